Context: an optimization exercise on an open-source flow, tuned for small area. The choices shown serve that exercise and are no tape-out recipe. In this exercise RTL edits were held to simulation tests only and were not proved equivalent to the original. Runs are listed by start time; runs that overlapped did not see each other's results, and the first one shown may already differ from the original design. Some runs may be left out. An edit can pass the tests and still lose a function that they never use. The clock port is modelled as an ideal driver; clocking choices that lean on that would not hold on a real chip. No activity file was given, so power comes from the tool's default toggle rates.

**design/flow/design.v**
```verilog
module final_project(clk, rst, a_in, sw, HEX3, HEX2, HEX1, btn2, btn1, btn0, HEX0, led);
	input clk;
	input rst;
	input [3:0] a_in;
	input [5:0] sw;
	output reg [0:7] HEX3;
	output reg [0:7] HEX2;
	output reg [0:7] HEX1;
	output reg [0:7] HEX0;
	input btn2;
	input btn1;
	input btn0;
	output reg [9:0] led;
	reg [9:0] n;
	reg [3:0] i, j;
	reg c;
	localparam [0:7] SEG0 = 8'b00000011;
	localparam [0:7] SEG1 = 8'b10011111;
	localparam [0:7] SEG2 = 8'b00100101;
	localparam [0:7] SEG3 = 8'b00001101;
	localparam [0:7] SEG4 = 8'b10011001;
	localparam [0:7] SEG5 = 8'b01001001;
	localparam [0:7] SEG6 = 8'b01000001;
	localparam [0:7] SEG7 = 8'b00011011;
	localparam [0:7] SEG8 = 8'b00000001;
	localparam [0:7] SEG9 = 8'b00001001;
	localparam [0:7] answer0 = SEG4;
	localparam [0:7] answer1 = SEG3;
	localparam [0:7] answer2 = SEG2;
	localparam [0:7] answer3 = SEG1;
	function [0:7] num;
		input [3:0] k;
		case (k)
			4'd0: num = SEG0;
			4'd1: num = SEG1;
			4'd2: num = SEG2;
			4'd3: num = SEG3;
			4'd4: num = SEG4;
			4'd5: num = SEG5;
			4'd6: num = SEG6;
			4'd7: num = SEG7;
			4'd8: num = SEG8;
			4'd9: num = SEG9;
			default: num = 8'b00000000;
		endcase
	endfunction
	reg [0:7] h3, h2, h1, h0;
	reg [0:7] nh3, nh2, nh1, nh0;
	reg [9:0] nled, nn;
	reg [3:0] ni, nj;
	reg nc;
	reg guess;
	always @* begin
		h3 = HEX3; h2 = HEX2; h1 = HEX1; h0 = HEX0;
		nled = led; nn = n; ni = i; nj = j; nc = c;
		if (sw[4]) begin
			h3 = SEG0; h2 = SEG0; h1 = SEG0; h0 = SEG0;
			ni = 4'd0;
			nj = 4'd0;
			if (n < 10'd10) nled[n] = 1'b0;
			if (nled[0] == 1'b0) begin
				h3 = 8'b11100011;  
				h2 = 8'b00000011;  
				h1 = 8'b01001001;  
				h0 = 8'b01100001;  
			end
			nc = 1'b0;
		end else begin
			if (sw[3] && a_in <= 4'd9) h3 = num(a_in);
			if (sw[2]) h2 = num(a_in);
			if (sw[1]) h1 = num(a_in);
			if (sw[0]) h0 = num(a_in);
		end
		guess = sw[5] && !c;
		if (guess && h3 == answer3)
			nj = nj + 4'd1;
		else if (guess && (h3 == answer0 || h3 == answer1 || h3 == answer2) &&
		         h2 != answer2 && h1 != answer1 && h0 != answer0)
			ni = ni + 4'd1;
		if (guess && h2 == answer2)
			nj = nj + 4'd1;
		else if (guess && (h2 == answer0 || h2 == answer1 || h2 == answer3) &&
		         h3 != answer3 && h1 != answer1 && h0 != answer0)
			ni = ni + 4'd1;
		if (guess && h1 == answer1)
			nj = nj + 4'd1;
		else if (guess && (h1 == answer0 || h1 == answer2 || h1 == answer3) &&
		         h2 != answer2 && h3 != answer3 && h0 != answer0)
			ni = ni + 4'd1;
		if (guess && h0 == answer0)
			nj = nj + 4'd1;
		else if (guess && (h0 == answer1 || h0 == answer2 || h0 == answer3) &&
		         h2 != answer2 && h1 != answer1 && h3 != answer3)
			ni = ni + 4'd1;
		nh3 = h3; nh2 = h2; nh1 = h1; nh0 = h0;
		if (guess && nj == 4'd4) begin
			nh3 = 8'b01000001;  
			nh2 = 8'b11000101;  
			nh1 = 8'b11000101;  
			nh0 = 8'b10000101;  
		end else if (guess) begin
			nh3 = num(nj);
			nh2 = 8'b00010001;  
			nh1 = num(ni);
			nh0 = 8'b00000001;  
			nc = 1'b1;
			nn = n - 10'd1;
		end
	end
	always @(posedge clk) begin
		if (rst) begin
			HEX3 <= SEG0;
			HEX2 <= SEG0;
			HEX1 <= SEG0;
			HEX0 <= SEG0;
			led <= 10'b1111111111;
			n <= 10'd10;
			i <= 4'd0;
			j <= 4'd0;
			c <= 1'b0;
		end else begin
			HEX3 <= nh3;
			HEX2 <= nh2;
			HEX1 <= nh1;
			HEX0 <= nh0;
			led <= nled;
			n <= nn;
			i <= ni;
			j <= nj;
			c <= nc;
		end
	end
endmodule
```
**design/flow/run.sh**
```bash
#!/bin/bash
# synth_recipe.tcl (not shown) runs the flow's synth.tcl, then flattens the netlist and writes it again
# the make line also repeats each setting of config.mk as NAME=value (left out here)
make -C /OpenROAD-flow-scripts/flow DESIGN_CONFIG=/design/flow/config.mk WORK_HOME=/design/flow/orfs CLKGATE_MAP_FILE= SYNTH_SCRIPT=/design/flow/synth_recipe.tcl finish
```
**design/flow/config.mk**
```make
export PLATFORM = sky130hd
export DESIGN_NAME = final_project
export DESIGN_NICKNAME = final_project
export VERILOG_FILES = /design/flow/design.v
export SDC_FILE = /design/flow/constraint.sdc
export NUM_CORES = 4
export LEC_CHECK = 0
export CAP_MARGIN = 20
export CORE_MARGIN = 2
export CORE_UTILIZATION = 40
export SLEW_MARGIN = 20
```
**design/flow/constraint.sdc**
```tcl
create_clock -name core_clock -period 8.0 [get_ports {clk}]
set_input_delay 1.6000 -clock core_clock [delete_from_list [all_inputs] [get_ports {clk}]]
set_output_delay 1.6000 -clock core_clock [all_outputs]
set_load 0.01 [all_outputs]
```
==> summary.md, run 1 <==
| Metric | Value |
|---|---|
| Die Height | `117 µm` |
| Most frequent cells after synthesis | `68 x nor2_1, 67 x nand2_1, 61 x dfxtp_1` |
| Most common cell in the netlist | `nor2_1` |
| Async SR Flop Fraction | `0%` |
| Post-CTS resize count | `0` |
| Register area | `0.00122 mm²` |
| CTS Sinks | `~60` |
| Xor/xnor share of the synthesized area | `5.26%` |
| Kind of cell adding the most delay to the critical path | `simple AND/OR/NAND/NOR gates` |
| Area of the multi-input gates | `0.00363 mm²` |
| Critical path type | `in -> reg` |
| Layout area overhead | `18.7%` |
| Max Clock Skew | `0.00586 ns` |
| H-tree Lvls | `3` |
| Initial cell density of the core | `40.9%` |
| Fin area | `0.00610 mm²` |
| Synth Cell Area | `0.00514 mm²` |
| EDFF count, synth | `0` |
| Total global routing overflow | `0` |
| CP max stage cell | `clkdlybuf4s50_1` |
| Core Area | `0.0126 mm²` |
| Vias in the first global route | `5014` |
| Slew Viols, Final | `0` |
| CP cell instances | `clkdlybuf4s50_1 -> inv_1 -> ha_1 -> or3b_2 -> a31o_2 -> a22oi_2 -> nand3_1 -> nor2_1 -> nand2_1 -> o21ai_0 -> ha_1 -> nand2_1 -> or4_1 -> mux2i_1 -> xor2_1 -> xnor2_1 -> o2111ai_1 -> xnor2_2 -> o21ai_1 -> buf_4 -> or3_1 -> mux2i_1` |
| Synth Area in Adders | `6.09%` |
| Mapped Nets | `705` |
| DRC | `0` |
| Top post-synthesis cells by area | `dfxtp_1 24%, ha_1 6.1%, nor2_1 5.0%` |
| Final Instance Count excl. Fillers | `883` |
| Leakage dissipation | `2.36 nW` |
| Setup violators final | `0` |
| IO buf count | `53` |
| Worst EP required | `8.23 ns` |
| Largest family of logic cells by synthesized area | `simple AND/OR/NAND/NOR gates` |
| Slew headroom | `roughly two fifths` |
| Largest net degree at the start of global routing | `31` |
| Seq cells post-synth | `61` |
| Worst-Margin Slew | `0.913 ns` |
| Outcome | `finished clean` |
| First-pass GRT wire length | `25400 µm` |
| Post-DRT Antenna Nets | `0` |
| Final #Nets | `746` |
| Fmax achieved | `approximately 0.14 GHz` |
| Postcts setup bufs | `0` |
| Share of the synthesized area in the top cell type | `23.8%` |
| Clock Path Buffers | `2` |
| Tmin final | `7.10 ns` |
| Synth area leader | `dfxtp_1` |
| Dpl cells | `867` |
| Drt initial violations | `404` |
| # IOs | `57` |
| CP max stage delay | `0.53 ns` |
| # diodes | `0` |
| Post-CTS Hold Fix Bufs | `0` |
| Die W | `117 µm` |
| DR vias/cell | `roughly 6` |
| Placed Instance Area | `0.00581 mm²` |
| Synth Flop Type | `dfxtp_1` |
| Root Buffer | `clkbuf_16` |
| RSZ-0062 raised after global routing | `false` |
| Startpoint types | `primary input` |
| Layout cells sized above 1 | `between 10% and 20%` |
| Maximum vdd drop | `0.0000931 V` |
| CP bufs+invs | `3` |
| Seq/Total Area, Yosys | `23.8%` |
| Mapped Cells | `between 600 and 700` |
| Initial antenna violation count | `0` |
| Multiplexer share of the synthesized area | `4.21%` |
| GR Util All Layers | `22.8%` |
| Hold WC Path Type | `reg -> reg` |
| Die area | `approximately 0.014 mm²` |
| Hpwl dp | `11600 µm` |
| Power per Cell Area | `142 mW/mm²` |
| TritonRoute pass-1 iters | `5` |
| Synth warn | `1` |
| Fin crit share | `88.8%` |
| Arrival @ worst endpoint | `7.33 ns` |
| Post-synth cell types | `89` |
| Routed WL | `15700 µm` |
| Mapped Avg Cell Area | `7.73 µm²` |
| Placer Congestion | `between 0.9 and 1` |
| Placement Rows | `41` |
| Max_cap viols | `0` |
| Endpoints failing hold | `0` |
| Filler cells | `1197` |
| TritonCTS buffer count | `9` |
| TritonCTS clock tree | `yes` |
| Via Count | `5151` |
| CP Capture Type | `register` |
| Final setup TNS | `0 ns` |
| Post-synthesis simple-gate area fraction | `31.0%` |
| Clock Latency Late Sink | `0.34 ns` |
| Clock slew at reported path FFs | `around 0.06 ns` |
| Complex-gate fraction of the synthesized area | `24.0%` |
| Max FO, Critical Path | `12` |
| Routed len/inst | `approximately 18 µm` |
## state kept, by name, summed over array words and instances (netlist names)
| register | cells |
|---|---|
| led | 10 |
| HEX0 | 8 |
| HEX2 | 8 |
| c | 1 |
| HEX1 | 8 |
| j | 4 |
| HEX3 | 8 |
| n | 10 |
| i | 4 |
## stage by stage
step	power, W	util (%)	hold slack, ns	setup WS (ns)
final	0.000869	48.5	0.445	0.898
after detailed placement	0.000488	46.2	0.440	0.585
after floorplan	0.000434	-	0.454	1.88
after global routing	0.000905	48.5	0.482	0.560
after CTS	0.000875	48.5	0.450	0.910
after global placement	0.000487	46.2	0.437	0.765
## placed cells by master, fill, tap and decap left out, types with 5 or more instances in the layout
cell type        instances
nor2_1                  68
nand2_1                 67
dfxtp_1                 61
clkdlybuf4s50_1         53
a21oi_1                 33
o21ai_0                 32
ha_1                    25
inv_1                   23
xnor2_1                 17
nor3_1                  17
buf_4                   17
mux2i_1                 16
nand3_1                 15
nand2b_1                14
nand4_1                 14
nor2b_1                 13
or3_1                   13
xor2_1                  12
o211ai_1                11
and2_1                   9
clkbuf_16                9
a31oi_1                  8
a21o_1                   7
nor4_1                   6
o21ai_1                  6
a211oi_1                 6
o2111ai_1                6
o31ai_1                  6
or2_2                    5
mux2_2                   5
and3_1                   5
and4_1                   5
## cell type report
type	count	area share (%)
clock buffer	11	4.14
tap	172	3.53
inverter	23	1.42
sequential	61	20.0
timing repair buffer	70	10.8
clock inverter	5	0.677
multi-input combinational	541	59.4
## path summary, 6_finish.rpt
check | start | slack, ns | end | cells past startpoint
worst max-delay path | a_in[0] | 0.90 | n[3] | 22
worst min-delay path | led[8] | 0.45 | led[8] | 2
worst max register to register | n[0] | 2.66 | HEX1[3] | 18
worst min register to register | led[8] | 0.45 | led[8] | 2
## kinds of logic after synthesis
family	Yosys count
AND/OR/NAND/NOR	292
multiplexers	21
adder cells (fa/ha/maj)	25
XOR/XNOR	30
flip-flops	61
buffers and inverters	63
AO/OA/AOI/OAI	173
## routing by layer
layer | vias up | part of all wire (%) | track usage [%]
li1 | 2521 | - | -
met1 | 2402 | 45 | 29.1
met2 | 200 | 46 | 37.0
met3 | 28 | 7.3 | 5.11
met4 | 0 | 2.1 | 9.26
met5 | - | 0 | 0
## power breakdown
group	switching [W]	total, W	internal (W)
registers	0.0000115	0.000326	0.000314
clock network	0.000154	0.000384	0.000230
logic	0.0000962	0.000159	0.0000628
total	0.000262	0.000869	0.000607
## worst min-delay path, delay by kind of cell, from the launching register on
family | cells | cell delay, ns
DFF | 1 | 0.31
and+or+nand+nor | 2 | 0.09
==> run 2, diff against run 1 <==
==> design/flow/design.v (replaced) <==
module final_project(clk, rst, a_in, sw, HEX3, HEX2, HEX1, btn2, btn1, btn0, HEX0, led);
	input clk;
	input rst;
	input [3:0] a_in;
	input [5:0] sw;
	output reg [0:7] HEX3;
	output reg [0:7] HEX2;
	output reg [0:7] HEX1;
	output reg [0:7] HEX0;
	input btn2;
	input btn1;
	input btn0;
	output reg [9:0] led;
	reg [3:0] d3, d2, d1, d0;    
	reg [9:0] n;                 
	reg [3:0] i, j;              
	reg c;                       
	localparam [3:0] CL  = 4'b1011;  
	localparam [3:0] CA  = 4'b1011;  
	localparam [3:0] CE  = 4'b1011;  
	localparam [3:0] CO  = 4'b1111;  
	localparam [3:0] CD  = 4'b1111;  
	function [0:7] seg;
		input [3:0] k;
		seg = (k == 4'd0) ? 8'b00000011 :
		      (k == 4'd1) ? 8'b10011111 :
		      (k == 4'd2) ? 8'b00100101 :
		      (k == 4'd3) ? 8'b00001101 :
		      (k == 4'd4) ? 8'b10011001 :
		      (k == 4'd5) ? 8'b01001001 :
		      (k == 4'd6) ? 8'b01000001 :
		      (k == 4'd7) ? 8'b00011011 :
		      (k == 4'd8) ? 8'b00000001 :
		      (k == 4'd9) ? 8'b00001001 : 8'b00000000;
	endfunction
	function [3:0] fix;
		input [3:0] v;
		fix = {v[3:1], v[0] & ~(v[3] & (v[2] | v[1]))};
	endfunction
	always @* begin
		HEX3 = (d3 == CL) ? 8'b11100011 : seg(d3);
		HEX2 = (d2 == CA) ? 8'b00010001 : (d2 == CO) ? 8'b11000101 : seg(d2);
		HEX1 = (d1 == CO) ? 8'b11000101 : seg(d1);
		HEX0 = (d0 == CE) ? 8'b01100001 : (d0 == CD) ? 8'b10000101 : seg(d0);
	end
	wire big = a_in[3] & (a_in[2] | a_in[1]);
	wire ld3 = sw[3] & ~big;
	wire [3:0] fa = fix(a_in);
	wire [3:0] h3 = ld3   ? a_in : d3;
	wire [3:0] h2 = sw[2] ? fa : d2;
	wire [3:0] h1 = sw[1] ? fa : d1;
	wire [3:0] h0 = sw[0] ? fa : d0;
	wire guess = sw[5] & ~c;
	wire s = guess & ~sw[4];
	wire e3 = s & (h3 == 4'd1);
	wire e2 = s & (h2 == 4'd2);
	wire e1 = s & (h1 == 4'd3);
	wire e0 = s & (h0 == 4'd4);
	wire nob = ~(e3 | e2 | e1 | e0);
	wire c3 = s & nob & (h3 == 4'd2 || h3 == 4'd3 || h3 == 4'd4);
	wire c2 = s & nob & (h2 == 4'd1 || h2 == 4'd3 || h2 == 4'd4);
	wire c1 = s & nob & (h1 == 4'd1 || h1 == 4'd2 || h1 == 4'd4);
	wire c0 = s & nob & (h0 == 4'd1 || h0 == 4'd2 || h0 == 4'd3);
	wire [2:0] nb = {e3 & e2 & e1 & e0,
	                 (e3 & e2) ^ (e1 & e0) ^ ((e3 ^ e2) & (e1 ^ e0)),
	                 e3 ^ e2 ^ e1 ^ e0};
	wire [2:0] nw = {c3 & c2 & c1 & c0,
	                 (c3 & c2) ^ (c1 & c0) ^ ((c3 ^ c2) & (c1 ^ c0)),
	                 c3 ^ c2 ^ c1 ^ c0};
	wire [3:0] bj = sw[4] ? 4'd0 : j;
	wire [3:0] bi = sw[4] ? 4'd0 : i;
	wire [3:0] nj = bj + {1'b0, nb};
	wire [3:0] ni = bi + {1'b0, nw};
	wire good = guess & (nj == 4'd4);
	wire res = guess & ~good;
	wire [9:0] nn = n - 10'd1;
	wire lo = (n[9:4] == 6'd0);
	wire [9:0] hit;
	genvar k;
	generate for (k = 0; k < 10; k = k + 1) begin : g_hit
		assign hit[k] = lo & (n[3:0] == k);
	end endgenerate
	wire lose = ~led[0] | hit[0];
	always @(posedge clk) begin
		if (rst) begin
			d3 <= 4'd0;
			d2 <= 4'd0;
			d1 <= 4'd0;
			d0 <= 4'd0;
			led <= 10'b1111111111;
			n <= 10'd10;
			i <= 4'd0;
			j <= 4'd0;
			c <= 1'b0;
		end else begin
			if (good) begin
				d3 <= 4'd6; d2 <= CO; d1 <= CO; d0 <= CD;
			end else if (res) begin
				d3 <= fix(nj); d2 <= CA; d1 <= fix(ni); d0 <= 4'd8;
			end else if (sw[4]) begin
				d3 <= lose ? CL : 4'd0;
				d2 <= 4'd0;
				d1 <= lose ? 4'd5 : 4'd0;
				d0 <= lose ? CE : 4'd0;
			end else begin
				d3 <= h3; d2 <= h2; d1 <= h1; d0 <= h0;
			end
			if (sw[4]) led <= led & ~hit;
			if (res) n <= nn;
			i <= ni;
			j <= nj;
			c <= res | (c & ~sw[4]);
		end
	end
endmodule
==> design/flow/flow/run.sh (new file) <==
#!/bin/bash
# The standard layout, except:
#  - ABC maps the logic with flow/abc.script (area-oriented) instead of ORFS's script,
#  - no adder extraction (ABC maps the adders with the rest of the logic),
#  - each port gets a sky130_fd_sc_hd__buf_1 as its port buffer.
set -euo pipefail
W=$PWD
export MY_ABC_SCRIPT=$W/flow/abc.script
cat flow/abc_override.tcl synth_recipe.tcl > my_synth.tcl
sed "s#SYNTH_SCRIPT=[^ ]*#SYNTH_SCRIPT=$W/my_synth.tcl#" standard.sh > my_standard.sh
export BUFFER_PORTS_ARGS="-buffer_cell sky130_fd_sc_hd__buf_1"
bash my_standard.sh ADDER_MAP_FILE= finish > make_finish.log 2>&1
==> design/flow/flow/abc.script (new file) <==
strash
&get -n
&deepsyn -T 20
&put
dch
amap
==> design/flow/flow/abc_override.tcl (new file) <==
# Run ABC on this flow's own script (flow/abc.script) in place of ORFS's.
proc abc {args} {
  set i [lsearch -exact $args -script]
  if { $i >= 0 } { lset args [expr { $i + 1 }] $::env(MY_ABC_SCRIPT) }
  puts "abc with $::env(MY_ABC_SCRIPT)"
  yosys abc {*}$args
}
==> design/flow/standard.sh (new file) <==
#!/bin/bash
# synth_recipe.tcl (not shown) runs the flow's synth.tcl, then flattens the netlist and writes it again
# the make line also repeats each setting of config.mk as NAME=value (left out here)
make -C /OpenROAD-flow-scripts/flow DESIGN_CONFIG=/design/flow/config.mk WORK_HOME=/design/flow/orfs CLKGATE_MAP_FILE= SYNTH_SCRIPT=/design/flow/synth_recipe.tcl "${@:-finish}"
removed: design/flow/run.sh
==> run 2 against run 1 <==
Clock-buffer cell count down 6. Sequential share of layout area up 12 points. Global-route usage down 4.9 points. Synthesized area down 53%. Worst hold slack better by 0.020 ns. Sequential power down 26%. Register-to-register slack better by 0.19 ns. Die area down 52%. Setup slack better by 1.1 ns. Critical path depth up 6. Highest routed layer unchanged.
==> summary.md, run 2 <==
| Metric | Value |
|---|---|
| # IOs | `57 (unchanged)` |
| CP Capture Type | `register` |
| Seq/Total Area, Yosys | `37.6% (+14 points)` |
| Arrival @ worst endpoint | `6.19 ns (-1.14 ns)` |
| Final setup TNS | `0 ns (unchanged)` |
| Root Buffer | `clkbuf_8` |
| Hpwl dp | `4560 µm (-61%)` |
| Synth Flop Type | `dfxtp_1` |
| TritonCTS clock tree | `yes` |
| Initial cell density of the core | `40.9% (+0.046 points)` |
| Core Area | `0.00585 mm² (-53%)` |
| TritonRoute pass-1 iters | `4 (-1)` |
| Most frequent cells after synthesis | `78 x nor2_1, 45 x dfxtp_1, 44 x clkinv_1` |
| Post-DRT Antenna Nets | `0 (unchanged)` |
| Outcome | `finished clean` |
| Max FO, Critical Path | `7 (-5)` |
| Top post-synthesis cells by area | `dfxtp_1 38%, nor2_1 12%, clkinv_1 6.9%` |
| IO buf count | `53 (unchanged)` |
| Max_cap viols | `0 (unchanged)` |
| Routed len/inst | `12.0 µm (-33%)` |
| Hold Path Stages | `1 (-1)` |
| Seq cells post-synth | `45 (-26%)` |
| Most common cell in the netlist | `nor2_1` |
| Fin crit share | `75.1% (-14 points)` |
| Post-CTS Hold Fix Bufs | `0 (unchanged)` |
| R2R depth | `32 (+14)` |
| Power per Cell Area | `187 mW/mm² (+31%)` |
| Mapped Nets | `361 (-49%)` |
| Post-CTS resize count | `0 (unchanged)` |
| Layout cells sized above 1 | `2.21% (-7.9 points)` |
| DR vias/cell | `5.22 (-11%)` |
| Slew headroom | `59.7% (+21 points)` |
| Mapped Avg Cell Area | `6.92 µm² (-10%)` |
| Place WS | `1.74 ns (+1.15 ns)` |
| H-tree Lvls | `2 (-1)` |
| Placer Congestion | `0.800 (-16%)` |
| Largest net degree at the start of global routing | `28 (-9.7%)` |
| Placement Rows | `28 (-32%)` |
| RSZ-0062 raised after global routing | `false` |
| Reg2reg start | `d2[0]` |
| Initial antenna violation count | `0 (unchanged)` |
| Fmax achieved | `0.166 GHz (+18%)` |
| Filler cells | `583 (-51%)` |
| Most frequent cells in the layout | `78 x nor2_1, 53 x buf_1, 45 x dfxtp_1, 44 x clkinv_1, 39 x nand2_1` |
| Hold_sp | `n[9]` |
| Endpoints failing hold | `0 (unchanged)` |
| Setup ws final | `1.99 ns (+1.09 ns)` |
| Maximum vdd drop | `0.0000972 V (+4.4%)` |
| DRC | `0 (unchanged)` |
| Die area | `0.00662 mm² (-52%)` |
| Synth Cell Area | `0.00239 mm² (-53%)` |
| Clock Path Buffers | `2 (unchanged)` |
| Setup violators final | `0 (unchanged)` |
| Hold Path End | `n[9]` |
| Share of the synthesized area in the top cell type | `37.6% (+14 points)` |
| Startpoint types | `primary input` |
| Leakage dissipation | `1.01 nW (-57%)` |
| CTS Sinks | `45 (-26%)` |
| Via Count | `2520 (-51%)` |
| Die Height | `81.4 µm (-31%)` |
| Layout area overhead | `17.4%` |
| Routed WL | `5770 µm (-63%)` |
| Slew Viols, Final | `0 (unchanged)` |
| Drt initial violations | `121 (-70%)` |
| Total global routing overflow | `0 (unchanged)` |
| Post-layout util | `48.1% (-0.49 points)` |
| GR Util All Layers | `17.9% (-4.9 points)` |
| Clock slew at reported path FFs | `0.09 ns (+0.03 ns)` |
| TritonCTS buffer count | `5 (-4)` |
| # diodes | `0 (unchanged)` |
| Largest registers | `led: 10 flops, n: 10 flops` |
| Post-synth cell types | `34 (-62%)` |
| Tmin final | `6.01 ns (-1.09 ns)` |
| R2R Path End | `n[7]` |
| Async SR Flop Fraction | `0% (unchanged)` |
| Mapped Cells | `346 (-48%)` |
| Synth area leader | `dfxtp_1` |
| Clock Latency Late Sink | `0.30 ns (-0.04 ns)` |
| Max Clock Skew | `0.0181 ns (+0.0123 ns)` |
| Final #Nets | `422 (-43%)` |
| First-pass GRT wire length | `9380 µm (-63%)` |
| EDFF count, synth | `0 (unchanged)` |
| Commonest non-fill, non-tap cell in the layout | `nor2_1` |
| Synth warn | `1 (unchanged)` |
| Worst EP required | `8.18 ns (-0.05 ns)` |
| Worst-Margin Slew | `0.599 ns (-0.314 ns)` |
| Power Total | `0.000525 W (-40%)` |
| Postcts setup bufs | `0 (unchanged)` |
| Critical path type | `in -> reg` |
| Vias in the first global route | `2209 (-56%)` |
| Die W | `81.4 µm (-31%)` |
| Hold WC Path Type | `reg -> reg` |
| Reg2reg setup slack | `2.85 ns (+0.19 ns)` |
-- run 2: changes by cell type in the layout (fill, tap and decap cells not counted), sizes merged, moves of 13 or more --
cell           before  now
buf                17   54
dfxtp              61   45
inv                26    2
ha                 25    0
clkinv              0   44
xnor2              18    0
clkdlybuf4s50      53    0
a21oi              33   20
nand2              68   39
mux2i              16    0
nor2b              15    1
-- run 2: per-layer routing --
layer	wire, µm	part of all wire (%)	GRT usage [%]	up-vias
met5	0	0	0	-
met4	78	1.4	6.10	0
met1	2640	46	21.1	1124
met2	2800	49	32.5	53
met3	253	4.4	3.00	9
li1	-	-	-	1334
-- run 2: per-stage QoR --
step | std cells | area [µm²] | hold slack [ns]
finish | 483 | 2810 | 0.465
global route | 483 | 2810 | 0.492
CTS | 483 | 2810 | 0.463
detailed placement | 475 | 2700 | 0.447
global placement | 475 | 2700 | 0.439
floorplan | 346 | 2390 | 0.423
-- run 2: layout make-up --
cell class | count | area, µm² | area share [%]
clock buffer | 5 | 68.8 | 2.45
clock inverter | 3 | 47.5 | 1.69
inverter | 44 | 165 | 5.87
multi-input combinational | 257 | 1330 | 47.3
sequential | 45 | 901 | 32.0
tap | 75 | 93.8 | 3.34
timing repair buffer | 54 | 206 | 7.34
-- run 2: how the worst max path moves through the flow --
stage / slack [ns] / depth (start not counted) / endpoint / startpoint
2_1_floorplan: 2.64 / 27 / n[7] / a_in[0]
3_3_place_gp: 1.79 / 28 / n[7] / a_in[1]
3_5_place_dp: 1.74 / 28 / n[7] / a_in[1]
4_1_cts: 2.04 / 28 / n[7] / a_in[1]
5_1_grt: 1.36 / 28 / n[7] / a_in[1]
6_report: 1.99 / 28 / n[7] / a_in[1]
-- run 2: report_power, final --
part	total [W]	switching, W	internal, W
Clock	0.000178	0.0000831	0.0000953
Combinational	0.000104	0.0000679	0.0000363
Sequential	0.000242	0.00000872	0.000233
Total	0.000525	0.000160	0.000365
-- run 2: cells by family after synthesis --
logic type / count (synthesis) / synth area share [%]
AOI/OAI and AO/OA: 104 / 28.1
buffers and inverters: 44 / 6.90
DFF: 45 / 37.6
and+or+nand+nor: 153 / 27.4
-- run 2: worst max-delay path, cell delays in order --
cell and delay [ns]:
buf_1 0.18, o21a_1 0.21, nor3_1 0.25, clkinv_1 0.17, a22oi_1 0.28, nand2_1 0.12, and2_0 0.20, nor2_1 0.17
o21ai_0 0.11, nand3_1 0.09, nand3_1 0.10, a211oi_1 0.34, a21oi_1 0.15, o21ai_0 0.27, or4b_1 0.18, nor2_1 0.06
nor2_1 0.21, clkinv_1 0.20, nor2_1 0.24, nand2_1 0.12, nor2_1 0.17, nand2_1 0.13, nor2_1 0.15, clkinv_1 0.09
nor2_1 0.14, clkinv_1 0.07, a21oi_1 0.14, nor2_1 0.05
==> run 3, diff against run 2 <==
--- a/design/flow/config.mk
+++ b/design/flow/config.mk
@@ -8,4 +8,7 @@
 export CAP_MARGIN = 20
 export CORE_MARGIN = 2
 export CORE_UTILIZATION = 40
+export CTS_BUF_LIST = sky130_fd_sc_hd__clkbuf_8
+export CTS_CLUSTER_DIAMETER = 200
+export CTS_CLUSTER_SIZE = 50
 export SLEW_MARGIN = 20
==> run 3 against run 2 <==
First-iteration DRC count grew 18%. Die area is 0.90% higher. Final cell count up 0.62%. Total power fell by 9.5%. Clock power is 24% lower. Register-to-register slack lost 0.42 ns. Global-route usage is 0.26 points higher. Critical path type unchanged. Critical endpoint unchanged.
==> summary.md, run 3 <==
| Metric | Value |
|---|---|
| Placer Congestion | `0.837 (+4.7%)` |
| Layout area overhead | `15.9%` |
| Root Buffer | `clkbuf_8` |
| Largest family of logic cells by synthesized area | `simple AND/OR/NAND/NOR gates` |
| Leakage dissipation | `0.952 nW (-5.8%)` |
| Commonest non-fill, non-tap cell in the layout | `nor2_1` |
| Arrival @ worst endpoint | `6.50 ns (+0.31 ns)` |
| Synth Flop Type | `dfxtp_1` |
| Post-DRT Antenna Nets | `0 (unchanged)` |
| First-pass GRT wire length | `9590 µm (+2.3%)` |
| IO buf count | `53 (unchanged)` |
| Placement Rows | `28 (unchanged)` |
| Vias in the first global route | `2188 (-0.95%)` |
| Seq/Total Area, Yosys | `37.3% (-0.35 points)` |
| Sequential power share | `51.0% (+4.9 points)` |
| R2R depth | `25 (-22%)` |
| Internal | `0.000326 W (-11%)` |
| Layout cells sized above 1 | `1.95% (-0.26 points)` |
| Complex-gate fraction of the synthesized area | `27.1% (-0.99 points)` |
| Slew headroom | `35.7% (-24 points)` |
| Top post-synthesis cells by area | `dfxtp_1 37%, nor2_1 12%, clkinv_1 7.3%` |
| Max FO, Critical Path | `6 (-1)` |
| Post-synth cell types | `33 (-2.9%)` |
| Synth warn | `1 (unchanged)` |
| Fmax achieved | `0.158 GHz (-4.9%)` |
| DR vias/cell | `5.24 (+0.37%)` |
| Largest net degree at the start of global routing | `31 (+11%)` |
| CP dominant cell by count | `nor2_1` |
| Worst setup path startpoint | `a_in[1]` |
| # diodes | `0 (unchanged)` |
| Synth Area in Adders | `0% (unchanged)` |
| Slew Viols, Final | `0 (unchanged)` |
| Post-synthesis simple-gate area fraction | `28.4% (+0.93 points)` |
| R2R Path End | `n[7]` |
| Async SR Flop Fraction | `0% (unchanged)` |
| Outcome | `finished clean` |
| Hpwl dp | `4540 µm (-0.35%)` |
| Setup violators final | `0 (unchanged)` |
| Max_cap viols | `0 (unchanged)` |
| GR Util All Layers | `18.2% (+0.26 points)` |
| Total global routing overflow | `0 (unchanged)` |
| Die Height | `81.7 µm (+0.45%)` |
| TritonCTS buffer count | `5 (unchanged)` |
| Endpoints failing hold | `0 (unchanged)` |
| TritonRoute pass-1 iters | `4 (unchanged)` |
| Maximum vdd drop | `0.000135 V (+39%)` |
| Core Area | `0.00589 mm² (+0.60%)` |
| Clock slew at reported path FFs | `0.08 ns (about the same)` |
| Multiplexer share of the synthesized area | `0% (unchanged)` |
| CP max stage delay | `0.43 ns (+0.09 ns)` |
| Drt initial violations | `143 (+18%)` |
| Capture point of the worst path | `n[7]` |
| Most common cell in the netlist | `nor2_1` |
| Hold_ws | `0.475 ns (+0.00995 ns)` |
| Hold WC Path Type | `reg -> reg` |
| Hold_sp | `n[9]` |
| Tmin final | `6.32 ns (+0.308 ns)` |
| Largest registers | `led: 10 flops, n: 10 flops` |
| Initial cell density of the core | `41.1% (+0.14 points)` |
| Final #Nets | `426 (+0.95%)` |
| Mapped Cells | `350 (+1.2%)` |
| Most frequent cells in the layout | `80 x nor2_1, 53 x buf_1, 47 x clkinv_1, 45 x dfxtp_1` |
| Mapped Nets | `365 (+1.1%)` |
| TritonCTS clock tree | `yes` |
| Sw frac | `31.4% (+0.94 points)` |
| Synth Cell Area | `0.00242 mm² (+0.94%)` |
| Reg2reg start | `d2[0]` |
| Routed len/inst | `12.1 µm (+1.2%)` |
| Post-layout util | `47.6% (-0.43 points)` |
| Clock share of power | `28.5% (-5.5 points)` |
| Post-CTS resize count | `0 (unchanged)` |
| Synth area leader | `dfxtp_1` |
| H-tree Lvls | `2 (unchanged)` |
| DRC | `0 (unchanged)` |
| Power per Cell Area | `169 mW/mm² (-9.2%)` |
| Via Count | `2545 (+0.99%)` |
| Hold Path Stages | `1 (unchanged)` |
| Place WS | `1.36 ns (-0.376 ns)` |
| Mapped Avg Cell Area | `6.91 µm² (-0.21%)` |
| CTS Sinks | `45 (unchanged)` |
| Post-CTS Hold Fix Bufs | `0 (unchanged)` |
| Die area | `0.00668 mm² (+0.90%)` |
| EDFF count, synth | `0 (unchanged)` |
| Reg2reg setup slack | `2.43 ns (-0.42 ns)` |
| Startpoint types | `primary input` |
| RSZ-0062 raised after global routing | `false` |
| Logic pwr share | `20.5% (+0.6 points)` |
| Xor/xnor share of the synthesized area | `0% (unchanged)` |
| Seq cells post-synth | `45 (unchanged)` |
| Max Clock Skew | `0.00997 ns (-0.00816 ns)` |
| CP Capture Type | `register` |
| Critical path type | `in -> reg` |
| Postcts setup bufs | `0 (unchanged)` |
| Die W | `81.7 µm (+0.45%)` |
| Share of the synthesized area in the top cell type | `37.3% (-0.35 points)` |
| CP max stage cell | `nor3b_1` |
| Final setup TNS | `0 ns (unchanged)` |
| Setup ws final | `1.68 ns (-0.308 ns)` |
| Initial antenna violation count | `0 (unchanged)` |
| # IOs | `57 (unchanged)` |
| Worst-Margin Slew | `0.940 ns (+0.342 ns)` |
| Clock Path Buffers | `2 (unchanged)` |
| NetSw | `0.000149 W (-6.7%)` |
| Fin crit share | `78.9% (+3.9 points)` |
| Routed WL | `5880 µm (+1.9%)` |
| Worst EP required | `8.19 ns (about the same)` |
| Most frequent cells after synthesis | `80 x nor2_1, 47 x clkinv_1, 45 x dfxtp_1` |
| Clock Latency Late Sink | `0.30 ns (about the same)` |
==> run 3: per-stage QoR <==
stage | area (µm²) | total power, W | cells
floorplan | 2420 | 0.000312 | 350
global placement | 2720 | 0.000344 | 479
detailed placement | 2720 | 0.000344 | 479
CTS | 2800 | 0.000481 | 486
global route | 2800 | 0.000506 | 486
finish | 2800 | 0.000475 | 486
==> run 3: worst min-delay path by stage <==
stage          endpoint  slack (ns)
6_report           n[9]        0.48
2_1_floorplan      n[9]        0.43
3_5_place_dp       n[9]        0.46
4_1_cts               c        0.48
3_3_place_gp       n[9]        0.45
5_1_grt            n[9]        0.50
==> run 3: per-layer routing <==
metal / wire length (µm) / part of all wire (%) / track usage, % / up-vias
li1: - / - / - / 1346
met1: 2850 / 48 / 22.8 / 1129
met2: 2680 / 46 / 31.5 / 63
met3: 304 / 5.2 / 3.74 / 7
met4: 48 / 0.82 / 4.83 / 0
met5: 0 / 0 / 0 / -
==> run 3: final cells by class <==
type / instances / area [µm²]
inverters: 47 / 176
well taps: 75 / 93.8
multi-input cells: 258 / 1340
clock inverters: 2 / 16.3
clock buffers: 5 / 68.8
fillers: 615 / 3080
repair buffers: 54 / 206
flip-flops and latches: 45 / 901
==> run 3: power groups by stage <==
| stage | clock network (W) | registers [W] | logic, W |
|---|---|---|---|
| after floorplan | 0 | 0.000245 | 0.0000662 |
| after global placement | 0 | 0.000247 | 0.0000962 |
| after detailed placement | 0 | 0.000247 | 0.0000967 |
| after CTS | 0.000141 | 0.000242 | 0.0000974 |
| after global routing | 0.000151 | 0.000244 | 0.000111 |
| final | 0.000135 | 0.000242 | 0.0000974 |
==> run 3: logic make-up (layout without fill, tap and decap cells) <==
logic type	Yosys count	after routing
AND/OR/NAND/NOR	157	157
flip-flops	45	45
AO/OA/AOI/OAI	101	101
buffers and inverters	47	108
==> run 3: critical path, delay by kind of cell <==
family,cells,cell delay (ns)
buffers and inverters,4,0.61
AND/OR/NAND/NOR,13,2.13
AO/OA/AOI/OAI,10,2.15
==> run 4, diff against run 3 <==
==> design/flow/flow/run.sh (replaced) <==
#!/bin/bash
# The standard layout, except:
#  - ABC maps the logic with flow/abc.script (area-oriented) instead of ORFS's script,
#  - no adder extraction (ABC maps the adders with the rest of the logic),
#  - each port gets a sky130_fd_sc_hd__buf_1 as its port buffer,
#  - the clock tree is built without dummy loads, in clusters of up to 50 sinks.
set -euo pipefail
W=$PWD
export MY_ABC_SCRIPT=$W/flow/abc.script
cat flow/abc_override.tcl synth_recipe.tcl > my_synth.tcl
sed "s#SYNTH_SCRIPT=[^ ]*#SYNTH_SCRIPT=$W/my_synth.tcl#" standard.sh > my_standard.sh
export CTS_ARGS="-sink_clustering_enable -repair_clock_nets -sink_clustering_size 50 -sink_clustering_max_diameter 500 -buf_list sky130_fd_sc_hd__clkbuf_8 -root_buf sky130_fd_sc_hd__clkbuf_8 -dont_use_dummy_load"
export BUFFER_PORTS_ARGS="-buffer_cell sky130_fd_sc_hd__buf_1"
bash my_standard.sh ADDER_MAP_FILE= finish > make_finish.log 2>&1
==> run 4 against run 3 <==
Still clean. Fmax hardly changed. Clock-buffer cell count did not move. Sequential share of layout area grew 0.19 points. Utilization is 0.28 points lower. Die area unchanged. Worst hold slack barely moved. Final cell count is 0.41% lower. Sequential cell count unchanged. Synthesized area unchanged. First-iteration DRC count fell by 1.4%. Global-route usage shrank 0.069 points. Highest routed layer unchanged.
==> summary.md, run 4 <==
| Metric | Value |
|---|---|
| Vias in the first global route | `2181 (-0.32%)` |
| Worst-Margin Slew | `0.940 ns (-0.000822 ns)` |
| First-pass GRT wire length | `9560 µm (-0.36%)` |
| Post-DRT Antenna Nets | `0 (unchanged)` |
| Largest registers | `led: 10 flops, n: 10 flops` |
| Clock slew at reported path FFs | `0.08 ns (about the same)` |
| Endpoints failing hold | `0 (unchanged)` |
| TritonRoute pass-1 iters | `4 (unchanged)` |
| Post-synth cell types | `33 (unchanged)` |
| Arrival @ worst endpoint | `6.51 ns (about the same)` |
| Hpwl dp | `4540 µm (unchanged)` |
| Core Area | `0.00589 mm² (unchanged)` |
| Die area | `0.00668 mm² (unchanged)` |
| # diodes | `0 (unchanged)` |
| Slew Viols, Final | `0 (unchanged)` |
| Synth area leader | `dfxtp_1` |
| Slew headroom | `35.7% (+0.056 points)` |
| Die Height | `81.7 µm (unchanged)` |
| Postcts setup bufs | `0 (unchanged)` |
| TritonCTS buffer count | `5 (unchanged)` |
| Worst setup path startpoint | `a_in[1]` |
| CP dominant cell by count | `nor2_1` |
| Tmin final | `6.32 ns (+0.00243 ns)` |
| Reg2reg setup slack | `2.44 ns (about the same)` |
| CP bufs+invs | `4 (unchanged)` |
| H-tree Lvls | `2 (unchanged)` |
| GR Util All Layers | `18.1% (-0.069 points)` |
| Most common cell in the netlist | `nor2_1` |
| Xor/xnor share of the synthesized area | `0% (unchanged)` |
| CP max stage cell | `a211oi_1` |
| Fmax achieved | `0.158 GHz (about the same)` |
| Maximum vdd drop | `0.000133 V (-1.6%)` |
| Post-synthesis simple-gate area fraction | `28.4% (unchanged)` |
| Setup violators final | `0 (unchanged)` |
| Max Clock Skew | `0.0226 ns (+0.0127 ns)` |
| Hold WC Path Type | `reg -> reg` |
| Power per Cell Area | `166 mW/mm² (-1.8%)` |
| Final #Nets | `426 (unchanged)` |
| TritonCTS clock tree | `yes` |
| Post-CTS Hold Fix Bufs | `0 (unchanged)` |
| Layout cells sized above 1 | `1.47% (-0.48 points)` |
| Synth Cell Area | `0.00242 mm² (unchanged)` |
| Routed len/inst | `12.1 µm (about the same)` |
| Top post-synthesis cells by area | `dfxtp_1 37%, nor2_1 12%, clkinv_1 7.3%` |
| Via Count | `2537 (-0.31%)` |
| Initial antenna violation count | `0 (unchanged)` |
| Commonest non-fill, non-tap cell in the layout | `nor2_1` |
| Hold_ws | `0.475 ns (-0.0000600 ns)` |
| Critical path type | `in -> reg` |
| Mapped Nets | `365 (unchanged)` |
| Die W | `81.7 µm (unchanged)` |
| Placer Congestion | `0.837 (unchanged)` |
| Max_cap viols | `0 (unchanged)` |
| Largest net degree at the start of global routing | `31 (unchanged)` |
| DRC | `0 (unchanged)` |
| Power Total | `0.000464 W (-2.3%)` |
| Mapped Cells | `350 (unchanged)` |
| Worst EP required | `8.19 ns (about the same)` |
| Largest family of logic cells by synthesized area | `simple AND/OR/NAND/NOR gates` |
| Placement Rows | `28 (unchanged)` |
| Layout area overhead | `15.3%` |
| IO buf count | `53 (unchanged)` |
| CTS Sinks | `45 (unchanged)` |
| RSZ-0062 raised after global routing | `false` |
| Place WS | `1.36 ns (unchanged)` |
| Routed WL | `5850 µm (-0.46%)` |
| Initial cell density of the core | `41.1% (unchanged)` |
| Async SR Flop Fraction | `0% (unchanged)` |
| Clock Path Buffers | `2 (unchanged)` |
| Synth warn | `1 (unchanged)` |
| Complex-gate fraction of the synthesized area | `27.1% (unchanged)` |
| Setup ws final | `1.68 ns (-0.00243 ns)` |
| Final setup TNS | `0 ns (unchanged)` |
| Kind of cell adding the most delay to the critical path | `compound AO/OA/AOI/OAI gates` |
| Leakage dissipation | `0.948 nW (-0.45%)` |
| Seq/Total Area, Yosys | `37.3% (unchanged)` |
| Multiplexer share of the synthesized area | `0% (unchanged)` |
| CP Capture Type | `register` |
| Hold_sp | `n[9]` |
| CP max stage delay | `0.47 ns (+0.04 ns)` |
| Root Buffer | `clkbuf_8` |
| # IOs | `57 (unchanged)` |
| Synth Area in Adders | `0% (unchanged)` |
| Total global routing overflow | `0 (unchanged)` |
| DR vias/cell | `5.24 (about the same)` |
| Startpoint types | `primary input` |
| Seq cells post-synth | `45 (unchanged)` |
| Share of the synthesized area in the top cell type | `37.3% (unchanged)` |
| Mapped Avg Cell Area | `6.91 µm² (unchanged)` |
| Synth Flop Type | `dfxtp_1` |
| Reg2reg start | `d2[0]` |
| Post-CTS resize count | `0 (unchanged)` |
| Most frequent cells in the layout | `80 x nor2_1, 53 x buf_1, 47 x clkinv_1, 45 x dfxtp_1` |
| EDFF count, synth | `0 (unchanged)` |
| Clock Latency Late Sink | `0.30 ns (about the same)` |
| Max FO, Critical Path | `6 (unchanged)` |
| Fin crit share | `79.0% (about the same)` |
| Outcome | `finished clean` |
| Most frequent cells after synthesis | `80 x nor2_1, 47 x clkinv_1, 45 x dfxtp_1` |
| Drt initial violations | `141 (-1.4%)` |
run 4: cell counts after synthesis:
Identical to the previous run, type by type.
run 4: final cells by class:
class	instances	area, µm²
tap	75	93.8
sequential	45	901
fill	616	3100
multi-input combinational	258	1340
clock buffer	5	68.8
inverter	47	176
timing repair buffer	54	206
run 4: layer usage:
layer / vias to the layer above / track usage, % / part of all wire (%)
li1: 1344 / - / -
met1: 1127 / 22.8 / 49
met2: 59 / 31.2 / 46
met3: 7 / 3.74 / 5.0
met4: 0 / 4.83 / 0.79
met5: - / 0 / 0
run 4: through the flow:
stage          util [%]  cells  area, µm²
2_1_floorplan         -    350       2420
3_3_place_gp       46.2    479       2720
3_5_place_dp       46.2    479       2720
4_1_cts            47.3    484       2790
5_1_grt            47.3    484       2790
6_report           47.3    484       2790
run 4: logic make-up after synthesis:
logic type,after synthesis
AND/OR/NAND/NOR,157
buffers and inverters,47
AO/OA/AOI/OAI,101
flip-flops,45
run 4: final timing paths:
check / endpoint / cells past startpoint
max: n[7] / 26
min: n[9] / 1
max reg2reg: n[7] / 25
min reg2reg: n[9] / 1
run 4: power by group:
part | total, W | internal (W) | switching, W
logic | 0.0000971 | 0.0000330 | 0.0000641
clock network | 0.000124 | 0.0000563 | 0.0000680
registers | 0.000242 | 0.000233 | 0.00000962
total | 0.000464 | 0.000322 | 0.000142
run 4: worst register-to-register path, cell delays in order, from the launching register on:
cell	delay [ns]
dfxtp_1	0.41
clkinv_1	0.16
a2111oi_0	0.84
o32ai_1	0.21
nor3b_1	0.44
nor2_1	0.13
a21oi_1	0.19
a21oi_1	0.09
o21ai_0	0.13
nor2_1	0.16
o21ai_0	0.22
o21ai_0	0.14
o21ai_0	0.30
nor4_1	0.14
a21oi_1	0.38
clkinv_1	0.27
nor2_1	0.22
nand2_1	0.12
nor2_1	0.17
nand2_1	0.13
nor2_1	0.15
clkinv_1	0.09
nor2_1	0.13
clkinv_1	0.08
a21oi_1	0.14
nor2_1	0.05
==> run 5, diff against run 4 <==
==> design/flow/design.v (replaced) <==
module final_project(clk, rst, a_in, sw, HEX3, HEX2, HEX1, btn2, btn1, btn0, HEX0, led);
	input clk;
	input rst;
	input [3:0] a_in;
	input [5:0] sw;
	output reg [0:7] HEX3;
	output reg [0:7] HEX2;
	output reg [0:7] HEX1;
	output reg [0:7] HEX0;
	input btn2;
	input btn1;
	input btn0;
	output reg [9:0] led;
	reg [3:0] d3, d2, d1, d0;    
	reg [9:0] n;                 
	reg [3:0] i, j;              
	reg c;                       
	function [0:7] seg;
		input [3:0] k;
		seg = (k == 4'd0) ? 8'b00000011 :
		      (k == 4'd1) ? 8'b10011111 :
		      (k == 4'd2) ? 8'b00100101 :
		      (k == 4'd3) ? 8'b00001101 :
		      (k == 4'd4) ? 8'b10011001 :
		      (k == 4'd5) ? 8'b01001001 :
		      (k == 4'd6) ? 8'b01000001 :
		      (k == 4'd7) ? 8'b00011011 :
		      (k == 4'd8) ? 8'b00000001 :
		      (k == 4'd9) ? 8'b00001001 : 8'b00000000;
	endfunction
	function [3:0] fix;
		input [3:0] v;
		fix = {v[3:1], v[0] & ~(v[3] & (v[2] | v[1]))};
	endfunction
	always @* begin
		HEX3 = (d3 == 4'b1011) ? 8'b11100011 : seg(d3);                  
		HEX2 = (d2 == 4'b1011) ? 8'b00010001 :                           
		       (d2 == 4'b1111) ? 8'b11000101 : seg(d2);                  
		HEX1 = (d1 == 4'b1111) ? 8'b11000101 : seg(d1);                  
		HEX0 = (d0 == 4'b1011) ? 8'b01100001 :                           
		       (d0 == 4'b1111) ? 8'b10000101 : seg(d0);                  
	end
	wire big = a_in[3] & (a_in[2] | a_in[1]);
	wire ld3 = sw[3] & ~big;
	wire [3:0] fa = fix(a_in);
	wire [3:0] h3 = ld3   ? a_in : d3;
	wire [3:0] h2 = sw[2] ? fa : d2;
	wire [3:0] h1 = sw[1] ? fa : d1;
	wire [3:0] h0 = sw[0] ? fa : d0;
	wire guess = sw[5] & ~c;
	wire s = guess & ~sw[4];
	wire e3 = h3 == 4'd1;
	wire e2 = h2 == 4'd2;
	wire e1 = h1 == 4'd3;
	wire e0 = h0 == 4'd4;
	wire nob = ~(e3 | e2 | e1 | e0);
	wire c3 = nob & (h3 == 4'd2 || h3 == 4'd3 || h3 == 4'd4);
	wire c2 = nob & (h2 == 4'd1 || h2 == 4'd3 || h2 == 4'd4);
	wire c1 = nob & (h1 == 4'd1 || h1 == 4'd2 || h1 == 4'd4);
	wire c0 = nob & (h0 == 4'd1 || h0 == 4'd2 || h0 == 4'd3);
	wire [2:0] nb = s ? {2'b0, e3} + {2'b0, e2} + {2'b0, e1} + {2'b0, e0} : 3'd0;
	wire [2:0] nw = s ? {2'b0, c3} + {2'b0, c2} + {2'b0, c1} + {2'b0, c0} : 3'd0;
	wire clr = rst | sw[4];
	wire [3:0] nj = j + {1'b0, nb};
	wire [3:0] ni = i + {1'b0, nw};
	wire good = s & (nj == 4'd4);
	wire res = guess & ~good;
	wire lo = (n[9:4] == 6'd0);
	wire [9:0] hit;
	genvar k;
	generate for (k = 0; k < 10; k = k + 1) begin : g_hit
		assign hit[k] = lo & (n[3:0] == k);
	end endgenerate
	wire lose = ~led[0] | hit[0];
	wire [10:0] t;
	assign t[0] = res;
	generate for (k = 0; k < 10; k = k + 1) begin : g_dec
		assign t[k + 1] = t[k] & ~n[k];
	end endgenerate
	always @(posedge clk) begin
		if (rst) begin
			d3 <= 4'd0; d2 <= 4'd0; d1 <= 4'd0; d0 <= 4'd0;
		end else if (guess) begin
			d3 <= sw[4] ? 4'd0 : fix(nj) | {2'b0, good, 1'b0};  
			d2 <= {1'b1, good, 2'b11};                    
			d1 <= sw[4] ? 4'd0 : fix(ni) | {4{good}};     
			d0 <= {1'b1, good, good, good};               
		end else if (sw[4]) begin
			d3 <= lose ? 4'b1011 : 4'd0;                  
			d2 <= 4'd0;                                   
			d1 <= lose ? 4'd5 : 4'd0;                     
			d0 <= lose ? 4'b1011 : 4'd0;                  
		end else begin
			d3 <= h3; d2 <= h2; d1 <= h1; d0 <= h0;
		end
		if (clr) begin
			i <= 4'd0;
			j <= 4'd0;
		end else begin
			i <= ni;
			j <= nj;
		end
		if (rst) begin
			led <= 10'b1111111111;
			n <= 10'd10;
			c <= 1'b0;
		end else begin
			if (sw[4]) led <= led & ~hit;
			n <= n ^ t;
			c <= res | (c & ~sw[4]);
		end
	end
endmodule
==> design/flow/flow/run.sh (replaced) <==
#!/bin/bash
# The standard layout, except:
#  - ABC maps the logic with flow/abc.script.in (area-oriented) instead of ORFS's script,
#    once per seed, keeping the smallest result,
#  - no adder extraction (ABC maps the adders with the rest of the logic),
#  - each port gets a sky130_fd_sc_hd__buf_1 as its port buffer,
#  - the clock tree is built without dummy loads, in clusters of up to 50 sinks.
set -euo pipefail
W=$PWD
export MY_ABC_SCRIPT=$W/flow/abc.script.in
export MY_ABC_SEEDS="0 1 2 3 4 5 6 7 8 9 10 11"
export MY_ABC_DIR=$W
cat flow/abc_override.tcl synth_recipe.tcl > my_synth.tcl
sed "s#SYNTH_SCRIPT=[^ ]*#SYNTH_SCRIPT=$W/my_synth.tcl#" standard.sh > my_standard.sh
export CTS_ARGS="-sink_clustering_enable -repair_clock_nets -sink_clustering_size 50 -sink_clustering_max_diameter 500 -buf_list sky130_fd_sc_hd__clkbuf_8 -root_buf sky130_fd_sc_hd__clkbuf_8 -dont_use_dummy_load"
export BUFFER_PORTS_ARGS="-buffer_cell sky130_fd_sc_hd__buf_1"
bash my_standard.sh ADDER_MAP_FILE= finish > make_finish.log 2>&1
==> design/flow/flow/abc.script.in (new file) <==
strash
&get -n
&deepsyn -T 10 -S @SEED@
&put
dch
amap
==> design/flow/flow/abc_override.tcl (replaced) <==
# Run ABC with this flow's area script (flow/abc.script.in) once per seed of its
# &deepsyn step, and keep the netlist with the smallest cell area.
proc abc {args} {
  set i [lsearch -exact $args -script]
  set libs {}
  foreach {k v} $args { if { $k eq "-liberty" } { lappend libs -liberty $v } }
  set tmpl [read [open $::env(MY_ABC_SCRIPT)]]
  yosys design -save my_pre_abc
  set best_area 1e30
  set best_seed -1
  foreach seed $::env(MY_ABC_SEEDS) {
    yosys design -load my_pre_abc
    set f [file join $::env(MY_ABC_DIR) abc_seed$seed.script]
    set fh [open $f w]
    puts $fh [string map [list @SEED@ $seed] $tmpl]
    close $fh
    set a $args
    lset a [expr { $i + 1 }] $f
    yosys abc {*}$a
    set st [yosys tee -q -s result.string stat {*}$libs]
    regexp {Chip area for module [^:]*:\s*([0-9.]+)} $st -> area
    puts "abc seed $seed: area $area"
    if { $area < $best_area } {
      set best_area $area
      set best_seed $seed
      yosys design -save my_best_abc
    }
  }
  puts "abc: kept seed $best_seed, area $best_area"
  yosys design -load my_best_abc
}
--- a/design/flow/config.mk
+++ b/design/flow/config.mk
@@ -8,7 +8,4 @@
 export CAP_MARGIN = 20
 export CORE_MARGIN = 2
 export CORE_UTILIZATION = 40
-export CTS_BUF_LIST = sky130_fd_sc_hd__clkbuf_8
-export CTS_CLUSTER_DIAMETER = 200
-export CTS_CLUSTER_SIZE = 50
 export SLEW_MARGIN = 20
removed: design/flow/flow/abc.script
==> run 5 against run 4 <==
Synthesized area decreased by 3.6%. Largest cell class unchanged. Setup slack worse by 0.39 ns. Critical path type unchanged. Fmax is 5.8% lower. Design area is 3.2% lower. Critical endpoint is now n[9].
==> summary.md, run 5 <==
| Metric | Value |
|---|---|
| Power per Cell Area | `174 mW/mm² (+4.5%)` |
| Final setup TNS | `0 ns (unchanged)` |
| Endpoints failing hold | `0 (unchanged)` |
| Die Height | `80.3 µm (-1.7%)` |
| Postcts setup bufs | `0 (unchanged)` |
| Complex-gate fraction of the synthesized area | `30.4% (+3.4 points)` |
| Final #Nets | `396 (-7.0%)` |
| DR vias/cell | `5.36 (+2.3%)` |
| Fin area | `0.00270 mm² (-3.2%)` |
| Tmin final | `6.70 ns (+0.386 ns)` |
| Initial antenna violation count | `0 (unchanged)` |
| Synth Flop Type | `dfxtp_1` |
| Layout cells sized above 1 | `1.58% (+0.12 points)` |
| Outcome | `finished clean` |
| TritonRoute pass-1 iters | `4 (unchanged)` |
| IO buf count | `53 (unchanged)` |
| Multiplexer share of the synthesized area | `0% (unchanged)` |
| Synth area leader | `dfxtp_1` |
| Async SR Flop Fraction | `0% (unchanged)` |
| DRC | `0 (unchanged)` |
| Max FO, Critical Path | `5 (-1)` |
| Post-CTS Hold Fix Bufs | `0 (unchanged)` |
| Max_cap viols | `0 (unchanged)` |
| Clock Latency Late Sink | `0.30 ns (about the same)` |
| Power Total | `0.000469 W (+1.1%)` |
| Largest family of logic cells by synthesized area | `compound AO/OA/AOI/OAI gates` |
| Die area | `0.00645 mm² (-3.4%)` |
| Commonest non-fill, non-tap cell in the layout | `buf_1` |
| # IOs | `57 (unchanged)` |
| Routed len/inst | `12.2 µm (+1.1%)` |
| Slew headroom | `61.2% (+25 points)` |
| Clock slew at reported path FFs | `0.07 ns (about the same)` |
| Worst EP required | `8.22 ns (+0.03 ns)` |
| Placement Rows | `27 (-3.6%)` |
| Routed WL | `5510 µm (-5.8%)` |
| Arrival @ worst endpoint | `6.93 ns (+0.42 ns)` |
| Setup violators final | `0 (unchanged)` |
| EDFF count, synth | `0 (unchanged)` |
| Seq cells post-synth | `45 (unchanged)` |
| Xor/xnor share of the synthesized area | `0% (unchanged)` |
| Root Buffer | `clkbuf_8` |
| Startpoint types | `primary input` |
| TritonCTS clock tree | `yes` |
| Total global routing overflow | `0 (unchanged)` |
| Top post-synthesis cells by area | `dfxtp_1 39%, nor2_1 8.1%, clkinv_1 7.1%` |
| GR Util All Layers | `17.7% (-0.34 points)` |
| Largest net degree at the start of global routing | `23 (-26%)` |
| CP max stage cell | `o21ai_0` |
| Seq/Total Area, Yosys | `38.6% (+1.4 points)` |
| Hpwl dp | `4250 µm (-6.3%)` |
| H-tree Lvls | `2 (unchanged)` |
| Clock Path Buffers | `2 (unchanged)` |
| Mapped Cells | `320 (-8.6%)` |
| Synth Cell Area | `0.00233 mm² (-3.6%)` |
| Post-synth cell types | `33 (unchanged)` |
| Post-synthesis simple-gate area fraction | `23.8% (-4.5 points)` |
| Synth Area in Adders | `0% (unchanged)` |
| Hold WC Path Type | `reg -> reg` |
| Post-DRT Antenna Nets | `0 (unchanged)` |
| Post-CTS resize count | `0 (unchanged)` |
| Worst-Margin Slew | `0.577 ns (-0.363 ns)` |
| Most common cell in the netlist | `nor2_1` |
| Most frequent cells after synthesis | `50 x nor2_1, 45 x dfxtp_1, 44 x clkinv_1` |
| # diodes | `0 (unchanged)` |
| Fin crit share | `83.8% (+4.8 points)` |
| Mapped Nets | `335 (-8.2%)` |
| Slew Viols, Final | `0 (unchanged)` |
| Mapped Avg Cell Area | `7.28 µm² (+5.5%)` |
| Via Count | `2419 (-4.7%)` |
| CP dominant cell by count | `nor2_1` |
| First-pass GRT wire length | `9140 µm (-4.4%)` |
| RSZ-0062 raised after global routing | `false` |
| Placer Congestion | `0.829 (-0.94%)` |
| Share of the synthesized area in the top cell type | `38.6% (+1.4 points)` |
| CP max stage delay | `0.30 ns (-0.17 ns)` |
| Fmax achieved | `0.149 GHz (-5.8%)` |
| Critical path type | `in -> reg` |
| Core Area | `0.00557 mm² (-5.3%)` |
| Leakage dissipation | `0.897 nW (-5.4%)` |
| TritonCTS buffer count | `5 (unchanged)` |
| Most frequent cells in the layout | `53 x buf_1, 50 x nor2_1, 45 x dfxtp_1, 44 x clkinv_1, 28 x o21ai_0` |
| Hold_ws | `0.472 ns (-0.00333 ns)` |
| Largest registers | `led: 10 flops, n: 10 flops` |
| Maximum vdd drop | `0.000105 V (-21%)` |
| Vias in the first global route | `2149 (-1.5%)` |
| Post-layout util | `48.4% (+1.0 points)` |
| Drt initial violations | `100 (-29%)` |
| Filler cells | `600 (-2.6%)` |
| Max Clock Skew | `0.0149 ns (-0.00775 ns)` |
| Layout area overhead | `15.7%` |
| CP Capture Type | `register` |
| CTS Sinks | `45 (unchanged)` |
| Synth warn | `1 (unchanged)` |
| Placed Instance Area | `0.00263 mm² (-3.3%)` |
| Initial cell density of the core | `41.8% (+0.75 points)` |
| Die W | `80.3 µm (-1.7%)` |
run 5: cell types whose count changed in the layout (fill, tap and decap cells not counted), moves of 3 or more:
cell,change
nor2_1,-30
nand2_1,-7
o22ai_1,+7
nor3_1,-6
a21oi_1,+4
o221ai_1,+4
a221oi_1,-3
clkinv_1,-3
o31ai_1,-3
run 5: worst max-delay path: cells and delay by family:
family / cells / cell delay (ns)
compound gates: 10 / 1.77
buf+inv: 6 / 0.76
simple gates: 18 / 2.80
run 5: where the power goes:
group          total, W  internal, W  switching, W
sequential     0.000244     0.000233     0.0000109
clock          0.000125    0.0000564     0.0000682
combinational  0.000101    0.0000367     0.0000639
total          0.000469     0.000326      0.000143
run 5: layout make-up:
type	count	area, µm²	share of cell area [%]
clock buffers	5	68.8	2.55
inverters	44	165	6.13
multi-input cells	231	1260	46.9
flip-flops and latches	45	901	33.4
well taps	72	90.1	3.34
repair buffers	54	206	7.66
run 5: final timing paths:
kind / from / endpoint / slack, ns / cells past startpoint
worst max-delay path: a_in[2] / n[9] / 1.30 / 34
worst min-delay path: n[9] / n[9] / 0.47 / 1
worst max register to register: d3[2] / n[9] / 3.06 / 30
worst min register to register: n[9] / n[9] / 0.47 / 1
run 5: metrics by stage:
stage	worst slack, ns	cells
2_1_floorplan	2.00	320
3_3_place_gp	1.17	446
3_5_place_dp	1.06	446
4_1_cts	1.32	451
5_1_grt	0.580	451
6_report	1.30	451
run 5: cells by family (layout without fill, tap and decap cells):
logic type,count (synthesis),count (layout)
AND/OR/NAND/NOR,120,120
buffers and inverters,44,103
flip-flops,45,45
AO/OA/AOI/OAI,111,111
run 5: routing by layer:
layer	share of wire, %	GRT usage, %
met3	4.2	3.71
met5	0	0
met1	48	22.2
met4	1.5	5.25
met2	46	30.6
==> run 6, diff against run 5 <==
--- a/design/flow/design.v
+++ b/design/flow/design.v
@@ -30,15 +30,15 @@
 	endfunction
 	function [3:0] fix;
 		input [3:0] v;
-		fix = {v[3:1], v[0] & ~(v[3] & (v[2] | v[1]))};
+		fix = {v[3:1], v[0] | (v[3] & (v[2] | v[1]))};
 	endfunction
 	always @* begin
-		HEX3 = (d3 == 4'b1011) ? 8'b11100011 : seg(d3);                  
-		HEX2 = (d2 == 4'b1011) ? 8'b00010001 :                           
-		       (d2 == 4'b1111) ? 8'b11000101 : seg(d2);                  
-		HEX1 = (d1 == 4'b1111) ? 8'b11000101 : seg(d1);                  
-		HEX0 = (d0 == 4'b1011) ? 8'b01100001 :                           
-		       (d0 == 4'b1111) ? 8'b10000101 : seg(d0);                  
+		HEX3 = (d3 == 4'b1010) ? 8'b11100011 : seg(d3);                  
+		HEX2 = (d2 == 4'b1010) ? 8'b00010001 :                           
+		       (d2 == 4'b1110) ? 8'b11000101 : seg(d2);                  
+		HEX1 = (d1 == 4'b1110) ? 8'b11000101 : seg(d1);                  
+		HEX0 = (d0 == 4'b1010) ? 8'b01100001 :                           
+		       (d0 == 4'b1110) ? 8'b10000101 : seg(d0);                  
 	end
 	wire big = a_in[3] & (a_in[2] | a_in[1]);
 	wire ld3 = sw[3] & ~big;
@@ -82,14 +82,14 @@
 			d3 <= 4'd0; d2 <= 4'd0; d1 <= 4'd0; d0 <= 4'd0;
 		end else if (guess) begin
 			d3 <= sw[4] ? 4'd0 : fix(nj) | {2'b0, good, 1'b0};  
-			d2 <= {1'b1, good, 2'b11};                    
-			d1 <= sw[4] ? 4'd0 : fix(ni) | {4{good}};     
-			d0 <= {1'b1, good, good, good};               
+			d2 <= {1'b1, good, 2'b10};                    
+			d1 <= sw[4] ? 4'd0 : good ? 4'b1110 : fix(ni);     
+			d0 <= {1'b1, good, good, 1'b0};               
 		end else if (sw[4]) begin
-			d3 <= lose ? 4'b1011 : 4'd0;                  
+			d3 <= lose ? 4'b1010 : 4'd0;                  
 			d2 <= 4'd0;                                   
 			d1 <= lose ? 4'd5 : 4'd0;                     
-			d0 <= lose ? 4'b1011 : 4'd0;                  
+			d0 <= lose ? 4'b1010 : 4'd0;                  
 		end else begin
 			d3 <= h3; d2 <= h2; d1 <= h1; d0 <= h0;
 		end
==> design/flow/flow/run.sh (replaced) <==
#!/bin/bash
# The standard layout, except:
#  - ABC maps the logic with flow/abc.script.in (area-oriented) instead of ORFS's script,
#    once per seed, keeping the smallest result,
#  - no adder extraction (ABC maps the adders with the rest of the logic),
#  - each port gets a sky130_fd_sc_hd__buf_1 as its port buffer,
#  - the clock tree is built without dummy loads, in clusters of up to 50 sinks,
#    and its buffers are then shrunk while the clock slew stays low (flow/resize_cts.tcl).
set -euo pipefail
W=$PWD
export MY_ABC_SCRIPT=$W/flow/abc.script.in
export MY_ABC_SEEDS="$(seq -s " " 0 23)"
export MY_ABC_DIR=$W
cat flow/abc_override.tcl synth_recipe.tcl > my_synth.tcl
sed "s#SYNTH_SCRIPT=[^ ]*#SYNTH_SCRIPT=$W/my_synth.tcl#" standard.sh > my_standard.sh
export CTS_ARGS="-sink_clustering_enable -repair_clock_nets -sink_clustering_size 50 -sink_clustering_max_diameter 500 -buf_list sky130_fd_sc_hd__clkbuf_8 -root_buf sky130_fd_sc_hd__clkbuf_8 -dont_use_dummy_load"
export POST_CTS_TCL=$W/flow/resize_cts.tcl
export BUFFER_PORTS_ARGS="-buffer_cell sky130_fd_sc_hd__buf_1"
bash my_standard.sh ADDER_MAP_FILE= finish > make_finish.log 2>&1
==> design/flow/flow/resize_cts.tcl (new file) <==
# Shrink the clock buffers CTS placed: the root buffer only drives the other
# clock buffers, and each leaf buffer takes the smallest size that keeps its
# flip-flops' clock slew under a margin.
set block [ord::get_db_block]
set db [ord::get_db]
set slew_cap 0.110
proc out_net { inst } {
  foreach it [$inst getITerms] { if { [$it isOutputSignal] } { return [$it getNet] } }
  return ""
}
proc max_clk_slew { } {
  set mx 0
  foreach p [get_pins -hierarchical */CLK] {
    set s [get_property $p slew_max]
    if { $s > $mx } { set mx $s }
  }
  return $mx
}
set clkbufs {}
foreach inst [$block getInsts] {
  if { [string match "sky130_fd_sc_hd__clkbuf_*" [[$inst getMaster] getName]] } { lappend clkbufs $inst }
}
estimate_parasitics -placement
puts "clock slew before: [max_clk_slew]"
foreach inst $clkbufs {
  set orig [[$inst getMaster] getName]
  foreach size {1 2 4 8} {
    set m "sky130_fd_sc_hd__clkbuf_$size"
    if { $m eq $orig } { break }
    $inst swapMaster [$db findMaster $m]
    estimate_parasitics -placement
    if { [max_clk_slew] <= $slew_cap } {
      puts "[$inst getName]: $orig -> $m"
      set orig ""
      break
    }
    $inst swapMaster [$db findMaster $orig]
  }
}
estimate_parasitics -placement
puts "clock slew after: [max_clk_slew]"
==> run 6 against run 5 <==
Clock-buffer cell count unchanged. Global-route usage down 0.085 points. Worst hold slack worse by 0.020 ns. Critical path type unchanged. Critical endpoint unchanged. Largest cell class unchanged. Highest routed layer unchanged.
==> summary.md, run 6 <==
| Metric | Value |
|---|---|
| Via Count | `2458 (+1.6%)` |
| CP max stage cell | `nor3_1` |
| # diodes | `0 (unchanged)` |
| Die area | `0.00647 mm² (+0.26%)` |
| Kind of cell adding the most delay to the critical path | `simple AND/OR/NAND/NOR gates` |
| Most frequent cells in the layout | `66 x nor2_1, 53 x buf_1, 45 x clkinv_1, 45 x dfxtp_1, 34 x nand2_1` |
| Max FO, Critical Path | `5 (unchanged)` |
| Clock slew at reported path FFs | `0.09 ns (+0.02 ns)` |
| Outcome | `finished clean` |
| Hold WC Path Type | `reg -> reg` |
| TritonCTS clock tree | `yes` |
| Share of the synthesized area in the top cell type | `38.5% (-0.10 points)` |
| Mapped Nets | `350 (+4.5%)` |
| Mapped Cells | `335 (+4.7%)` |
| CTS Sinks | `45 (unchanged)` |
| First-pass GRT wire length | `9090 µm (-0.45%)` |
| DRC | `0 (unchanged)` |
| Final setup TNS | `0 ns (unchanged)` |
| Most common cell in the netlist | `nor2_1` |
| Layout area overhead | `14.6%` |
| EDFF count, synth | `0 (unchanged)` |
| Synth Cell Area | `0.00234 mm² (+0.27%)` |
| Seq cells post-synth | `45 (unchanged)` |
| Core Area | `0.00557 mm² (unchanged)` |
| Critical path type | `in -> reg` |
| Slew headroom | `48.7% (-12 points)` |
| Total global routing overflow | `0 (unchanged)` |
| TritonRoute pass-1 iters | `4 (unchanged)` |
| RSZ-0062 raised after global routing | `false` |
| Layout cells sized above 1 | `1.02% (-0.57 points)` |
| Tmin final | `6.56 ns (-0.142 ns)` |
| Endpoints failing hold | `0 (unchanged)` |
| CP bufs+invs | `2 (-4)` |
| Most frequent cells after synthesis | `66 x nor2_1, 45 x clkinv_1, 45 x dfxtp_1` |
| Worst EP required | `8.43 ns (+0.21 ns)` |
| CP dominant cell by count | `nor2_1` |
| Hpwl dp | `4350 µm (+2.3%)` |
| Synth area leader | `dfxtp_1` |
| CP Capture Type | `register` |
| Synth warn | `1 (unchanged)` |
| Largest net degree at the start of global routing | `20 (-13%)` |
| Initial antenna violation count | `0 (unchanged)` |
| Max Clock Skew | `0.0233 ns (+0.00846 ns)` |
| Commonest non-fill, non-tap cell in the layout | `nor2_1` |
| Arrival @ worst endpoint | `6.99 ns (+0.06 ns)` |
| Initial cell density of the core | `41.9% (+0.11 points)` |
| Fin crit share | `82.0% (-1.8 points)` |
| Routed WL | `5600 µm (+1.6%)` |
| Startpoint types | `primary input` |
| # IOs | `57 (unchanged)` |
| Leakage dissipation | `0.938 nW (+4.5%)` |
| Async SR Flop Fraction | `0% (unchanged)` |
| IO buf count | `53 (unchanged)` |
| Worst-Margin Slew | `0.769 ns (+0.192 ns)` |
| CP max stage delay | `0.31 ns (about the same)` |
| Die Height | `80.4 µm (+0.13%)` |
| Power Total | `0.000457 W (-2.6%)` |
| Placement Rows | `27 (unchanged)` |
| GR Util All Layers | `17.7% (-0.085 points)` |
| Seq/Total Area, Yosys | `38.5% (-0.10 points)` |
| Hold_ws | `0.452 ns (-0.0202 ns)` |
| Clock Latency Late Sink | `0.50 ns (+0.20 ns)` |
| Synth Flop Type | `dfxtp_1` |
| Routed len/inst | `12.0 µm (-1.4%)` |
| Mapped Avg Cell Area | `6.98 µm² (-4.2%)` |
| Vias in the first global route | `2116 (-1.5%)` |
| Slew Viols, Final | `0 (unchanged)` |
| Drt initial violations | `143 (+43%)` |
| Largest registers | `led: 10 flops, n: 10 flops` |
| DR vias/cell | `5.29 (-1.4%)` |
| Max_cap viols | `0 (unchanged)` |
| Post-DRT Antenna Nets | `0 (unchanged)` |
| Top post-synthesis cells by area | `dfxtp_1 39%, nor2_1 11%, clkinv_1 7.2%` |
| Final #Nets | `410 (+3.5%)` |
| Power per Cell Area | `171 mW/mm² (-2.0%)` |
| Post-synth cell types | `30 (-9.1%)` |
| Maximum vdd drop | `0.0000868 V (-17%)` |
| Setup violators final | `0 (unchanged)` |
| Reg2reg setup slack | `2.91 ns (-0.15 ns)` |
| Placer Congestion | `0.800 (-3.5%)` |
| Die W | `80.4 µm (+0.13%)` |
| Fmax achieved | `0.152 GHz (+2.2%)` |
-- run 6: cell count changes in the layout (fill, tap and decap cells not counted), moves of 3 or more --
cell     change
nand2_1     +13
nor2b_1      -3
nor3_1       -3
or2_0        +3
o21a_1       -3
o22a_1       -3
nor2_1      +16
-- run 6: worst register-to-register path, delay by kind of cell, from the launching register on --
family           cells  cell delay (ns)
AND/OR/NAND/NOR     18             2.94
flip-flops           1             0.38
AO/OA/AOI/OAI       10             1.70
-- run 6: metal layers --
metal / share of wire (%) / vias to the layer above / routed length (µm) / GRT usage [%]
li1: - / 1299 / - / -
met1: 47 / 1097 / 2630 / 21.9
met2: 46 / 60 / 2580 / 30.3
met3: 6.4 / 2 / 358 / 3.93
met4: 0.55 / 0 / 31 / 5.59
met5: 0 / - / 0 / 0
-- run 6: layout make-up --
| class | count | area [µm²] |
|---|---|---|
| clock buffers | 5 | 52.6 |
| flip-flops and latches | 45 | 901 |
| repair buffers | 53 | 199 |
| multi-input cells | 245 | 1270 |
| inverters | 45 | 169 |
| well taps | 72 | 90.1 |
| fillers | 589 | 2900 |
-- run 6: logic make-up (layout without fill, tap and decap cells) --
family	after synthesis	in the layout	share of synthesized area [%]
AND/OR/NAND/NOR	142	142	26.8
flip-flops	45	45	38.5
buffers and inverters	45	103	7.23
AO/OA/AOI/OAI	103	103	27.5
-- run 6: power by group --
group          leakage, nW  switching, W  internal, W
registers            0.366     0.0000105     0.000234
logic                0.544     0.0000692    0.0000361
clock network       0.0274     0.0000665    0.0000407
total                0.938      0.000146     0.000311
-- run 6: through the flow --
step / cells / instance area (µm²) / worst slack, ns / utilization (%)
final: 465 / 2680 / 1.44 / 48.1
after global routing: 465 / 2680 / 0.622 / 48.1
after detailed placement: 460 / 2630 / 0.909 / 47.1
after global placement: 460 / 2630 / 1.01 / 47.1
after floorplan: 335 / 2340 / 1.94 / -
-- run 6: worst paths after layout --
kind	startpoint	to	cells past startpoint
max	a_in[1]	n[9]	35
min	c	c	2
max reg2reg	d0[1]	n[9]	28
min reg2reg	c	c	2
==> run 7, diff against run 6 <==
--- a/design/flow/flow/run.sh
+++ b/design/flow/flow/run.sh
@@ -1,7 +1,8 @@
 #!/bin/bash
 # The standard layout, except:
-#  - ABC maps the logic with flow/abc.script.in (area-oriented) instead of ORFS's script,
-#    once per seed, keeping the smallest result,
+#  - ABC maps the logic with flow/abc.script.in (area-oriented) instead of ORFS's script:
+#    101 seeds are tried stand-alone (flow/abc_try.sh), the best 4 rerun in yosys and the
+#    smallest result kept (flow/abc_override.tcl),
 #  - no adder extraction (ABC maps the adders with the rest of the logic),
 #  - each port gets a sky130_fd_sc_hd__buf_1 as its port buffer,
 #  - the clock tree is built without dummy loads, in clusters of up to 50 sinks,
@@ -9,7 +10,8 @@
 set -euo pipefail
 W=$PWD
 export MY_ABC_SCRIPT=$W/flow/abc.script.in
-export MY_ABC_SEEDS="$(seq -s " " 0 23)"
+export MY_ABC_SEEDS="$(seq -s " " 0 100)"
+export MY_ABC_TRY=$W/flow/abc_try.sh
 export MY_ABC_DIR=$W
 cat flow/abc_override.tcl synth_recipe.tcl > my_synth.tcl
 sed "s#SYNTH_SCRIPT=[^ ]*#SYNTH_SCRIPT=$W/my_synth.tcl#" standard.sh > my_standard.sh
==> design/flow/flow/abc_override.tcl (replaced) <==
# Run ABC with this flow's area script (flow/abc.script.in), trying many seeds
# of its &deepsyn step: every seed is tried in a stand-alone ABC on the logic
# yosys hands to ABC (in parallel), then yosys's abc runs the best few seeds
# and the netlist with the smallest cell area is kept.
proc abc {args} {
  set i [lsearch -exact $args -script]
  set libs {}
  set rl "read_lib -w"
  set lib_files {}
  for { set k 0 } { $k < [llength $args] - 1 } { incr k } {
    set v [lindex $args [expr { $k + 1 }]]
    switch -- [lindex $args $k] {
      -liberty { lappend libs -liberty $v; lappend lib_files $v }
      -dont_use { append rl " -X $v" }
    }
  }
  append rl " [join $lib_files { }]"
  set abc_bin yosys-abc
  if { [info exists ::env(YOSYS_EXE)] } {
    set abc_bin [file join [file dirname $::env(YOSYS_EXE)] yosys-abc]
  }
  set dir $::env(MY_ABC_DIR)
  set tmpl [read [open $::env(MY_ABC_SCRIPT)]]
  yosys design -save my_pre_abc
  # 1. the logic as ABC sees it, and the library as yosys gives it to ABC
  set f [file join $dir abc_dump.script]
  set fh [open $f w]
  puts $fh "write_blif [file join $dir abc_in.blif]\nstrash\ndch\namap"
  close $fh
  set a $args
  lset a [expr { $i + 1 }] $f
  yosys abc {*}$a
  # 2. try every seed stand-alone
  set seeds [exec bash $::env(MY_ABC_TRY) $abc_bin [file join $dir abc_in.blif] $::env(MY_ABC_SCRIPT) $rl {*}$::env(MY_ABC_SEEDS)]
  puts "abc seeds by stand-alone area: $seeds"
  # 3. run the best few in yosys
  yosys design -load my_pre_abc
  set best_area 1e30
  set best_seed -1
  foreach seed [lrange $seeds 0 3] {
    yosys design -load my_pre_abc
    set f [file join $dir abc_seed$seed.script]
    set fh [open $f w]
    puts $fh [string map [list @SEED@ $seed] $tmpl]
    close $fh
    set a $args
    lset a [expr { $i + 1 }] $f
    yosys abc {*}$a
    set st [yosys tee -q -s result.string stat {*}$libs]
    regexp {Chip area for module [^:]*:\s*([0-9.]+)} $st -> area
    puts "abc seed $seed: area $area"
    if { $area < $best_area } {
      set best_area $area
      set best_seed $seed
      yosys design -save my_best_abc
    }
  }
  puts "abc: kept seed $best_seed, area $best_area"
  yosys design -load my_best_abc
}
==> design/flow/flow/abc_try.sh (new file) <==
#!/bin/bash
# usage: abc_try.sh ABC_BINARY IN.blif SCRIPT.in "READ_LIB_CMD" SEED...
# Runs SCRIPT.in (with @SEED@ replaced) on IN.blif for every seed, in parallel,
# and prints the seeds ordered by mapped cell area (smallest first).
abc=$1; blif=$2; tmpl=$3; rl=$4; shift 4
export abc blif tmpl rl
printf '%s\n' "$@" | xargs -P "${NUM_CORES:-4}" -I{} bash -c '
  s={}
  script=$(sed "s/@SEED@/$s/g" "$tmpl" | tr "\n" ";")
  a=$("$abc" -c "$rl; read_blif $blif; $script print_stats" 2>&1 | grep -o "area =[0-9.]*" | tail -1 | cut -d= -f2)
  echo "${a:-1e30} $s"
' | sort -g | awk '{print $2}' | tr '\n' ' '
==> run 7 against run 6 <==
Still clean on timing, DRC and antenna. Critical path type unchanged. Non-clock buffer count increased by 1. Global-route usage up 0.47 points. Sequential share of layout area increased by 0.27 points. Design area shrank 0.79%. Fmax increased by 5.7%. Worst hold slack better by 0.0088 ns. Total power rose by 3.4%. Sequential power barely moved.
==> summary.md, run 7 <==
| Metric | Value |
|---|---|
| Slew Viols, Final | `0 (unchanged)` |
| Outcome | `finished clean` |
| Endpoints failing hold | `0 (unchanged)` |
| Synth area leader | `dfxtp_1` |
| Area of the multi-input gates | `0.00123 mm² (-3.0%)` |
| Critical path type | `in -> reg` |
| Clock Latency Late Sink | `0.52 ns (+0.02 ns)` |
| Initial antenna violation count | `0 (unchanged)` |
| Mapped Cells | `334 (-0.30%)` |
| Seq/Total Area, Yosys | `38.9% (+0.38 points)` |
| Layout cells sized above 1 | `1.27% (+0.25 points)` |
| Routed len/inst | `11.9 µm (-1.6%)` |
| DRC | `0 (unchanged)` |
| CP max stage delay | `0.39 ns (+0.08 ns)` |
| Worst EP required | `8.41 ns (-0.02 ns)` |
| CP dominant cell by count | `nand2_1` |
| CP max stage cell | `nor4_1` |
| Die area | `0.00641 mm² (-0.92%)` |
| Most frequent cells after synthesis | `66 x nor2_1, 49 x clkinv_1, 45 x dfxtp_1` |
| Most frequent cells in the layout | `66 x nor2_1, 53 x buf_1, 49 x clkinv_1, 45 x dfxtp_1, 40 x nand2_1` |
| Most common cell in the netlist | `nor2_1` |
| Register area | `901 µm² (unchanged)` |
| Synth Cell Area | `0.00231 mm² (-0.96%)` |
| Power Total | `0.000472 W (+3.4%)` |
| Commonest non-fill, non-tap cell in the layout | `nor2_1` |
| Mapped Avg Cell Area | `6.93 µm² (-0.67%)` |
| Vias in the first global route | `2219 (+4.9%)` |
| Max Clock Skew | `0.0233 ns (-0.0000318 ns)` |
| Fmax achieved | `0.161 GHz (+5.7%)` |
| Via Count | `2434 (-0.98%)` |
| Largest registers | `led: 10 flops, n: 10 flops` |
| Initial cell density of the core | `41.8% (-0.15 points)` |
| CTS Sinks | `45 (unchanged)` |
| Slew headroom | `33.5% (-15 points)` |
| Synth Flop Type | `dfxtp_1` |
| Die Height | `80.1 µm (-0.46%)` |
| First-pass GRT wire length | `9360 µm (+3.0%)` |
| Routed WL | `5510 µm (-1.6%)` |
| Placed Instance Area | `0.00261 mm² (-0.57%)` |
| Setup violators final | `0 (unchanged)` |
| Final setup TNS | `0 ns (unchanged)` |
| Post-DRT Antenna Nets | `0 (unchanged)` |
| Hold WC Path Type | `reg -> reg` |
| Drt initial violations | `52 (-64%)` |
| Power per Cell Area | `178 mW/mm² (+4.2%)` |
| IO buf count | `53 (unchanged)` |
| # IOs | `57 (unchanged)` |
| Filler cells | `571 (-3.1%)` |
| Post-layout util | `48.0% (-0.091 points)` |
| # diodes | `0 (unchanged)` |
| Seq cells post-synth | `45 (unchanged)` |
| Hold_ws | `0.461 ns (+0.00883 ns)` |
| Final #Nets | `410 (unchanged)` |
| Max FO, Critical Path | `5 (unchanged)` |
| Layout area overhead | `14.8%` |
| Mapped Nets | `349 (-0.29%)` |
| GR Util All Layers | `18.1% (+0.47 points)` |
| RSZ-0062 raised after global routing | `false` |
| CP Capture Type | `register` |
| Total global routing overflow | `0 (unchanged)` |
| Leakage dissipation | `0.926 nW (-1.3%)` |
| Placer Congestion | `0.806 (+0.72%)` |
| Post-synth cell types | `30 (unchanged)` |
| Fin area | `0.00266 mm² (-0.79%)` |
| TritonRoute pass-1 iters | `5 (+1)` |
| Top post-synthesis cells by area | `dfxtp_1 39%, nor2_1 11%, clkinv_1 7.9%` |
| EDFF count, synth | `0 (unchanged)` |
| Core Area | `0.00554 mm² (-0.61%)` |
| Arrival @ worst endpoint | `6.62 ns (-0.37 ns)` |
| Fin crit share | `77.6% (-4.4 points)` |
| Placement Rows | `27 (unchanged)` |
| Worst-Margin Slew | `0.972 ns (+0.203 ns)` |
| Share of the synthesized area in the top cell type | `38.9% (+0.38 points)` |
| Tmin final | `6.21 ns (-0.354 ns)` |
| Largest net degree at the start of global routing | `22 (+10%)` |
| Async SR Flop Fraction | `0% (unchanged)` |
| Die W | `80.1 µm (-0.46%)` |
| Maximum vdd drop | `0.000115 V (+33%)` |
| Startpoint types | `primary input` |
| TritonCTS clock tree | `yes` |
| Synth warn | `1 (unchanged)` |
| Hpwl dp | `4290 µm (-1.3%)` |
| Max_cap viols | `0 (unchanged)` |
| Clock slew at reported path FFs | `0.08 ns (about the same)` |
| DR vias/cell | `5.23 (-0.98%)` |
==> run 7: changes by cell type after synthesis, moves of 3 or more <==
cell / before / now
a21oi_1: 24 / 19
clkinv_1: 45 / 49
nand2_1: 34 / 40
or2_0: 9 / 6
or3_1: 6 / 0
==> run 7: through the flow <==
| stage | cells | setup slack, ns |
|---|---|---|
| floorplan | 334 | 2.30 |
| global placement | 460 | 1.39 |
| detailed placement | 460 | 1.35 |
| global route | 465 | 1.22 |
| finish | 465 | 1.79 |
==> run 7: cells by family after synthesis <==
family	synth area share, %
buffers and inverters	7.95
XOR/XNOR	0.378
AND/OR/NAND/NOR	24.9
AO/OA/AOI/OAI	27.8
flip-flops	38.9
==> run 7: critical path: cells and delay by family <==
family | cells | cell delay [ns]
and+or+nand+nor | 19 | 2.83
buffers and inverters | 2 | 0.25
AOI/OAI and AO/OA | 11 | 1.92
==> run 7: final timing paths <==
kind	from	end	slack [ns]	cells past startpoint
worst min-delay path	n[9]	n[9]	0.46	1
worst max-delay path	a_in[1]	n[9]	1.79	32
worst max register to register	d2[0]	n[9]	3.01	29
worst min register to register	n[9]	n[9]	0.46	1
==> run 7: layout make-up <==
type                       instances  share of cell area (%)
clock buffer                       5                    1.74
sequential                        45                    33.9
inverter                          49                    6.92
timing repair buffer              54                    7.77
multi-input combinational        240                    46.3
tap                               72                    3.39
==> run 7: where the power goes <==
| part | internal (W) | total [W] | switching [W] |
|---|---|---|---|
| logic | 0.0000418 | 0.000124 | 0.0000824 |
| clock network | 0.0000355 | 0.000103 | 0.0000671 |
| registers | 0.000235 | 0.000245 | 0.0000100 |
| total | 0.000313 | 0.000472 | 0.000160 |
==> run 7: metal layers <==
layer	up-vias	global-route usage (%)	part of all wire (%)
li1	1288	-	-
met2	59	31.8	48
met1	1083	22.2	46
met4	0	3.90	0.53
met3	4	4.94	5.7
met5	-	0	0
==> run 8, diff against run 7 <==
--- a/design/flow/design.v
+++ b/design/flow/design.v
@@ -3,10 +3,10 @@
 	input rst;
 	input [3:0] a_in;
 	input [5:0] sw;
-	output reg [0:7] HEX3;
-	output reg [0:7] HEX2;
-	output reg [0:7] HEX1;
-	output reg [0:7] HEX0;
+	output [0:7] HEX3;
+	output [0:7] HEX2;
+	output [0:7] HEX1;
+	output [0:7] HEX0;
 	input btn2;
 	input btn1;
 	input btn0;
@@ -15,31 +15,46 @@
 	reg [9:0] n;                 
 	reg [3:0] i, j;              
 	reg c;                       
-	function [0:7] seg;
-		input [3:0] k;
-		seg = (k == 4'd0) ? 8'b00000011 :
-		      (k == 4'd1) ? 8'b10011111 :
-		      (k == 4'd2) ? 8'b00100101 :
-		      (k == 4'd3) ? 8'b00001101 :
-		      (k == 4'd4) ? 8'b10011001 :
-		      (k == 4'd5) ? 8'b01001001 :
-		      (k == 4'd6) ? 8'b01000001 :
-		      (k == 4'd7) ? 8'b00011011 :
-		      (k == 4'd8) ? 8'b00000001 :
-		      (k == 4'd9) ? 8'b00001001 : 8'b00000000;
-	endfunction
 	function [3:0] fix;
 		input [3:0] v;
-		fix = {v[3:1], v[0] | (v[3] & (v[2] | v[1]))};
+		reg big_;
+		begin
+			big_ = v[3] & (v[2] | v[1]);
+			fix = v | {3'b0, big_};
+		end
 	endfunction
-	always @* begin
-		HEX3 = (d3 == 4'b1010) ? 8'b11100011 : seg(d3);                  
-		HEX2 = (d2 == 4'b1010) ? 8'b00010001 :                           
-		       (d2 == 4'b1110) ? 8'b11000101 : seg(d2);                  
-		HEX1 = (d1 == 4'b1110) ? 8'b11000101 : seg(d1);                  
-		HEX0 = (d0 == 4'b1010) ? 8'b01100001 :                           
-		       (d0 == 4'b1110) ? 8'b10000101 : seg(d0);                  
-	end
+	assign HEX3[0] = (~d3[3] & ~d3[2] & ~d3[1] & d3[0]) | (d3[3] & d3[1] & ~d3[0]) | (d3[2] & ~d3[1] & ~d3[0]);
+	assign HEX3[1] = ~((d3[3] & d3[0]) | (~d3[3] & ~d3[2]) | (~d3[1] & ~d3[0]) | (d3[1] & d3[0]));
+	assign HEX3[2] = (~d3[2] & d3[1] & ~d3[0]);
+	assign HEX3[3] = (~d3[3] & ~d3[2] & ~d3[1] & d3[0]) | (~d3[3] & d3[2] & d3[1] & d3[0]) | (d3[2] & ~d3[1] & ~d3[0]);
+	assign HEX3[4] = (d3[2] & ~d3[1] & ~d3[0]) | (~d3[3] & d3[0]) | (~d3[2] & ~d3[1] & d3[0]);
+	assign HEX3[5] = ~((~d3[1] & ~d3[0]) | (d3[2]) | (d3[3]));
+	assign HEX3[6] = (~d3[3] & ~d3[2] & ~d3[1]) | (d3[3] & d3[1] & ~d3[0]) | (~d3[3] & d3[2] & d3[1] & d3[0]);
+	assign HEX3[7] = (~d3[3]) | (~d3[0]) | (~d3[2] & ~d3[1]);
+	assign HEX2[0] = ~((~d2[2] & ~d2[0]) | (d2[3] & d2[0]) | (d2[2] & d2[0]) | (~d2[3] & d2[1]));
+	assign HEX2[1] = (d2[2] & d2[1] & ~d2[0]) | (~d2[3] & d2[2] & ~d2[1] & d2[0]);
+	assign HEX2[2] = (~d2[3] & ~d2[2] & d2[1] & ~d2[0]);
+	assign HEX2[3] = (~d2[3] & ~d2[2] & ~d2[1] & d2[0]) | (~d2[3] & d2[2] & d2[1] & d2[0]) | (d2[3] & ~d2[2] & d2[1] & ~d2[0]) | (d2[2] & ~d2[1] & ~d2[0]);
+	assign HEX2[4] = (~d2[3] & d2[0]) | (~d2[2] & ~d2[1] & d2[0]) | (~d2[3] & d2[2] & ~d2[1]);
+	assign HEX2[5] = (d2[3] & d2[2] & ~d2[0]) | (~d2[3] & ~d2[2] & d2[0]) | (~d2[3] & ~d2[2] & d2[1]);
+	assign HEX2[6] = (~d2[3] & ~d2[2] & ~d2[1]) | (~d2[3] & d2[2] & d2[1] & d2[0]);
+	assign HEX2[7] = (~d2[3]) | (~d2[0]) | (~d2[2] & ~d2[1]);
+	assign HEX1[0] = ~((~d1[2] & ~d1[0]) | (d1[3] & d1[0]) | (d1[2] & d1[0]) | (~d1[3] & d1[1]));
+	assign HEX1[1] = (d1[2] & d1[1] & ~d1[0]) | (~d1[3] & d1[2] & ~d1[1] & d1[0]);
+	assign HEX1[2] = (~d1[2] & d1[1] & ~d1[0]);
+	assign HEX1[3] = (~d1[3] & ~d1[2] & ~d1[1] & d1[0]) | (~d1[3] & d1[2] & d1[1] & d1[0]) | (d1[2] & ~d1[1] & ~d1[0]);
+	assign HEX1[4] = (d1[2] & ~d1[1] & ~d1[0]) | (~d1[3] & d1[0]) | (~d1[2] & ~d1[1] & d1[0]);
+	assign HEX1[5] = ~((~d1[1] & ~d1[0]) | (~d1[3] & d1[2]) | (d1[3] & d1[0]));
+	assign HEX1[6] = (~d1[3] & ~d1[2] & ~d1[1]) | (~d1[3] & d1[2] & d1[1] & d1[0]);
+	assign HEX1[7] = (~d1[3]) | (~d1[0]) | (~d1[2] & ~d1[1]);
+	assign HEX0[0] = ~((~d0[2] & ~d0[0]) | (d0[3] & d0[0]) | (d0[2] & d0[0]) | (~d0[3] & d0[1]));
+	assign HEX0[1] = (d0[3] & ~d0[2] & d0[1] & ~d0[0]) | (~d0[3] & d0[2] & ~d0[1] & d0[0]) | (~d0[3] & d0[2] & d0[1] & ~d0[0]);
+	assign HEX0[2] = (~d0[2] & d0[1] & ~d0[0]);
+	assign HEX0[3] = (~d0[3] & ~d0[2] & ~d0[1] & d0[0]) | (~d0[3] & d0[2] & d0[1] & d0[0]) | (d0[2] & ~d0[1] & ~d0[0]);
+	assign HEX0[4] = (~d0[3] & d0[0]) | (~d0[2] & ~d0[1] & d0[0]) | (~d0[3] & d0[2] & ~d0[1]);
+	assign HEX0[5] = (d0[3] & d0[2] & ~d0[0]) | (~d0[3] & ~d0[2] & d0[0]) | (~d0[3] & ~d0[2] & d0[1]);
+	assign HEX0[6] = (~d0[3] & ~d0[2] & ~d0[1]) | (~d0[3] & d0[2] & d0[1] & d0[0]);
+	assign HEX0[7] = (~d0[3]) | (~d0[0]) | (~d0[2] & ~d0[1]);
 	wire big = a_in[3] & (a_in[2] | a_in[1]);
 	wire ld3 = sw[3] & ~big;
 	wire [3:0] fa = fix(a_in);
@@ -81,15 +96,15 @@
 		if (rst) begin
 			d3 <= 4'd0; d2 <= 4'd0; d1 <= 4'd0; d0 <= 4'd0;
 		end else if (guess) begin
-			d3 <= sw[4] ? 4'd0 : fix(nj) | {2'b0, good, 1'b0};  
-			d2 <= {1'b1, good, 2'b10};                    
-			d1 <= sw[4] ? 4'd0 : good ? 4'b1110 : fix(ni);     
-			d0 <= {1'b1, good, good, 1'b0};               
+			d3 <= sw[4] ? 4'd0 : good ? 4'd6 : fix(nj);      
+			d2 <= good ? 4'd14 : 4'd10;                         
+			d1 <= sw[4] ? 4'd0 : good ? 4'd14 : fix(ni);      
+			d0 <= good ? 4'd14 : 4'd8;                         
 		end else if (sw[4]) begin
-			d3 <= lose ? 4'b1010 : 4'd0;                  
+			d3 <= lose ? 4'd10 : 4'd0;                      
 			d2 <= 4'd0;                                   
 			d1 <= lose ? 4'd5 : 4'd0;                     
-			d0 <= lose ? 4'b1010 : 4'd0;                  
+			d0 <= lose ? 4'd10 : 4'd0;                      
 		end else begin
 			d3 <= h3; d2 <= h2; d1 <= h1; d0 <= h0;
 		end
==> run 8 against run 7 <==
Non-clock buffer count unchanged. Utilization down 0.11 points. Register-to-register slack better by 0.12 ns. Synthesized cell count down 2.7%. Sequential share of layout area up 0.29 points. Clock skew up 0.0053 ns. Final cell count down 1.9%. Via count down 2.4%. Global-route usage up 0.13 points. Worst hold slack better by 0.0064 ns. Die area down 0.92%. Clock-buffer cell count unchanged. Critical path type unchanged.
==> summary.md, run 8 <==
| Metric | Value |
|---|---|
| Vias in the first global route | `2162 (-2.6%)` |
| Fmax achieved | `0.157 GHz (-2.8%)` |
| Worst-Margin Slew | `0.534 ns (-0.438 ns)` |
| Final setup TNS | `0 ns (unchanged)` |
| Dpl cells | `451 (-2.0%)` |
| Max_cap viols | `0 (unchanged)` |
| Layout area overhead | `15.0%` |
| Mapped Avg Cell Area | `7.05 µm² (+1.8%)` |
| NetSw | `0.000134 W (-16%)` |
| # IOs | `57 (unchanged)` |
| EDFF count, synth | `0 (unchanged)` |
| CP max stage delay | `0.35 ns (-0.04 ns)` |
| Placement Rows | `27 (unchanged)` |
| Hold WC Path Type | `reg -> reg` |
| Max Clock Skew | `0.0286 ns (+0.00532 ns)` |
| Die area | `0.00635 mm² (-0.92%)` |
| Clock share of power | `23.4% (+1.7 points)` |
| Complex-gate fraction of the synthesized area | `27.8% (about the same)` |
| CP Capture Type | `register` |
| Sw frac | `30.9% (-2.9 points)` |
| DR vias/cell | `5.21 (-0.50%)` |
| Core Area | `0.00551 mm² (-0.61%)` |
| Tmin final | `6.39 ns (+0.180 ns)` |
| TritonCTS clock tree | `yes` |
| Max FO, Critical Path | `5 (unchanged)` |
| Power Total | `0.000434 W (-8.0%)` |
| # diodes | `0 (unchanged)` |
| Async SR Flop Fraction | `0% (unchanged)` |
| Maximum vdd drop | `0.000106 V (-8.2%)` |
| IO buf count | `53 (unchanged)` |
| TritonRoute pass-1 iters | `4 (-1)` |
| Grt peak-use layer | `met2` |
| CTS Sinks | `45 (unchanged)` |
| Largest family of logic cells by synthesized area | `compound AO/OA/AOI/OAI gates` |
| Met2 Use GR | `32.1% (+0.35 points)` |
| Largest registers | `led: 10 flops, n: 10 flops` |
| CP dominant cell by count | `nand2_1` |
| Xor/xnor share of the synthesized area | `0.382% (+0.0037 points)` |
| Worst EP required | `8.40 ns (about the same)` |
| RSZ-0062 raised after global routing | `false` |
| Initial antenna violation count | `0 (unchanged)` |
| Placer Congestion | `0.828 (+2.7%)` |
| Logic pwr share | `21.1% (-5.2 points)` |
| Largest net degree at the start of global routing | `21 (-4.5%)` |
| Clock slew at reported path FFs | `0.08 ns (about the same)` |
| Reg2reg setup slack | `3.13 ns (+0.12 ns)` |
| Setup violators final | `0 (unchanged)` |
| Endpoints failing hold | `0 (unchanged)` |
| Kind of cell adding the most delay to the critical path | `simple AND/OR/NAND/NOR gates` |
| Top post-synthesis cells by area | `dfxtp_1 39%, nor2_1 11%, o21ai_0 6.3%` |
| Mapped Cells | `325 (-2.7%)` |
| Initial cell density of the core | `41.6% (-0.15 points)` |
| Power per Cell Area | `165 mW/mm² (-7.2%)` |
| Die Height | `79.7 µm (-0.46%)` |
| Synth warn | `1 (unchanged)` |
| Critical path type | `in -> reg` |
| Drt initial violations | `88 (+69%)` |
| Final Instance Count excl. Fillers | `456 (-1.9%)` |
| Sequential power share | `55.5% (+3.5 points)` |
| Hpwl dp | `4080 µm (-5.0%)` |
| Post-synthesis simple-gate area fraction | `26.4% (+1.5 points)` |
| Routing usage on met3 | `4.30% (-0.65 points)` |
| Via Count | `2375 (-2.4%)` |
| Die W | `79.7 µm (-0.46%)` |
| DRC | `0 (unchanged)` |
| Outcome | `finished clean` |
| Seq cells post-synth | `45 (unchanged)` |
| Arrival @ worst endpoint | `6.79 ns (+0.17 ns)` |
| CP max stage cell | `nor3_1` |
| Startpoint types | `primary input` |
| First-pass GRT wire length | `9300 µm (-0.66%)` |
| Slew Viols, Final | `0 (unchanged)` |
| Commonest non-fill, non-tap cell in the layout | `nor2_1` |
| Leakage dissipation | `0.920 nW (-0.64%)` |
| Slew headroom | `64.3% (+31 points)` |
| Routed WL | `5280 µm (-4.2%)` |
| Total global routing overflow | `0 (unchanged)` |
| Internal | `0.000300 W (-4.0%)` |
| CP bufs+invs | `3 (+1)` |
| Fin crit share | `79.8% (+2.2 points)` |
| Synth Cell Area | `0.00229 mm² (-0.97%)` |
| Layout cells sized above 1 | `1.30% (+0.030 points)` |
| Most common cell in the netlist | `nor2_1` |
| Share of the synthesized area in the top cell type | `39.3% (+0.38 points)` |
| Seq/Total Area, Yosys | `39.3% (+0.38 points)` |
| Synth Flop Type | `dfxtp_1` |
| Mapped Nets | `340 (-2.6%)` |
| Post-DRT Antenna Nets | `0 (unchanged)` |
| Synth area leader | `dfxtp_1` |
| Most frequent cells after synthesis | `65 x nor2_1, 45 x dfxtp_1, 37 x clkinv_1` |
| Met1 GRT Util | `22.1% (-0.048 points)` |
| Final #Nets | `401 (-2.2%)` |
| Multiplexer share of the synthesized area | `0% (unchanged)` |
| Most frequent cells in the layout | `65 x nor2_1, 53 x buf_1, 45 x dfxtp_1, 37 x clkinv_1` |
| Post-synth cell types | `31 (+3.3%)` |
| GR Util All Layers | `18.3% (+0.13 points)` |
| Clock Latency Late Sink | `0.50 ns (-0.02 ns)` |
| Synth Area in Adders | `0% (unchanged)` |
| Routed len/inst | `11.6 µm (-2.3%)` |
## run 8: kinds of logic (layout without fill, tap and decap cells)
kind of cell           after synthesis  after routing
AO/OA/AOI/OAI                      104            104
flip-flops                          45             45
AND/OR/NAND/NOR                    138            138
buffers and inverters               37             96
XOR/XNOR                             1              1
## run 8: path summary, 6_finish.rpt
check        endpoint  cells past startpoint  startpoint
max              n[9]                     32     a_in[1]
min              n[9]                      1        n[9]
max reg2reg      n[9]                     28       d0[1]
min reg2reg      n[9]                      1        n[9]
## run 8: layer usage
| layer | vias to the layer above | routed length, µm | part of all wire [%] |
|---|---|---|---|
| li1 | 1270 | - | - |
| met1 | 1045 | 2440 | 46 |
| met2 | 54 | 2500 | 47 |
| met3 | 6 | 290 | 5.5 |
| met4 | 0 | 54 | 1.0 |
| met5 | - | 0 | 0 |
## run 8: cell type report
class / count / area [µm²]
Clock buffer: 5 / 46.3
Fill cell: 593 / 2870
Inverter: 37 / 139
Multi-Input combinational cell: 243 / 1250
Sequential cell: 45 / 901
Tap cell: 72 / 90.1
Timing Repair Buffer: 54 / 206
## run 8: metrics by stage
step	area [µm²]	worst slack, ns	hold slack [ns]	util [%]
global route	2640	0.710	0.500	47.9
finish	2640	1.61	0.467	47.9
floorplan	2290	2.17	0.435	-
global placement	2590	1.27	0.453	47.0
detailed placement	2590	1.15	0.458	47.0
## run 8: power groups by stage
stage,registers (W),logic [W],clock network (W)
floorplan,0.000244,0.0000656,0
global placement,0.000246,0.0000905,0
detailed placement,0.000246,0.0000915,0
global route,0.000243,0.000106,0.000115
finish,0.000241,0.0000916,0.000102
==> run 9, diff against run 8 <==
--- a/design/flow/flow/run.sh
+++ b/design/flow/flow/run.sh
@@ -1,16 +1,16 @@
 #!/bin/bash
 # The standard layout, except:
-#  - ABC maps the logic with flow/abc.script.in (area-oriented) instead of ORFS's script:
-#    101 seeds are tried stand-alone (flow/abc_try.sh), the best 4 rerun in yosys and the
-#    smallest result kept (flow/abc_override.tcl),
+#  - ABC maps the logic with flow/abc.script.in or flow/abc2.script.in (area-oriented)
+#    instead of ORFS's script: both with 101 seeds are tried stand-alone (flow/abc_try.sh),
+#    the best 4 rerun in yosys and the smallest result kept (flow/abc_override.tcl),
 #  - no adder extraction (ABC maps the adders with the rest of the logic),
 #  - each port gets a sky130_fd_sc_hd__buf_1 as its port buffer,
 #  - the clock tree is built without dummy loads, in clusters of up to 50 sinks,
 #    and its buffers are then shrunk while the clock slew stays low (flow/resize_cts.tcl).
 set -euo pipefail
 W=$PWD
-export MY_ABC_SCRIPT=$W/flow/abc.script.in
-export MY_ABC_SEEDS="$(seq -s " " 0 100)"
+export MY_ABC_SCRIPTS="$W/flow/abc.script.in $W/flow/abc2.script.in"
+export MY_ABC_CANDIDATES="$(for k in 0 1; do for s in $(seq 0 100); do printf '%s:%s ' $k $s; done; done)"
 export MY_ABC_TRY=$W/flow/abc_try.sh
 export MY_ABC_DIR=$W
 cat flow/abc_override.tcl synth_recipe.tcl > my_synth.tcl
==> design/flow/flow/abc2.script.in (new file) <==
strash
&get -n
&deepsyn -T 10 -S @SEED@
&put
dch -r
amap -m
--- a/design/flow/flow/abc_override.tcl
+++ b/design/flow/flow/abc_override.tcl
@@ -1,6 +1,6 @@
-# Run ABC with this flow's area script (flow/abc.script.in), trying many seeds
-# of its &deepsyn step: every seed is tried in a stand-alone ABC on the logic
-# yosys hands to ABC (in parallel), then yosys's abc runs the best few seeds
+# Run ABC with this flow's area scripts (flow/abc*.script.in), trying many seeds
+# of their &deepsyn step: every script and seed is tried in a stand-alone ABC on
+# the logic yosys hands to ABC (in parallel), then yosys's abc runs the best few
 # and the netlist with the smallest cell area is kept.
 proc abc {args} {
   set i [lsearch -exact $args -script]
@@ -20,7 +20,7 @@
     set abc_bin [file join [file dirname $::env(YOSYS_EXE)] yosys-abc]
   }
   set dir $::env(MY_ABC_DIR)
-  set tmpl [read [open $::env(MY_ABC_SCRIPT)]]
+  set tmpls $::env(MY_ABC_SCRIPTS)
   yosys design -save my_pre_abc
   # 1. the logic as ABC sees it, and the library as yosys gives it to ABC
   set f [file join $dir abc_dump.script]
@@ -31,17 +31,19 @@
   lset a [expr { $i + 1 }] $f
   yosys abc {*}$a
   # 2. try every seed stand-alone
-  set seeds [exec bash $::env(MY_ABC_TRY) $abc_bin [file join $dir abc_in.blif] $::env(MY_ABC_SCRIPT) $rl {*}$::env(MY_ABC_SEEDS)]
-  puts "abc seeds by stand-alone area: $seeds"
+  set seeds [exec bash $::env(MY_ABC_TRY) $abc_bin [file join $dir abc_in.blif] $rl $tmpls {*}$::env(MY_ABC_CANDIDATES)]
+  puts "abc candidates by stand-alone area: $seeds"
   # 3. run the best few in yosys
   yosys design -load my_pre_abc
   set best_area 1e30
   set best_seed -1
   foreach seed [lrange $seeds 0 3] {
     yosys design -load my_pre_abc
-    set f [file join $dir abc_seed$seed.script]
+    lassign [split $seed :] k s
+    set tmpl [read [open [lindex $tmpls $k]]]
+    set f [file join $dir abc_${k}_$s.script]
     set fh [open $f w]
-    puts $fh [string map [list @SEED@ $seed] $tmpl]
+    puts $fh [string map [list @SEED@ $s] $tmpl]
     close $fh
     set a $args
     lset a [expr { $i + 1 }] $f
==> design/flow/flow/abc_try.sh (replaced) <==
#!/bin/bash
# usage: abc_try.sh ABC_BINARY IN.blif "READ_LIB_CMD" "SCRIPT0.in SCRIPT1.in ..." CANDIDATE...
# A candidate is K:S, script K with seed S (@SEED@ replaced). Runs every candidate
# on IN.blif in parallel and prints the candidates ordered by mapped cell area.
abc=$1; blif=$2; rl=$3; tmpls=$4; shift 4
export abc blif rl tmpls
printf '%s\n' "$@" | xargs -P "${NUM_CORES:-4}" -I{} bash -c '
  c={}
  k=${c%%:*}; s=${c##*:}
  read -r -a t <<< "$tmpls"
  script=$(sed "s/@SEED@/$s/g" "${t[$k]}" | tr "\n" ";")
  a=$("$abc" -c "$rl; read_blif $blif; $script print_stats" 2>&1 | grep -o "area =[0-9.]*" | tail -1 | cut -d= -f2)
  echo "${a:-1e30} $c"
' | sort -g | awk '{print $2}' | tr '\n' ' '
==> run 9 against run 8 <==
Die area down 0.26%. Critical endpoint unchanged. Still clean on timing, DRC and antenna. Critical path depth did not move. Sequential power hardly changed. Final cell count shrank 0.22%. Clock-buffer cell count is the same. Clock skew is 0.0026 ns higher. Sequential share of layout area rose by 0.081 points. Utilization fell by 0.11 points.
==> summary.md, run 9 <==
| Metric | Value |
|---|---|
| CP max stage cell | `nor3_1` |
| Post-synth cell types | `30 (-3.2%)` |
| DR vias/cell | `5.28 (+1.4%)` |
| Initial cell density of the core | `41.5% (-0.11 points)` |
| Mapped Nets | `339 (-0.29%)` |
| Final setup TNS | `0 ns (unchanged)` |
| Top post-synthesis cells by area | `dfxtp_1 39%, nor2_1 11%, o21ai_0 6.6%` |
| Seq/Total Area, Yosys | `39.4% (+0.11 points)` |
| Core Area | `0.00551 mm² (unchanged)` |
| Synth Flop Type | `dfxtp_1` |
| Arrival @ worst endpoint | `6.71 ns (-0.08 ns)` |
| RSZ-0062 raised after global routing | `false` |
| Final #Nets | `400 (-0.25%)` |
| TritonCTS clock tree | `yes` |
| Register area | `901 µm² (unchanged)` |
| Mapped Cells | `324 (-0.31%)` |
| Sequential power share | `55.6% (about the same)` |
| Area of the multi-input gates | `0.00125 mm² (-0.20%)` |
| First-pass GRT wire length | `9280 µm (-0.23%)` |
| Post-DRT Antenna Nets | `0 (unchanged)` |
| # diodes | `0 (unchanged)` |
| Setup violators final | `0 (unchanged)` |
| CTS Sinks | `45 (unchanged)` |
| Max_cap viols | `0 (unchanged)` |
| EDFF count, synth | `0 (unchanged)` |
| Largest registers | `led: 10 flops, n: 10 flops` |
| Worst setup path startpoint | `a_in[2]` |
| Critical path type | `in -> reg` |
| Worst EP required | `8.42 ns (+0.02 ns)` |
| TritonRoute pass-1 iters | `5 (+1)` |
| Reg2reg setup slack | `3.04 ns (-0.09 ns)` |
| Layout area overhead | `15.0% (about the same)` |
| Maximum vdd drop | `0.000108 V (+2.4%)` |
| Logic pwr share | `21.0% (about the same)` |
| R2R Path End | `n[9]` |
| Outcome | `finished clean` |
| DRC | `0 (unchanged)` |
| Fin crit share | `78.5% (-1.3 points)` |
| CP max stage delay | `0.34 ns (about the same)` |
| Synth warn | `1 (unchanged)` |
| Drt initial violations | `135 (+53%)` |
| Internal | `0.000300 W (-0.18%)` |
| Die W | `79.6 µm (-0.13%)` |
| Largest net degree at the start of global routing | `21 (unchanged)` |
| Share of the synthesized area in the top cell type | `39.4% (+0.11 points)` |
| Synth Cell Area | `0.00229 mm² (-0.27%)` |
| Power per Cell Area | `165 mW/mm² (about the same)` |
| Total global routing overflow | `0 (unchanged)` |
| Initial antenna violation count | `0 (unchanged)` |
| GR Util All Layers | `18.2% (-0.048 points)` |
| Die area | `0.00634 mm² (-0.26%)` |
| Endpoints failing hold | `0 (unchanged)` |
| Max Clock Skew | `0.0313 ns (+0.00263 ns)` |
| Most frequent cells in the layout | `64 x nor2_1, 53 x buf_1, 45 x dfxtp_1, 36 x clkinv_1` |
| Most common cell in the netlist | `nor2_1` |
| CP dominant cell by count | `nand2_1` |
| Hpwl dp | `4190 µm (+2.7%)` |
| Sw frac | `30.9% (about the same)` |
| Placement Rows | `27 (unchanged)` |
| Reg2reg start | `d0[1]` |
| Slew headroom | `63.8% (-0.49 points)` |
| Capture point of the worst path | `n[9]` |
| Commonest non-fill, non-tap cell in the layout | `nor2_1` |
| Most frequent cells after synthesis | `64 x nor2_1, 45 x dfxtp_1, 36 x clkinv_1` |
| Tmin final | `6.28 ns (-0.104 ns)` |
| Placer Congestion | `0.853 (+3.1%)` |
| IO buf count | `53 (unchanged)` |
| Routed WL | `5460 µm (+3.4%)` |
| R2R depth | `28 (unchanged)` |
| Filler cells | `597 (+0.67%)` |
| Via Count | `2404 (+1.2%)` |
| Mapped Avg Cell Area | `7.06 µm² (about the same)` |
| Vias in the first global route | `2173 (+0.51%)` |
| CP Capture Type | `register` |
| Leakage dissipation | `0.920 nW (about the same)` |
| Worst-Margin Slew | `0.541 ns (+0.00740 ns)` |
| Startpoint types | `primary input` |
| Hold WC Path Type | `reg -> reg` |
| # IOs | `57 (unchanged)` |
| Layout cells sized above 1 | `1.31% (+0.0034 points)` |
| Place WS | `1.24 ns (+0.0973 ns)` |
| Setup ws final | `1.72 ns (+0.104 ns)` |
| Die Height | `79.6 µm (-0.13%)` |
| Seq cells post-synth | `45 (unchanged)` |
| Clock Latency Late Sink | `0.53 ns (+0.03 ns)` |
| Async SR Flop Fraction | `0% (unchanged)` |
| Synth area leader | `dfxtp_1` |
| Clock slew at reported path FFs | `0.08 ns (about the same)` |
| NetSw | `0.000134 W (about the same)` |
| Clock share of power | `23.4% (about the same)` |
| Max FO, Critical Path | `5 (unchanged)` |
| Fmax achieved | `0.159 GHz (+1.7%)` |
| Slew Viols, Final | `0 (unchanged)` |
| Routed len/inst | `12.0 µm (+3.6%)` |
-- run 9: cell count changes in the layout (fill, tap and decap cells not counted), sizes merged --
cell    change
clkinv      -1
a21oi       +1
a211o       -1
o21bai      +2
o211ai      -1
a211oi      +1
nand2       +1
nor2        -1
o21ai       +1
or2         -2
o31ai       -2
o221ai      +1
-- run 9: worst min-delay path by stage --
stage / to / cells past startpoint / from / slack [ns]
detailed placement: c / 2 / c / 0.46
global placement: c / 2 / c / 0.45
finish: c / 2 / c / 0.47
floorplan: n[9] / 1 / n[9] / 0.43
global route: c / 2 / c / 0.50
-- run 9: power by group through the flow --
| stage | logic, W | clock network, W | registers (W) |
|---|---|---|---|
| final | 0.0000912 | 0.000102 | 0.000241 |
| after global routing | 0.000104 | 0.000112 | 0.000243 |
| after detailed placement | 0.0000905 | 0 | 0.000246 |
| after global placement | 0.0000893 | 0 | 0.000246 |
| after floorplan | 0.0000648 | 0 | 0.000244 |
-- run 9: area by class of cell --
type | count | share of cell area (%)
flip-flops and latches | 45 | 34.3
multi-input cells | 243 | 47.5
well taps | 72 | 3.43
clock buffers | 5 | 1.76
repair buffers | 54 | 7.85
inverters | 36 | 5.14
-- run 9: worst max-delay path, delay by kind of cell --
family,cells,cell delay (ns)
AOI/OAI and AO/OA,11,1.96
buffers and inverters,3,0.42
and+or+nand+nor,18,2.73
-- run 9: cells by family (layout without fill, tap and decap cells) --
kind of cell	count (synthesis)	count (layout)	synth area share, %
XOR/XNOR	1	1	0.383
buffers and inverters	36	95	5.91
AO/OA/AOI/OAI	106	106	28.4
AND/OR/NAND/NOR	136	136	25.9
flip-flops	45	45	39.4
-- run 9: per-layer routing --
layer	vias up	track usage, %	wire length, µm
li1	1263	-	-
met1	1061	21.8	2540
met2	73	32.0	2520
met3	7	4.19	332
met4	0	6.03	76
met5	-	0	0
-- run 9: stage by stage --
stage	util, %	hold slack (ns)	std cells	power (W)	area, µm²
6_report	47.7	0.470	455	0.000434	2630
3_5_place_dp	46.9	0.458	450	0.000336	2580
5_1_grt	47.7	0.498	455	0.000459	2630
2_1_floorplan	-	0.435	324	0.000309	2290
3_3_place_gp	46.9	0.454	450	0.000335	2580
==> run 10, diff against run 9 <==
--- a/design/flow/design.v
+++ b/design/flow/design.v
@@ -64,15 +64,19 @@
 	wire [3:0] h0 = sw[0] ? fa : d0;
 	wire guess = sw[5] & ~c;
 	wire s = guess & ~sw[4];
-	wire e3 = h3 == 4'd1;
-	wire e2 = h2 == 4'd2;
-	wire e1 = h1 == 4'd3;
-	wire e0 = h0 == 4'd4;
+	wire e3 = (~h3[3] & ~h3[2] & ~h3[1] & h3[0]);
+	wire e2 = (~h2[3] & ~h2[2] & h2[1] & ~h2[0]);
+	wire e1 = (~h1[3] & ~h1[2] & h1[1] & h1[0]);
+	wire e0 = (h0[2] & ~h0[1] & ~h0[0]);
+	wire x3 = (~h3[3] & ~h3[2] & h3[1]) | (h3[2] & ~h3[1] & ~h3[0]);
+	wire x2 = (~h2[3] & ~h2[2] & h2[0]) | (h2[2] & ~h2[1] & ~h2[0]);
+	wire x1 = (~h1[3] & ~h1[2] & h1[0]) | (~h1[3] & ~h1[2] & h1[1]) | (h1[2] & ~h1[1] & ~h1[0]);
+	wire x0 = (~h0[3] & ~h0[2] & h0[0]) | (~h0[3] & ~h0[2] & h0[1]);
 	wire nob = ~(e3 | e2 | e1 | e0);
-	wire c3 = nob & (h3 == 4'd2 || h3 == 4'd3 || h3 == 4'd4);
-	wire c2 = nob & (h2 == 4'd1 || h2 == 4'd3 || h2 == 4'd4);
-	wire c1 = nob & (h1 == 4'd1 || h1 == 4'd2 || h1 == 4'd4);
-	wire c0 = nob & (h0 == 4'd1 || h0 == 4'd2 || h0 == 4'd3);
+	wire c3 = nob & x3;
+	wire c2 = nob & x2;
+	wire c1 = nob & x1;
+	wire c0 = nob & x0;
 	wire [2:0] nb = s ? {2'b0, e3} + {2'b0, e2} + {2'b0, e1} + {2'b0, e0} : 3'd0;
 	wire [2:0] nw = s ? {2'b0, c3} + {2'b0, c2} + {2'b0, c1} + {2'b0, c0} : 3'd0;
 	wire clr = rst | sw[4];
==> run 10 against run 9 <==
Design area is 1.2% lower. Critical path type unchanged. Via count fell by 3.7%. Largest power group unchanged. Sequential cell count stayed put. Largest cell class unchanged. Still clean on timing, DRC and antenna.
==> summary.md, run 10 <==
| Metric | Value |
|---|---|
| Power per Cell Area | `174 mW/mm² (+5.4%)` |
| Synth Flop Type | `dfxtp_1` |
| Final setup TNS | `0 ns (unchanged)` |
| Hold_sp | `c` |
| Post-DRT Antenna Nets | `0 (unchanged)` |
| Die Height | `79.1 µm (-0.65%)` |
| GR Util All Layers | `17.0% (-1.2 points)` |
| RSZ-0062 raised after global routing | `false` |
| DR vias/cell | `5.17 (-2.2%)` |
| Placer Congestion | `0.827 (-3.1%)` |
| Endpoints failing hold | `0 (unchanged)` |
| Fin crit share | `72.1% (-6.4 points)` |
| Initial antenna violation count | `0 (unchanged)` |
| Placement Rows | `27 (unchanged)` |
| Seq/Total Area, Yosys | `40.0% (+0.55 points)` |
| IO buf count | `53 (unchanged)` |
| Max Clock Skew | `0.0332 ns (+0.00196 ns)` |
| TritonRoute pass-1 iters | `4 (-1)` |
| Layout cells sized above 1 | `1.33% (+0.024 points)` |
| Seq cells post-synth | `45 (unchanged)` |
| Core Area | `0.00547 mm² (-0.61%)` |
| Sequential power share | `54.0% (-1.6 points)` |
| Die area | `0.00625 mm² (-1.3%)` |
| Slew Viols, Final | `0 (unchanged)` |
| Die W | `79.1 µm (-0.65%)` |
| Synth warn | `1 (unchanged)` |
| EDFF count, synth | `0 (unchanged)` |
| CP dominant cell by count | `nor2_1` |
| Hpwl dp | `3990 µm (-4.9%)` |
| Tmin final | `5.77 ns (-0.515 ns)` |
| Leakage dissipation | `0.894 nW (-2.8%)` |
| Vias in the first global route | `1994 (-8.2%)` |
| CP bufs+invs | `4 (+1)` |
| Reg2reg start | `d2[0]` |
| Critical path type | `in -> reg` |
| CP Capture Type | `register` |
| Clock Latency Late Sink | `0.51 ns (-0.02 ns)` |
| Setup violators final | `0 (unchanged)` |
| Max FO, Critical Path | `5 (unchanged)` |
| CP max stage cell | `o21a_1` |
| Most common cell in the netlist | `nor2_1` |
| Share of the synthesized area in the top cell type | `40.0% (+0.55 points)` |
| CP max stage delay | `0.23 ns (-0.11 ns)` |
| TritonCTS clock tree | `yes` |
| Routed len/inst | `11.3 µm (-5.7%)` |
| Fmax achieved | `0.173 GHz (+8.9%)` |
| Final #Nets | `393 (-1.8%)` |
| Worst EP required | `8.44 ns (+0.02 ns)` |
| Layout area overhead | `15.2%` |
| Startpoint types | `primary input` |
| Routed WL | `5070 µm (-7.2%)` |
| Dpl cells | `443 (-1.6%)` |
| Logic pwr share | `24.0% (+3.0 points)` |
| Outcome | `finished clean` |
| NetSw | `0.000144 W (+7.5%)` |
| Mapped Nets | `332 (-2.1%)` |
| Synth Cell Area | `0.00225 mm² (-1.4%)` |
| Most frequent cells in the layout | `63 x nor2_1, 53 x buf_1, 45 x dfxtp_1, 39 x clkinv_1, 29 x nand2_1` |
| CTS Sinks | `45 (unchanged)` |
| Mapped Cells | `317 (-2.2%)` |
| Worst setup path startpoint | `a_in[2]` |
| DRC | `0 (unchanged)` |
| Internal | `0.000307 W (+2.6%)` |
| Async SR Flop Fraction | `0% (unchanged)` |
| Sw frac | `31.9% (+1.0 points)` |
| Largest registers | `led: 10 flops, n: 10 flops` |
| Total global routing overflow | `0 (unchanged)` |
| # diodes | `0 (unchanged)` |
| Final Instance Count excl. Fillers | `448 (-1.5%)` |
| Commonest non-fill, non-tap cell in the layout | `nor2_1` |
| Hold WC Path Type | `reg -> reg` |
| Slew headroom | `57.8% (-6.0 points)` |
| Clock share of power | `22.1% (-1.3 points)` |
| Most frequent cells after synthesis | `63 x nor2_1, 45 x dfxtp_1, 39 x clkinv_1` |
| Arrival @ worst endpoint | `6.21 ns (-0.50 ns)` |
| Synth area leader | `dfxtp_1` |
| Initial cell density of the core | `41.2% (-0.32 points)` |
| Post-synth cell types | `30 (unchanged)` |
| Via Count | `2315 (-3.7%)` |
| Kind of cell adding the most delay to the critical path | `simple AND/OR/NAND/NOR gates` |
| Worst-Margin Slew | `0.632 ns (+0.0909 ns)` |
| Top post-synthesis cells by area | `dfxtp_1 40%, nor2_1 10%, clkinv_1 6.5%` |
| # IOs | `57 (unchanged)` |
| Largest net degree at the start of global routing | `26 (+24%)` |
| First-pass GRT wire length | `8610 µm (-7.2%)` |
| Mapped Avg Cell Area | `7.11 µm² (+0.81%)` |
| Clock slew at reported path FFs | `0.10 ns (+0.02 ns)` |
| Max_cap viols | `0 (unchanged)` |
| Maximum vdd drop | `0.000125 V (+15%)` |
| Drt initial violations | `50 (-63%)` |
| Hold_ws | `0.476 ns (+0.00616 ns)` |
-- run 10: layer usage --
| layer | global-route usage, % | part of all wire (%) | routed length, µm | vias to the layer above |
|---|---|---|---|---|
| li1 | - | - | - | 1237 |
| met1 | 20.9 | 48 | 2420 | 1033 |
| met2 | 29.5 | 46 | 2360 | 39 |
| met3 | 4.09 | 4.5 | 229 | 6 |
| met4 | 5.17 | 1.2 | 62 | 0 |
| met5 | 0 | 0 | 0 | - |
-- run 10: worst reg2reg max path: cells and delay by family (launching register included) --
family | cells | cell delay [ns]
compound gates | 7 | 1.29
flops | 1 | 0.43
simple gates | 19 | 2.38
buf+inv | 5 | 0.44
-- run 10: final timing paths --
kind                            slack [ns]  cells after the start  endpoint
worst max-delay path                  2.23                     35      n[9]
worst min-delay path                  0.48                      2         c
worst max register to register        3.40                     31      n[9]
worst min register to register        0.48                      2         c
-- run 10: kinds of logic (layout without fill, tap and decap cells) --
kind of cell / Yosys count / in the layout / share of synthesized area (%)
AOI/OAI and AO/OA: 101 / 101 / 28.0
buffers and inverters: 39 / 98 / 6.49
DFF: 45 / 45 / 40.0
and+or+nand+nor: 132 / 132 / 25.6
-- run 10: layout make-up --
class	count	area, µm²
Sequential cell	45	901
Clock buffer	5	46.3
Tap cell	72	90.1
Fill cell	592	2880
Timing Repair Buffer	54	206
Multi-Input combinational cell	233	1210
Inverter	39	146
-- run 10: metrics by stage --
step           utilization, %  area (µm²)  setup slack [ns]  total power, W
2_1_floorplan               -        2250              2.64        0.000325
3_3_place_gp             46.6        2550              1.81        0.000356
3_5_place_dp             46.6        2550              1.74        0.000357
5_1_grt                  47.5        2600              1.60        0.000484
6_report                 47.5        2600              2.23        0.000452
-- run 10: power by group through the flow --
stage          Combinational [W]  Sequential (W)   Clock, W
2_1_floorplan          0.0000775        0.000247          0
3_3_place_gp            0.000107        0.000249          0
3_5_place_dp            0.000108        0.000249          0
5_1_grt                 0.000123        0.000245   0.000115
6_report                0.000108        0.000244  0.0000996

==> what the ideal ports hide <==
Ports are ideal in the flow. The routed layouts listed here were re-timed in OpenROAD. Step 1 sets driving cells, clkbuf_16 on the clock port and buf_2 on the other inputs (assumed; they add their load-dependent delay and slew). Step 2, shift: input delay + t, output delay - t, t = (earliest + latest rising clock arrival at the registers) / 2. This alone moves slack from input paths to output paths. Three values: no drivers, after step 1, after step 2; two values: the first two.
| run | t (ns) | setup WS [ns] | worst data-port slew with drivers (ns) |
|---|---|---|---|
| run 1 | 0.373 | 0.898 / 0.909 / 0.536 | 0.05 |
| run 2 | 0.322 | 1.993 / 1.991 / 1.669 | 0.03 |
| run 3 | 0.318 | 1.684 / 1.677 / 1.359 | 0.04 |
| run 4 | 0.314 | 1.682 / 1.671 / 1.357 | 0.04 |
| run 5 | 0.316 | 1.296 / 1.302 / 0.986 | 0.04 |
| run 6 | 0.518 | 1.438 / 1.434 / 0.916 | 0.04 |
| run 7 | 0.534 | 1.792 / 1.795 / 1.260 | 0.04 |
| run 8 | 0.512 | 1.612 / 1.610 / 1.098 | 0.04 |
| run 9 | 0.536 | 1.717 / 1.718 / 1.182 | 0.04 |
| run 10 | 0.523 | 2.232 / 2.236 / 1.713 | 0.03 |
After both steps setup and hold are still met in every run listed. The setup slack of run 9, which loses most, moves by +0.001 ns with the drivers and by -0.535 ns with both steps.
